Background: an optimization exercise with open tools, aiming at a short achievable clock period and few clock cycles per item. Do not read the settings as production practice.
Function was checked by simulation only, so behaviour that the tests miss may differ from the original.
The runs stand in the order in which they began. Some may have run side by side, so a run need not build on the results above it, and the first need not be the original design.
Not every run is shown, and edits may drop behaviour that the tests do not exercise.
No activity file was given, so power comes from the tool's default toggle rates.

==> design.v <==
module memory (
    input logic clk,
    input logic [6:0] addr,
    input logic signed [10:0] data,
    input logic write_enable,
    input logic prog_we,
    input logic [6:0] prog_addr,
    input logic [10:0] prog_data,
    output logic signed [10:0] out
);
    logic signed [10:0] underlying_memory [0:99];
    assign out = (addr < 7'd100) ? underlying_memory[addr] : 11'sd0;
    always_ff @(posedge clk) begin
        if (prog_we)
            underlying_memory[prog_addr] <= prog_data;
        else if (write_enable)
            underlying_memory[addr] <= data;
    end
endmodule
module cpu (
    input logic clk,
    input logic reset,
    input logic cont,
    input logic prog_we,
    input logic [6:0] prog_addr,
    input logic [10:0] prog_data,
    output logic signed [10:0] out,
    output logic out_valid,
    output logic halted
);
    logic [6:0] mem_addr;
    logic signed [10:0] mem_data;
    logic mem_we;
    logic signed [10:0] mem_out;
    memory mem(.clk(clk),
               .addr(mem_addr),
               .data(mem_data),
               .write_enable(mem_we),
               .prog_we(prog_we),
               .prog_addr(prog_addr),
               .prog_data(prog_data),
               .out(mem_out));
    typedef enum logic [2:0] { FETCH, LATCH, EXEC, DATA, PAUSE } cpu_state;
    cpu_state state;
    logic [6:0] PC;
    logic [10:0] CIR;
    logic signed [10:0] ACC;
    logic cont_d;
    logic signed [10:0] wrapped_ACC;
    logic [6:0] operand;
    logic [3:0] opcode;
    always_comb begin
        wrapped_ACC = ((ACC + 999) % 1999) - 999;
        opcode = CIR / 100;
        operand = CIR % 100;
        halted = (state == PAUSE);
    end
    always_ff @(posedge clk or posedge reset) begin
        if (reset) begin
            PC <= 0;
            ACC <= 0;
            state <= FETCH;
            out <= 0;
            out_valid <= 0;
            cont_d <= 0;
            mem_we <= 0;
        end else begin
            mem_we <= 0;
            out_valid <= 0;
            cont_d <= cont;
            case(state)
                FETCH: begin
                    mem_addr <= PC;
                    ACC <= wrapped_ACC;
                    state <= LATCH;
                end
                LATCH: begin
                    CIR <= mem_out;
                    PC <= PC + 1;  
                    state <= EXEC;
                end
                EXEC: begin
                    state <= (opcode == 1 || opcode == 2 || opcode == 5) ? DATA : (opcode == 0 ? PAUSE : FETCH);
                    mem_addr <= operand;
                    case(opcode)
                        3: begin  
                            mem_we <= 1;
                            mem_data <= ACC;
                        end
                        6: PC <= operand;                      
                        7: PC <= (ACC == 0) ? operand : PC;  
                        8: PC <= (ACC >= 0) ? operand : PC;  
                        9: begin                               
                            out <= ACC;
                            out_valid <= 1;
                        end
                    endcase
                end
                DATA: begin
                    case(opcode)
                        1: ACC <= ACC + mem_out;  
                        2: ACC <= ACC - mem_out;  
                        5: ACC <= mem_out;  
                    endcase
                    state <= FETCH;
                end
                PAUSE: begin
                    if(cont && !cont_d)
                        state <= FETCH;
                end
                default: state <= FETCH;
            endcase
        end
    end
endmodule
==> run.sh <==
#!/bin/bash
# synth_recipe.tcl (not shown) runs the flow's synth.tcl, then flattens the netlist and writes it again
# the make line also repeats each setting of config.mk as NAME=value (left out here)
make -C /OpenROAD-flow-scripts/flow DESIGN_CONFIG=/design/flow/config.mk WORK_HOME=/design/flow/orfs CLKGATE_MAP_FILE= SYNTH_SCRIPT=/design/flow/synth_recipe.tcl finish
==> config.mk <==
export PLATFORM = sky130hd
export DESIGN_NAME = cpu
export DESIGN_NICKNAME = cpu
export VERILOG_FILES = /design/flow/design.v
export SDC_FILE = /design/flow/constraint.sdc
export NUM_CORES = 4
export LEC_CHECK = 0
export CAP_MARGIN = 20
export CORE_MARGIN = 2
export CORE_UTILIZATION = 40
export SLEW_MARGIN = 20
==> constraint.sdc <==
create_clock -name core_clock -period 10.0 [get_ports {clk}]
set_input_delay 2.0000 -clock core_clock [delete_from_list [all_inputs] [get_ports {clk}]]
set_output_delay 2.0000 -clock core_clock [all_outputs]
set_load 0.01 [all_outputs]
==> results of run 1 <==
==> metrics by stage <==
step	instances	hold WS [ps]	setup slack (ps)	area (µm²)
floorplan	2443	451	3570	48100
global placement	4007	488	2540	50400
detailed placement	4012	499	2370	50500
CTS	4222	512	2330	54100
global route	4232	523	1480	54300
finish	4232	511	2130	54300
==> state kept, by name (all words and copies together) (netlist names), named ones only <==
register	count
out_valid	1
mem_data	11
mem_we	1
mem.underlying_memory	1100
CIR	11
state	3
out	11
mem_addr	7
cont_d	1
PC	7
ACC	11
==> power by group <==
part | total [mW] | internal, mW | switching [mW]
registers | 6.06 | 5.69 | 0.364
clock network | 4.13 | 2.31 | 1.82
logic | 6.55 | 2.89 | 3.66
==> cells by family (layout without fill, tap and decap cells) <==
family | after synthesis | count (layout) | synth area share [%]
AO/OA/AOI/OAI | 209 | 209 | 2.91
XOR/XNOR | 55 | 55 | 1.02
adder cells (fa/ha/maj) | 22 | 22 | 0.577
buffers and inverters | 145 | 322 | 1.27
flip-flops | 1171 | 1171 | 72.6
multiplexers | 397 | 397 | 17.5
AND/OR/NAND/NOR | 444 | 444 | 4.16
==> cell type report <==
cell class,instances,area (µm²)
flip-flops and latches,1171,34900
well taps,1612,2020
fillers,10000,65400
inverters,20,75.1
clock inverters,76,631
repair buffers,92,866
multi-input cells,1127,12800
clock buffers,134,2950
==> cells in the mapped netlist (18+ instances only) <==
cell,instances
sky130_fd_sc_hd__nor3_1,25
sky130_fd_sc_hd__ha_1,19
sky130_fd_sc_hd__inv_1,20
sky130_fd_sc_hd__nand2b_1,19
sky130_fd_sc_hd__o21ai_0,49
sky130_fd_sc_hd__dfrtp_1,35
sky130_fd_sc_hd__clkbuf_1,67
sky130_fd_sc_hd__mux4_2,352
sky130_fd_sc_hd__xor2_1,24
sky130_fd_sc_hd__xnor2_1,30
sky130_fd_sc_hd__a21oi_1,42
sky130_fd_sc_hd__mux2_2,18
sky130_fd_sc_hd__nand2_1,144
sky130_fd_sc_hd__edfxtp_1,1129
sky130_fd_sc_hd__nand3_1,21
sky130_fd_sc_hd__mux2i_1,27
sky130_fd_sc_hd__buf_2,39
sky130_fd_sc_hd__nor2_1,164
==> per-layer routing <==
| metal | global-route usage (%) | share of wire, % |
|---|---|---|
| met1 | 25.8 | 43 |
| met5 | 0 | 0 |
| met4 | 5.21 | 2.5 |
| met3 | 3.14 | 6.0 |
| met2 | 29.7 | 49 |
==> critical path, delay by kind of cell, from the launching register on <==
| kind | cells | cell delay [ps] |
|---|---|---|
| AND/OR/NAND/NOR | 6 | 1890 |
| adder cells (fa/ha/maj) | 2 | 640 |
| AO/OA/AOI/OAI | 18 | 4430 |
| flip-flops | 1 | 480 |
| buffers and inverters | 1 | 80 |
| XOR/XNOR | 2 | 270 |
==> worst paths after layout <==
kind	from	to	cells after the start	slack, ps
min in group asynchronous	reset	out[7]	2	1830
hold reg to reg	out[9]	out[9]	1	510
setup reg to reg	CIR[6]	ACC[10]	29	2130
hold / removal	out[9]	out[9]	1	510
max in group asynchronous	reset	ACC[2]	3	7460
setup / recovery	CIR[6]	ACC[10]	29	2130
==> reports/metrics.json, run 1 <==
{
  "cts_resized": 0,
  "viasPerCell": 5.67,
  "worst_ir_drop_vdd_mv": 0.197,
  "placementRows": 127,
  "cts_hold_buf": 0,
  "die_height_um": 351,
  "cts_sinks": 1171,
  "cp_max_fo": 8,
  "dominant_register_cell_in_the_synthesized_netlist": "sky130_fd_sc_hd__edfxtp_1",
  "timing.fmax_mhz": 127,
  "io_buffer_count": 34,
  "utilization_pct": 45.4,
  "drt-total-wl_um": 112000,
  "most-common-layout-cells": "sky130_fd_sc_hd__edfxtp_1 (1129), sky130_fd_sc_hd__mux4_2 (352), sky130_fd_sc_hd__nand2_1 (131), sky130_fd_sc_hd__nor2_1 (122), sky130_fd_sc_hd__clkbuf_16 (115)",
  "critPathMaxStageDelay_ps": 810,
  "hold_path_class": "reg2reg",
  "p_leak_nw": 17.0,
  "clock_tree.buffer_depth": 3,
  "final_number_of_max_transition_violations": 0,
  "avg_synthesized_cell_area_um2": 19.7,
  "mappedNetlistArea_um2": 48100,
  "ys_seq_area_share_pct": 72.6,
  "fin_crit_ps": 7870,
  "final_common_cell": "sky130_fd_sc_hd__edfxtp_1",
  "grt.overflow.total": 0,
  "track_usage_pct": 18.4,
  "max_cap_viol_count": 0,
  "synthArstFlopShare_pct": 2.99,
  "setup.worst_path.class": "reg2reg",
  "cell_with_the_largest_stage_delay_on_the_worst_path": "sky130_fd_sc_hd__a311oi_1",
  "die_w_um": 351,
  "crit_arrival_ps": 8490,
  "report.power.total_mw": 16.7,
  "remaining_drc_errors": 0,
  "end_kind": "register",
  "drt_iter0_drc": 2348,
  "ys_types": 82,
  "grt_antenna_before_repair": 3,
  "min_period_over_period_pct": 78.7,
  "netlist.area_leader.share_pct": 70.5,
  "drive_above_1_share_pct": 25.4,
  "htreeDepth": 3,
  "synthesis.yosys.warnings": 2,
  "yosys-top-cells-area": "sky130_fd_sc_hd__edfxtp_1 (70%), sky130_fd_sc_hd__mux4_2 (16%), sky130_fd_sc_hd__dfrtp_1 (1.8%), sky130_fd_sc_hd__nor2_1 (1.3%), sky130_fd_sc_hd__nand2_1 (1.1%)",
  "synthesized_instance_count": 2443,
  "post-dp-hpwl_um": 68500,
  "cts-buffers-inserted": 115,
  "vias": 24000,
  "powerDensity_nw_per_um2": 308,
  "timing.critical_path.required_ps": 10620,
  "cts_post_setup_buffers_inserted": 0,
  "coreArea_um2": 120000,
  "grt_setup_unrepaired": "false",
  "setup-tns-final_ps": 0,
  "synth_largest_area_cell": "sky130_fd_sc_hd__edfxtp_1",
  "drtPass1Iterations": 5,
  "run_status": "complete, no violations",
  "drt.antenna.violating_nets": 0,
  "final-setup-viol-count": 0,
  "grt_max_degree": 101,
  "worst_setup_hold_path_clk_slew_ps": 60,
  "final_nets": 2569,
  "n_antenna_cell": 0,
  "area_growth_pct": 12.8,
  "synth-edff-count": 1129,
  "skew_ps": 34.2,
  "root_buffer": "sky130_fd_sc_hd__clkbuf_16",
  "die_area_um2": 123000,
  "timing_worst_slew_pin_value_ps": 1150,
  "floorplan.initialDensity_pct": 40.2,
  "grt_pass1_vias": 24400,
  "ys_ff_latch": 1171,
  "routed_wire_length_per_instance_um": 26.4,
  "tritoncts": "done",
  "worstSetupStartpointType": "register",
  "gp_congestion": 0.866,
  "clock_insertion_delay_worst_skew_ps": 700,
  "floorplan.io_pins": 35,
  "worst_slew_margin_rel_pct": 22.9,
  "grt_first_pass_wirelength_um": 166000,
  "timing.final.hold_violations": 0
}
Testbench counts, summed over its fixed seeds: cycles 241,995, programs 192.
==> run 2: changes to the inputs <==
==> design.v (replaced) <==
module memory (
    input  logic        clk,
    input  logic [6:0]  faddr,
    output logic [3:0]  fop,
    output logic [6:0]  fopd,
    input  logic [6:0]  daddr,
    output logic [10:0] dout,
    input  logic        we,
    input  logic [6:0]  waddr,
    input  logic [10:0] wdata
);
    logic [10:0] raw [0:99];
    logic [3:0]  op  [0:99];
    logic [6:0]  opd [0:99];
    logic [3:0] wop;
    logic [6:0] wopd;
    always_comb begin
        wop  = 4'((wdata / 11'd100) % 11'd16);
        wopd = 7'(wdata % 11'd100);
    end
    assign fop  = (faddr < 7'd100) ? op[faddr]  : 4'd0;
    assign fopd = (faddr < 7'd100) ? opd[faddr] : 7'd0;
    assign dout = (daddr < 7'd100) ? raw[daddr] : 11'd0;
    always_ff @(posedge clk) begin
        if (we) begin
            raw[waddr] <= wdata;
            op[waddr]  <= wop;
            opd[waddr] <= wopd;
        end
    end
endmodule
module cpu (
    input logic clk,
    input logic reset,
    input logic cont,
    input logic prog_we,
    input logic [6:0] prog_addr,
    input logic [10:0] prog_data,
    output logic signed [10:0] out,
    output logic out_valid,
    output logic halted
);
    localparam logic [3:0] OP_HLT = 4'd0, OP_ADD = 4'd1, OP_SUB = 4'd2,
                           OP_STA = 4'd3, OP_LDA = 4'd5, OP_BRA = 4'd6,
                           OP_BRZ = 4'd7, OP_BRP = 4'd8, OP_OUT = 4'd9;
    logic        lw_v;
    logic [6:0]  lw_a;
    logic [10:0] lw_d;
    always_ff @(posedge clk) begin
        lw_v <= prog_we;
        lw_a <= prog_addr;
        lw_d <= prog_data;
    end
    logic [6:0]  pc_f;
    logic        v_r, pt_r;
    logic [6:0]  pc_r;
    logic [3:0]  op_r;
    logic [6:0]  opd_r;
    logic        v_e;
    logic [3:0]  op_e;
    logic [6:0]  opd_e;
    logic [10:0] m_e;
    logic [10:0] acc;
    logic [3:0]  f_op;
    logic [6:0]  f_opd;
    logic [10:0] d_out;
    logic        sta_e;
    logic        mem_we;
    logic [6:0]  mem_wa;
    logic [10:0] mem_wd;
    assign sta_e  = v_e && (op_e == OP_STA);
    assign mem_we = lw_v || sta_e;
    assign mem_wa = lw_v ? lw_a : opd_e;
    assign mem_wd = lw_v ? lw_d : acc;
    memory mem (.clk(clk),
                .faddr(pc_f), .fop(f_op), .fopd(f_opd),
                .daddr(opd_r), .dout(d_out),
                .we(mem_we), .waddr(mem_wa), .wdata(mem_wd));
    logic [10:0] sum, acc_next;
    logic        big;
    always_comb begin
        case (op_e)
            OP_ADD:  sum = acc + m_e;
            OP_SUB:  sum = acc - m_e;
            OP_LDA:  sum = m_e;
            default: sum = acc;
        endcase
        if (!v_e) sum = acc;
        big = !sum[10] && (sum[9:5] == 5'b11111) && (sum[4] || sum[3]);
        acc_next = big ? {5'b10000, 6'(sum[5:0] + 6'd49)} : sum;
    end
    logic sta_hit_r;      
    logic sta_hit_f;      
    logic cond_z, cond_p, br_taken, mispred, halt_r, rv;
    always_comb begin
        sta_hit_r = sta_e && v_r && (opd_e == pc_r);
        sta_hit_f = sta_e && (opd_e == pc_f);
        rv = v_r && !sta_hit_r;
        cond_z = (sum == 11'd0);
        cond_p = !sum[10] && !big;
        case (op_r)
            OP_BRZ:  br_taken = cond_z;
            OP_BRP:  br_taken = cond_p;
            default: br_taken = pt_r;
        endcase
        mispred = rv && (br_taken != pt_r);
        halt_r  = rv && (op_r == OP_HLT);
    end
    logic f_pt;
    logic [6:0] pc_inc;
    assign f_pt   = (f_op == OP_BRA) || (f_op == OP_BRP);
    assign pc_inc = pc_f + 7'd1;
    logic f_stall;
    assign f_stall = halted || (lw_v && lw_a == pc_f);
    always_ff @(posedge clk or posedge reset) begin
        if (reset) begin
            pc_f <= 7'd0;
            v_r <= 1'b0;
            pt_r <= 1'b0;
            pc_r <= 7'd0;
            op_r <= 4'd0;
            opd_r <= 7'd0;
            v_e <= 1'b0;
            op_e <= 4'd0;
            opd_e <= 7'd0;
            m_e <= 11'd0;
            acc <= 11'd0;
            out <= 11'sd0;
            out_valid <= 1'b0;
            halted <= 1'b0;
        end else begin
            acc <= acc_next;
            out_valid <= v_e && (op_e == OP_OUT);
            if (v_e && (op_e == OP_OUT)) out <= acc;
            v_e <= rv && !halt_r;
            op_e <= op_r;
            opd_e <= opd_r;
            m_e <= (sta_e && opd_e == opd_r) ? acc : d_out;
            pc_r <= pc_f;
            op_r <= f_op;
            opd_r <= f_opd;
            pt_r <= f_pt;
            if (halted) begin
                v_r <= 1'b0;
                if (cont) halted <= 1'b0;
            end else if (halt_r) begin
                halted <= 1'b1;
                v_r <= 1'b0;
                pc_f <= pc_r + 7'd1;
            end else if (sta_hit_r) begin
                v_r <= 1'b0;
                pc_f <= pc_r;
            end else if (mispred) begin
                v_r <= 1'b0;
                pc_f <= br_taken ? opd_r : pc_r + 7'd1;
            end else if (sta_hit_f || f_stall) begin
                v_r <= 1'b0;
            end else begin
                v_r <= 1'b1;
                pc_f <= f_pt ? f_opd : pc_inc;
            end
        end
    end
endmodule
==> run 2 against run 1 <==
Compared with the run above:
- global-route usage increased by 2.4 points
- largest power group is now registers
- routed wire length is 100% higher
- sequential power rose by 110%
- maximum frequency is 8.9% higher
- critical path type unchanged
- largest cell class unchanged
==> reports/metrics.json, run 2 <==
{
  "skew_ps": 38.4,
  "drt-total-wl_um": 224000,
  "vias": 42000,
  "setup.worst_path.class": "reg2reg",
  "ys_seq_area_share_pct": 74.1,
  "area.sequential_um2": 62300,
  "netSwitchingFraction_pct": 35.1,
  "finish.cell_count_without_fillers": 7096,
  "yosys-top-cells-area": "sky130_fd_sc_hd__edfxtp_1 (71%), sky130_fd_sc_hd__mux4_2 (18%), sky130_fd_sc_hd__dfrtp_1 (2.2%), sky130_fd_sc_hd__nor2_1 (0.75%), sky130_fd_sc_hd__mux2i_1 (0.64%)",
  "final_number_of_max_transition_violations": 0,
  "mappedNetlistArea_um2": 84100,
  "post-dp-hpwl_um": 129000,
  "cts_post_setup_buffers_inserted": 0,
  "cts_hold_buf": 0,
  "coreArea_um2": 209000,
  "crit_arrival_ps": 7730,
  "worst_slew_margin_rel_pct": 16.7,
  "crit_chain": "buf_4 > mux2i_1 > clkinv_2 > buf_4 > a21oi_1 > a211oi_1 > mux2i_1 > o2111ai_1 > o2111ai_1 > o2bb2a_1 > o22ai_1 > nor2b_1 > o21ai_0 > a21oi_1 > mux2i_4 > buf_4",
  "pre_cts_ws_ps": 2540,
  "seq_power_share_pct": 40.1,
  "combinationalPowerShare_pct": 35.5,
  "placed_cells_incl_taps": 6709,
  "synthesized_instance_count": 3916,
  "grt.overflow.total": 0,
  "cts-buffers-inserted": 204,
  "cts_resized": 0,
  "routed_wire_length_per_instance_um": 31.6,
  "htreeDepth": 4,
  "final.hold.worst_slack_ps": 496,
  "floorplan.io_pins": 35,
  "largestRegisters": "mem.raw x900, mem.opd x700, mem.op x400",
  "avg_synthesized_cell_area_um2": 21.5,
  "area_growth_pct": 13.8,
  "end_kind": "register",
  "final_common_cell": "sky130_fd_sc_hd__edfxtp_1",
  "clock_insertion_delay_worst_skew_ps": 850,
  "power_switching_mw": 11.3,
  "die_height_um": 462,
  "drt_iter0_drc": 5360,
  "most-common-layout-cells": "sky130_fd_sc_hd__edfxtp_1 (2000), sky130_fd_sc_hd__mux4_2 (660), sky130_fd_sc_hd__clkbuf_16 (206), sky130_fd_sc_hd__buf_4 (158), sky130_fd_sc_hd__nand2_1 (118)",
  "drive_above_1_share_pct": 30.7,
  "timing_worst_slew_pin_value_ps": 1250,
  "grt_antenna_before_repair": 9,
  "max_cap_viol_count": 0,
  "gp_congestion": 0.913,
  "internal_power_mw": 20.9,
  "netlist.area_leader.share_pct": 71.4,
  "drt.antenna.violating_nets": 0,
  "final-setup-viol-count": 0,
  "synth-edff-count": 2000,
  "clkPwrFrac_pct": 24.4,
  "max_flop_register": "mem.raw",
  "floorplan.initialDensity_pct": 40.2,
  "remaining_drc_errors": 0,
  "cp_common_cell": "sky130_fd_sc_hd__buf_4",
  "run_status": "complete, no violations",
  "worstSetupStartpointType": "register",
  "ys_ff_latch": 2093,
  "fin_crit_ps": 7220,
  "grt_pass1_vias": 41800,
  "critPathMaxStageDelay_ps": 800,
  "cp_max_fo": 70,
  "hold_path_class": "reg2reg",
  "viasPerCell": 5.91,
  "placementRows": 168,
  "ys_types": 92,
  "grt_setup_unrepaired": "false",
  "largest_register_ffs": 900,
  "synthArstFlopShare_pct": 3.54,
  "worst_setup_hold_path_clk_slew_ps": 60,
  "timing.fmax_mhz": 138,
  "synth_largest_area_cell": "sky130_fd_sc_hd__edfxtp_1",
  "drtPass1Iterations": 6,
  "synth_top_cells_by_count": "sky130_fd_sc_hd__edfxtp_1 (2000), sky130_fd_sc_hd__mux4_2 (660), sky130_fd_sc_hd__nor2_1 (169), sky130_fd_sc_hd__nand2_1 (120), sky130_fd_sc_hd__clkbuf_1 (115)",
  "powerDensity_nw_per_um2": 337,
  "timing.final.hold_violations": 0,
  "dominant_register_cell_in_the_synthesized_netlist": "sky130_fd_sc_hd__edfxtp_1",
  "grt_max_degree": 109,
  "area_of_the_multi_input_gates_um2": 21100,
  "root_buffer": "sky130_fd_sc_hd__clkbuf_16",
  "cts_sinks": 2093,
  "postLayoutSetupSlackWorst_ps": 2780,
  "final_nets": 4149,
  "filler_cell_count": 17300,
  "worst_ir_drop_vdd_mv": 0.580,
  "min_period_over_period_pct": 72.2,
  "tritoncts": "done",
  "die_w_um": 462,
  "yosys.cell_count.top_type": "sky130_fd_sc_hd__edfxtp_1",
  "io_buffer_count": 34,
  "setup-tns-final_ps": 0,
  "track_usage_pct": 20.8,
  "cell_with_the_largest_stage_delay_on_the_worst_path": "sky130_fd_sc_hd__mux2i_1",
  "synthesis.yosys.warnings": 2,
  "timing.critical_path.required_ps": 10510,
  "grt_first_pass_wirelength_um": 318000,
  "p_leak_nw": 29.7,
  "die_area_um2": 214000,
  "clock_tree.buffer_depth": 3
}
## run 2: power by group through the flow
| stage | clock (mW) | combinational [mW] | sequential [mW] |
|---|---|---|---|
| detailed placement | 0 | 11.4 | 13.1 |
| global route | 8.33 | 12.1 | 13.0 |
| finish | 7.87 | 11.4 | 13.0 |
| floorplan | 0 | 7.10 | 13.0 |
| global placement | 0 | 11.1 | 13.2 |
| CTS | 8.00 | 11.4 | 13.0 |
## run 2: layer usage
layer  vias to the layer above  GRT usage [%]  routed length [µm]
li1                      17000              -                   -
met1                     22700           29.8               93300
met2                      1931           32.2              105000
met3                       330           3.80               19200
met4                         2           6.95                6920
met5                         -              0                  12
## run 2: logic make-up (layout without fill, tap and decap cells)
logic type | count (synthesis) | in the layout | share of synthesized area, %
flops | 2093 | 2093 | 74.1
mux | 744 | 744 | 18.7
simple gates | 470 | 470 | 2.62
compound gates | 281 | 281 | 2.41
buf+inv | 254 | 627 | 1.28
xor+xnor | 58 | 58 | 0.613
fa+ha+maj | 16 | 16 | 0.247
other cells | 0 | 2 | 0
## run 2: layout make-up
| type | count | share of cell area, % |
|---|---|---|
| Tap cell | 2805 | 3.67 |
| Multi-Input combinational cell | 1569 | 22.1 |
| Antenna cell | 2 | 0.00523 |
| Inverter | 42 | 0.177 |
| Timing Repair Buffer | 201 | 1.78 |
| Clock inverter | 140 | 1.62 |
| Clock buffer | 244 | 5.54 |
| Sequential cell | 2093 | 65.1 |
## run 2: worst max-delay path: cells and delay by family (launching register included)
kind / cells / cell delay, ps
buffers and inverters: 4 / 2370
AO/OA/AOI/OAI: 8 / 2100
multiplexers: 3 / 1840
flip-flops: 1 / 320
AND/OR/NAND/NOR: 1 / 170
## run 2: path summary, 6_finish.rpt
kind,depth (start not counted),end,slack [ps],start
min in group asynchronous,3,acc[0],1800,reset
min,0,pc_r[3],500,pc_f[3]
max in group asynchronous,3,pc_f[2],7450,reset
max reg2reg,16,mem.opd[16][4],2780,lw_v
min reg2reg,0,pc_r[3],500,pc_f[3]
max,16,mem.opd[16][4],2780,lw_v
## run 2: through the flow
step	cell area, µm²	power [mW]	util, %
2_1_floorplan	84100	20.1	-
4_1_cts	95600	32.4	45.7
6_report	95700	32.3	45.7
3_3_place_gp	88800	24.3	42.4
3_5_place_dp	88800	24.5	42.5
5_1_grt	95700	33.4	45.7
Testbench counts for the RTL of run 2, summed over its fixed seeds: cycles 84,141, programs 192.
==> run 3: changes to the inputs <==
==> design.v (replaced) <==
module memory (
    input  logic        clk,
    input  logic        reset,
    input  logic        we,
    input  logic        w_ld,      
    input  logic [6:0]  wa,
    input  logic [10:0] wd_ld,
    input  logic [10:0] wd_st,
    input  logic        pu_v,
    input  logic [6:0]  pu_a,
    input  logic        pu_d,
    input  logic [6:0]  fpc,
    output logic [55:0] fb,
    input  logic [6:0]  da,
    output logic [10:0] ma,
    input  logic [6:0]  db,
    output logic [10:0] mb
);
    typedef struct packed {
        logic       hlt;
        logic       enA;
        logic [1:0] kA;       
        logic [6:0] da;
        logic       enB;
        logic [1:0] kB;
        logic [6:0] db;
        logic       fa_in;    
        logic       fb_in;    
        logic       fb_v1;    
        logic       enS;
        logic [1:0] sS;       
        logic [6:0] sa;
        logic       enO;
        logic [1:0] sO;       
        logic       cnd;      
        logic       brz;
        logic       pred;     
        logic [6:0] tgt;
        logic [1:0] n;        
        logic [6:0] nxt;      
    } bundle_t;
    logic [10:0] raw [0:99];
    logic [3:0]  op  [0:99];
    logic [6:0]  opd [0:99];
    logic        pb  [0:99];
    logic [99:0][55:0] bt;
    function automatic logic [10:0] dec(input logic [10:0] w);
        logic [10:0] r;
        logic [21:0] ge;
        r = '0;
        ge[0] = 1'b1;
        ge[21] = 1'b0;
        for (int k = 1; k <= 20; k++) ge[k] = (w >= 11'(100 * k));
        for (int k = 0; k <= 20; k++)
            if (ge[k] && !ge[k + 1])
                r = r | {4'(k % 16), 7'(w[6:0] - 7'((100 * k) % 128))};
        dec = r;
    endfunction
    function automatic logic [55:0] mkb(input logic [11:0] o_f, input logic [20:0] d_f,
                                        input logic [2:0] p, input logic [6:0] j);
        bundle_t b;
        logic [3:0] o [0:2];
        logic [6:0] d [0:2];
        logic [1:0] nm;
        logic ns, no, stop, inc, isH, isM, isS, isO, isB, firstlda;
        logic [1:0] k;
        for (int i = 0; i < 3; i++) begin
            o[i] = o_f[4 * i +: 4];
            d[i] = d_f[7 * i +: 7];
        end
        b = '0;
        nm = 2'd0; ns = 1'b0; no = 1'b0; stop = 1'b0; firstlda = 1'b0;
        for (int i = 0; i < 3; i++) begin
            isH = (o[i] == 4'd0);
            isM = (o[i] == 4'd1) || (o[i] == 4'd2) || (o[i] == 4'd5);
            isS = (o[i] == 4'd3);
            isO = (o[i] == 4'd9);
            isB = (o[i] == 4'd6) || (o[i] == 4'd7) || (o[i] == 4'd8);
            k = (o[i] == 4'd5) ? 2'd0 : (o[i] == 4'd1) ? 2'd1 : 2'd2;
            if (i == 0) inc = 1'b1;
            else inc = !stop && !isH && !(isS && ns) && !(isO && no) &&
                       !(isM && nm == 2'd2) &&
                       !(isM && nm == 2'd1 && !firstlda && o[i] != 4'd5);
            if (!inc) stop = 1'b1;
            else begin
                b.n = 2'(i + 1);
                if (isH) begin
                    b.hlt = 1'b1;
                    stop = 1'b1;
                end
                if (isM) begin
                    if (nm == 2'd0) begin
                        b.enA = 1'b1; b.kA = k; b.da = d[i];
                        b.fa_in = ns && (b.sa == d[i]);
                        firstlda = (o[i] == 4'd5);
                    end else begin
                        b.enB = 1'b1; b.kB = k; b.db = d[i];
                        b.fb_in = ns && (b.sa == d[i]);
                        b.fb_v1 = (b.sS == 2'd1);
                    end
                    nm = nm + 2'd1;
                end
                if (isS) begin
                    b.enS = 1'b1; b.sS = nm; b.sa = d[i]; ns = 1'b1;
                    if (7'(d[i] - j) > 7'(i) && 7'(d[i] - j) < 7'd3) stop = 1'b1;
                end
                if (isO) begin
                    b.enO = 1'b1; b.sO = nm; no = 1'b1;
                end
                if (isB) begin
                    b.cnd = (o[i] != 4'd6);
                    b.brz = (o[i] == 4'd7);
                    b.tgt = d[i];
                    b.pred = (o[i] == 4'd6) || ((o[i] == 4'd8) ^ p[i]);
                    stop = 1'b1;
                end
            end
        end
        b.nxt = b.pred ? b.tgt : 7'(j + 7'(b.n));
        mkb = b;
    endfunction
    logic [10:0] dl, ds, dw;
    assign dl = dec(wd_ld);
    assign ds = dec(wd_st);
    assign dw = w_ld ? dl : ds;
    always_ff @(posedge clk) begin
        if (we) begin
            raw[wa] <= w_ld ? wd_ld : wd_st;
            op[wa]  <= dw[10:7];
            opd[wa] <= dw[6:0];
        end
    end
    always_ff @(posedge clk or posedge reset) begin
        if (reset) begin
            for (int j = 0; j < 100; j++) pb[j] <= 1'b0;
        end else if (pu_v) begin
            pb[pu_a] <= pu_d;
        end
    end
    for (genvar j = 0; j < 100; j++) begin : g_bt
        logic [11:0] o;
        logic [20:0] d;
        logic [2:0]  p;
        for (genvar i = 0; i < 3; i++) begin : g_i
            if (j + i < 100) begin : g_in
                assign o[4 * i +: 4] = op[j + i];
                assign d[7 * i +: 7] = opd[j + i];
                assign p[i] = pb[j + i];
            end else begin : g_out
                assign o[4 * i +: 4] = 4'd0;
                assign d[7 * i +: 7] = 7'd0;
                assign p[i] = 1'b0;
            end
        end
        logic [55:0] q;
        always_ff @(posedge clk) q <= mkb(o, d, p, 7'(j));
        assign bt[j] = q;
    end
    bundle_t hb;
    always_comb begin
        hb = '0;
        hb.hlt = 1'b1;
        hb.n = 2'd1;
        hb.nxt = fpc + 7'd1;
    end
    assign fb = (fpc < 7'd100) ? bt[fpc] : hb;
    assign ma = (da < 7'd100) ? raw[da] : 11'd0;
    assign mb = (db < 7'd100) ? raw[db] : 11'd0;
endmodule
module cpu (
    input logic clk,
    input logic reset,
    input logic cont,
    input logic prog_we,
    input logic [6:0] prog_addr,
    input logic [10:0] prog_data,
    output logic signed [10:0] out,
    output logic out_valid,
    output logic halted
);
    typedef struct packed {
        logic       hlt;
        logic       enA;
        logic [1:0] kA;
        logic [6:0] da;
        logic       enB;
        logic [1:0] kB;
        logic [6:0] db;
        logic       fa_in;
        logic       fb_in;
        logic       fb_v1;
        logic       enS;
        logic [1:0] sS;
        logic [6:0] sa;
        logic       enO;
        logic [1:0] sO;
        logic       cnd;
        logic       brz;
        logic       pred;
        logic [6:0] tgt;
        logic [1:0] n;
        logic [6:0] nxt;
    } bundle_t;
    function automatic logic [10:0] wrap(input logic [10:0] x);
        if (!x[10] && x[9:5] == 5'b11111 && (x[4] || x[3]))
            wrap = {5'b10000, 6'(x[5:0] + 6'd49)};
        else
            wrap = x;
    endfunction
    function automatic logic near(input logic [6:0] a, input logic [6:0] pc);
        logic [6:0] t;
        t = a - pc;
        near = t < 7'd3;
    endfunction
    logic        lw_v;
    logic [6:0]  lw_a;
    logic [10:0] lw_d;
    always_ff @(posedge clk) begin
        lw_v <= prog_we;
        lw_a <= prog_addr;
        lw_d <= prog_data;
    end
    logic        sb_v;
    logic [6:0]  sb_a;
    logic [10:0] sb_d;
    logic        s2_v;
    logic [6:0]  s2_a;
    logic        mem_we;
    logic [6:0]  mem_wa;
    assign mem_we = lw_v || sb_v;
    assign mem_wa = lw_v ? lw_a : sb_a;
    always_ff @(posedge clk) begin
        s2_v <= mem_we;
        s2_a <= mem_wa;
    end
    logic [6:0]  pc_f;
    logic        v_r;
    logic [6:0]  pc_r;
    bundle_t     b_r;
    logic        v_e;
    logic [6:0]  pc_e;
    bundle_t     b_e;
    logic [10:0] ma_e, mb_e;
    logic        fa_e, fb_e;     
    logic        v_w, brz_w, pred_w;
    logic [6:0]  tgt_w, ft_w, bpc_w;
    logic [10:0] acc;
    logic [55:0] f_b;
    bundle_t     fb;
    logic [10:0] m_a, m_b;
    logic        pu_v, pu_d;
    assign fb = f_b;
    memory mem (.clk(clk), .reset(reset),
                .we(mem_we), .w_ld(lw_v), .wa(mem_wa), .wd_ld(lw_d), .wd_st(sb_d),
                .pu_v(pu_v), .pu_a(bpc_w), .pu_d(pu_d),
                .fpc(pc_f), .fb(f_b),
                .da(b_r.da), .ma(m_a), .db(b_r.db), .mb(m_b));
    logic cond_w, mp_w;
    always_comb begin
        cond_w = brz_w ? (acc == 11'd0) : !acc[10];
        mp_w   = v_w && (cond_w != pred_w);
        pu_v   = v_w;
        pu_d   = cond_w ^ !brz_w;
    end
    logic [10:0] a_in, wa_v, v1, sa_e, v2lda, b_alu, v2alu, v2, fin, stv, outv;
    logic        ev;      
    always_comb begin
        ev = v_e && !mp_w;
        a_in  = b_e.fa_in ? acc : (fa_e ? sb_d : ma_e);
        wa_v  = wrap(a_in);
        case (b_e.kA)
            2'd1:    sa_e = wrap(acc + a_in);
            2'd2:    sa_e = wrap(acc - a_in);
            default: sa_e = wa_v;
        endcase
        v1 = sa_e;
        if (b_e.fb_in)
            v2lda = b_e.fb_v1 ? v1 : acc;
        else
            v2lda = wrap(fb_e ? sb_d : mb_e);
        b_alu = b_e.fb_in ? (b_e.fb_v1 ? wa_v : acc) : (fb_e ? sb_d : mb_e);
        v2alu = (b_e.kB == 2'd2) ? wrap(wa_v - b_alu) : wrap(wa_v + b_alu);
        v2 = (b_e.kB == 2'd0) ? v2lda : v2alu;
        fin = b_e.enB ? v2 : (b_e.enA ? v1 : acc);
        case (b_e.sS)
            2'd0:    stv = acc;
            2'd1:    stv = v1;
            default: stv = v2;
        endcase
        case (b_e.sO)
            2'd0:    outv = acc;
            2'd1:    outv = v1;
            default: outv = v2;
        endcase
    end
    logic se_v;
    logic smc_r, stall_f, halt_e;
    always_comb begin
        se_v    = v_e && b_e.enS;
        halt_e  = ev && b_e.hlt;
        smc_r   = v_r && se_v && near(b_e.sa, pc_r);
        stall_f = halted ||
                  (se_v && near(b_e.sa, pc_f)) ||
                  (sb_v && near(sb_a, pc_f)) ||
                  (lw_v && near(lw_a, pc_f)) ||
                  (s2_v && near(s2_a, pc_f));
    end
    logic [10:0] ra, rb;
    always_comb begin
        ra = (sb_v && sb_a == b_r.da) ? sb_d : m_a;
        rb = (sb_v && sb_a == b_r.db) ? sb_d : m_b;
    end
    always_ff @(posedge clk or posedge reset) begin
        if (reset) begin
            pc_f <= 7'd0;
            v_r <= 1'b0;
            pc_r <= 7'd0;
            b_r <= '0;
            v_e <= 1'b0;
            pc_e <= 7'd0;
            b_e <= '0;
            ma_e <= 11'd0;
            mb_e <= 11'd0;
            fa_e <= 1'b0;
            fb_e <= 1'b0;
            v_w <= 1'b0;
            brz_w <= 1'b0;
            pred_w <= 1'b0;
            tgt_w <= 7'd0;
            ft_w <= 7'd0;
            bpc_w <= 7'd0;
            acc <= 11'd0;
            sb_v <= 1'b0;
            sb_a <= 7'd0;
            sb_d <= 11'd0;
            out <= 11'sd0;
            out_valid <= 1'b0;
            halted <= 1'b0;
        end else begin
            if (ev) acc <= fin;
            sb_v <= ev && b_e.enS;
            sb_a <= b_e.sa;
            sb_d <= stv;
            out_valid <= ev && b_e.enO;
            if (ev && b_e.enO) out <= outv;
            v_w <= ev && b_e.cnd;
            brz_w <= b_e.brz;
            pred_w <= b_e.pred;
            tgt_w <= b_e.tgt;
            ft_w <= pc_e + 7'(b_e.n);
            bpc_w <= pc_e + 7'(b_e.n) - 7'd1;
            pc_e <= pc_r;
            b_e <= b_r;
            ma_e <= ra;
            mb_e <= rb;
            fa_e <= se_v && (b_e.sa == b_r.da);
            fb_e <= se_v && (b_e.sa == b_r.db);
            pc_r <= pc_f;
            b_r <= fb;
            if (halted && cont) halted <= 1'b0;
            if (mp_w) begin
                v_e <= 1'b0;
                v_r <= 1'b0;
                pc_f <= cond_w ? tgt_w : ft_w;
            end else if (halt_e) begin
                halted <= 1'b1;
                v_e <= 1'b0;
                v_r <= 1'b0;
                pc_f <= pc_e + 7'd1;
            end else if (smc_r) begin
                v_e <= 1'b0;
                v_r <= 1'b0;
                pc_f <= pc_r;
            end else if (stall_f) begin
                v_e <= v_r;
                v_r <= 1'b0;
            end else begin
                v_e <= v_r;
                v_r <= 1'b1;
                pc_f <= fb.nxt;
            end
        end
    end
endmodule
--- a/config.mk
+++ b/config.mk
@@ -5,7 +5,9 @@
 export SDC_FILE = /design/flow/constraint.sdc
 export NUM_CORES = 4
 export LEC_CHECK = 0
+export ABC_CLOCK_PERIOD_IN_PS = 3000
 export CAP_MARGIN = 20
 export CORE_MARGIN = 2
 export CORE_UTILIZATION = 40
+export SETUP_SLACK_MARGIN = 5
 export SLEW_MARGIN = 20
==> run 3 against run 2 <==
Compared with the run above:
- still clean
- total power rose to 3.2 times the previous value
- register-to-register slack improved by 1900 ps
- global-route usage rose by 16 points
- sequential share of layout area fell by 25 points
- sequential power rose to 2.9 times the previous value
- clock-buffer cell count rose by 1019
- hold slack got worse by 150 ps
- setup slack improved by 1900 ps
- first-iteration DRC count rose to 11 times the previous value
- via count rose to 8.4 times the previous value
- final cell count rose to 7.6 times the previous value
- combinational power rose to 2.8 times the previous value
==> reports/metrics.json, run 3 <==
{
  "run_status": "complete, no violations",
  "combinationalPowerShare_pct": 30.5,
  "fin_crit_ps": 5280,
  "ys_seq_area_share_pct": 45.5,
  "yosys-top-cells-area": "sky130_fd_sc_hd__dfxtp_1 (28%), sky130_fd_sc_hd__edfxtp_1 (16%), sky130_fd_sc_hd__mux4_2 (14%), sky130_fd_sc_hd__ha_1 (4.0%), sky130_fd_sc_hd__nand2_1 (3.9%)",
  "finish.cell_count_without_fillers": 53800,
  "dominant_register_cell_in_the_synthesized_netlist": "sky130_fd_sc_hd__dfxtp_1",
  "ys_types": 114,
  "die_w_um": 1010,
  "synth_largest_area_cell": "sky130_fd_sc_hd__dfxtp_1",
  "hold_path_class": "reg2reg",
  "filler_cell_count": 94400,
  "drt.antenna.violating_nets": 0,
  "die_height_um": 1010,
  "p_leak_nw": 174,
  "timing.final.hold_violations": 0,
  "ys_ff_latch": 8108,
  "remaining_drc_errors": 0,
  "grt_first_pass_wirelength_um": 2720000,
  "crit_chain": "buf_6 > buf_6 > mux2_4 > mux2i_4 > a211o_1 > nor2_4 > buf_12 > xnor2_4 > nand2_1 > o211ai_1 > o21ai_1 > ha_2 > fa_2 > a211oi_4 > o21ai_2 > a21o_1 > a222oi_1 > nand3_1 > mux2i_4 > nand2_4 > a311o_1 > o21bai_4 > nand2_2 > o21ai_2",
  "largest_register_ffs": 5583,
  "drive_above_1_share_pct": 19.0,
  "yosys.cell_count.top_type": "sky130_fd_sc_hd__dfxtp_1",
  "final_common_cell": "sky130_fd_sc_hd__dfxtp_1",
  "die_area_um2": 1030000,
  "timing.fmax_mhz": 190,
  "synth-edff-count": 2200,
  "grt_antenna_before_repair": 317,
  "final.hold.worst_slack_ps": 344,
  "clock_tree.buffer_depth": 5,
  "synthesized_instance_count": 39300,
  "grt.overflow.total": 0,
  "area_growth_pct": 14.8,
  "track_usage_pct": 37.3,
  "placementRows": 371,
  "final_nets": 40400,
  "grt_setup_unrepaired": "true",
  "utilization_pct": 46.0,
  "worst_ir_drop_vdd_mv": 0.352,
  "routed_wire_length_per_instance_um": 37.3,
  "floorplan.initialDensity_pct": 40.1,
  "final_number_of_max_transition_violations": 0,
  "design_area_um2": 469000,
  "drt_iter0_drc": 60000,
  "synthArstFlopShare_pct": 3.68,
  "end_kind": "register",
  "grt_pass1_vias": 328000,
  "cp_max_fo": 7,
  "cts-buffers-inserted": 886,
  "internal_power_mw": 66.3,
  "worstSetupStartpointType": "register",
  "clock_insertion_delay_worst_skew_ps": 1320,
  "gp_congestion": 1.02,
  "synthesis.yosys.warnings": 203,
  "synth_top_cells_by_count": "sky130_fd_sc_hd__dfxtp_1 (5610), sky130_fd_sc_hd__nand2_1 (4245), sky130_fd_sc_hd__clkbuf_1 (2643), sky130_fd_sc_hd__nor2_1 (2588), sky130_fd_sc_hd__mux4_2 (2466)",
  "most-common-layout-cells": "sky130_fd_sc_hd__dfxtp_1 (5606), sky130_fd_sc_hd__nand2_1 (4162), sky130_fd_sc_hd__mux4_2 (2466), sky130_fd_sc_hd__nor2_1 (2398), sky130_fd_sc_hd__edfxtp_1 (2200)",
  "io_buffer_count": 34,
  "placed_cells_incl_taps": 51100,
  "clkPwrFrac_pct": 33.6,
  "final-setup-viol-count": 0,
  "netSwitchingFraction_pct": 36.4,
  "viasPerCell": 6.58,
  "drt-total-wl_um": 2010000,
  "power_switching_mw": 37.9,
  "tritoncts": "done",
  "powerDensity_nw_per_um2": 222,
  "vias": 354000,
  "avg_synthesized_cell_area_um2": 10.4,
  "seq_power_share_pct": 35.9,
  "placement.cell_area_um2": 426000,
  "setup.worst_path.class": "reg2reg",
  "skew_ps": 156,
  "floorplan.io_pins": 35,
  "worst_setup_hold_path_clk_slew_ps": 70,
  "worst_slew_margin_rel_pct": 10.3,
  "timing_worst_slew_pin_value_ps": 1340,
  "critPathMaxStageDelay_ps": 450,
  "htreeDepth": 6,
  "timing.critical_path.required_ps": 11050,
  "setup-tns-final_ps": 0,
  "coreArea_um2": 1020000,
  "grt_max_degree": 143,
  "crit_arrival_ps": 6330,
  "root_buffer": "sky130_fd_sc_hd__clkbuf_16",
  "largestRegisters": "mem.g_bt.q x5583, mem.raw x1100, mem.opd x700",
  "max_cap_viol_count": 0,
  "min_period_over_period_pct": 52.8,
  "mappedNetlistArea_um2": 408000,
  "post-dp-hpwl_um": 1470000,
  "cts_sinks": 8108,
  "cell_with_the_largest_stage_delay_on_the_worst_path": "sky130_fd_sc_hd__a311o_1",
  "max_flop_register": "mem.g_bt.q",
  "cts_hold_buf": 0,
  "netlist.area_leader.share_pct": 27.5,
  "drtPass1Iterations": 14
}
==> run 3: cell types whose count changed in the layout (fill, tap and decap cells not counted), sizes merged, moves of 929 or more <==
cell    previous run  this run
inv               40      1621
o21ai             56      2267
nand3             44       973
xnor2             43      1142
nand2            121      4245
buf              167      2075
mux4             660      2466
nor2             169      2590
ha                15      1298
clkbuf           244      1268
dfxtp             19      5610
a21oi             39      1968
==> run 3: cell families after synthesis <==
| group | synth area share (%) |
|---|---|
| compound gates | 14.1 |
| xor+xnor | 3.48 |
| fa+ha+maj | 4.03 |
| buf+inv | 4.51 |
| flops | 45.5 |
| mux | 15.1 |
| other cells | 0.000918 |
| simple gates | 13.3 |
==> run 3: what timing repair did <==
action	CTS	global route
resized for setup	801	570
setup endpoints to repair	4339	3035
pin swaps	94	101
cloned	7	6
setup buffers	291	380
==> run 3: worst paths after layout <==
check,from,slack (ps),to,depth (start not counted)
max in group asynchronous,reset,7080,mem.pb[73],4
min reg2reg,b_r[27],340,b_e[27],0
min,b_r[27],340,b_e[27],0
max reg2reg,fa_e,4720,sb_d[7],24
min in group asynchronous,reset,1280,out_valid,3
max,fa_e,4720,sb_d[7],24
==> run 3: per-stage QoR <==
stage / power [mW] / setup slack, ps
global placement: 67.1 / 2610
detailed placement: 67.2 / 2680
floorplan: 53.3 / 3950
global route: 106 / 4530
CTS: 102 / 4740
finish: 104 / 4720
==> run 3: cell type report <==
| class | count | area [µm²] | area share (%) |
|---|---|---|---|
| antenna | 324 | 811 | 0.173 |
| timing repair inverter | 6 | 30.0 | 0.00641 |
| inverter | 1692 | 6610 | 1.41 |
| tap | 13600 | 17000 | 3.63 |
| multi-input combinational | 26300 | 210000 | 44.9 |
| clock inverter | 395 | 4630 | 0.988 |
| sequential | 8108 | 186000 | 39.7 |
| timing repair buffer | 2115 | 17300 | 3.70 |
| clock buffer | 1263 | 26100 | 5.57 |
==> run 3: power groups by stage <==
| stage | sequential (mW) | combinational (mW) | clock, mW |
|---|---|---|---|
| 2_1_floorplan | 37.1 | 16.2 | 0 |
| 3_3_place_gp | 38.1 | 29.0 | 0 |
| 3_5_place_dp | 38.1 | 29.0 | 0 |
| 4_1_cts | 37.3 | 30.1 | 35.0 |
| 5_1_grt | 37.4 | 32.1 | 36.3 |
| 6_report | 37.4 | 31.8 | 35.0 |
==> run 3: metal layers <==
layer / GRT usage [%] / vias to the layer above / wire length [µm]
li1: - / 145000 / -
met1: 49.8 / 178000 / 767000
met3: 12.4 / 4922 / 279000
met4: 22.2 / 166 / 146000
met2: 52.2 / 26200 / 814000
met5: 0.519 / - / 1570
==> run 3: worst max-delay path, delay by kind of cell (launching register included) <==
kind                     cells  cell delay [ps]
flip-flops                   1              410
buffers and inverters        3              390
adder cells (fa/ha/maj)      2              610
XOR/XNOR                     1              190
AND/OR/NAND/NOR              5              550
multiplexers                 3              770
AO/OA/AOI/OAI               10             2180
Testbench counts for the RTL of run 3, summed over its fixed seeds: cycles 48,492, programs 192.
==> run 4: changes to the inputs <==
==> design.v (replaced) <==
module memory #(parameter int W = 4) (
    input  logic        clk,
    input  logic        reset,
    input  logic        rwe,
    input  logic [6:0]  rwa,
    input  logic [10:0] rwd,
    input  logic        dwe,
    input  logic [6:0]  dwa,
    input  logic [10:0] dwd,
    input  logic        pu_v,
    input  logic [6:0]  pu_a,
    input  logic        pu_d,
    input  logic [6:0]  fpc,
    output logic [57:0] fb,
    input  logic [6:0]  da,
    output logic [10:0] ma,
    input  logic [6:0]  db,
    output logic [10:0] mb
);
    typedef struct packed {
        logic       hlt;
        logic       enA;
        logic [1:0] kA;       
        logic [6:0] da;
        logic       enB;
        logic [1:0] kB;
        logic [6:0] db;
        logic       enS;
        logic [6:0] sa;
        logic       enO;
        logic       cnd;      
        logic       brz;
        logic       pred;     
        logic [6:0] tgt;
        logic [2:0] n;        
        logic [1:0] pA, pB, pS, pO;   
        logic [6:0] nxt;      
    } bundle_t;
    typedef struct packed {
        logic J, P, Z, O, S, U, A, L, H;    
    } cls_t;
    logic [10:0] raw [0:99];
    logic [8:0]  cf  [0:99];
    logic [6:0]  opd [0:99];
    logic        pb  [0:99];
    logic [99:0][57:0] bt;
    function automatic logic [15:0] dec(input logic [10:0] w);
        logic [21:0] ge;
        logic [3:0]  op;
        logic [6:0]  opd;
        cls_t        c;
        op = '0;
        opd = '0;
        ge[0] = 1'b1;
        ge[21] = 1'b0;
        for (int k = 1; k <= 20; k++) ge[k] = (w >= 11'(100 * k));
        for (int k = 0; k <= 20; k++)
            if (ge[k] && !ge[k + 1]) begin
                op = op | 4'(k % 16);
                opd = opd | 7'(w[6:0] - 7'((100 * k) % 128));
            end
        c = '0;
        c.H = (op == 4'd0);
        c.A = (op == 4'd1);
        c.U = (op == 4'd2);
        c.S = (op == 4'd3);
        c.L = (op == 4'd5);
        c.J = (op == 4'd6);
        c.Z = (op == 4'd7);
        c.P = (op == 4'd8);
        c.O = (op == 4'd9);
        dec = {c, opd};
    endfunction
    function automatic logic [57:0] mkb(input logic [9*W-1:0] c_f, input logic [7*W-1:0] d_f,
                                        input logic [W-1:0] p, input logic [6:0] j);
        bundle_t b;
        logic [8:0] c [0:W-1];
        logic [6:0] d [0:W-1];
        logic [W-1:0] H, M, L, S, O, Br, ss, inc, mA, mB, sI, oI, bI;
        logic [1:0] kd [0:W-1];
        logic [1:0] nmb [0:W-1];     
        logic [W-1:0] anyS, anyO, firstL;
        logic [6:0] dd;
        logic [2:0] cnt;
        for (int i = 0; i < W; i++) begin
            c[i] = c_f[9 * i +: 9];
            d[i] = d_f[7 * i +: 7];
            H[i] = c[i][0];
            L[i] = c[i][1];
            M[i] = c[i][2] || c[i][3] || c[i][1];
            S[i] = c[i][4];
            O[i] = c[i][5];
            Br[i] = c[i][8] || c[i][6] || c[i][7];
            kd[i] = c[i][1] ? 2'd0 : c[i][2] ? 2'd1 : 2'd2;
            dd = d[i] - j;
            ss[i] = S[i] && (dd > 7'(i)) && (dd < 7'(W));
        end
        for (int i = 0; i < W; i++) begin
            anyS[i] = 1'b0; anyO[i] = 1'b0; firstL[i] = 1'b0; nmb[i] = 2'd0;
            for (int k = 0; k < i; k++) begin
                anyS[i] = anyS[i] | S[k];
                anyO[i] = anyO[i] | O[k];
            end
            for (int k = i - 1; k >= 0; k--)
                if (M[k]) firstL[i] = L[k];
            for (int k = 0; k < i; k++)
                if (M[k] && nmb[i] != 2'd2) nmb[i] = nmb[i] + 2'd1;
        end
        inc[0] = 1'b1;
        for (int i = 1; i < W; i++)
            inc[i] = inc[i - 1] && !H[i] && !Br[i - 1] && !H[i - 1] && !ss[i - 1] &&
                     !(S[i] && anyS[i]) && !(O[i] && anyO[i]) &&
                     !(M[i] && (nmb[i] == 2'd2 || (nmb[i] == 2'd1 && !firstL[i] && !L[i])));
        for (int i = 0; i < W; i++) begin
            mA[i] = inc[i] && M[i] && (nmb[i] == 2'd0);
            mB[i] = inc[i] && M[i] && (nmb[i] == 2'd1);
            sI[i] = inc[i] && S[i];
            oI[i] = inc[i] && O[i];
            bI[i] = inc[i] && Br[i];
        end
        b = '0;
        b.hlt = H[0];
        cnt = 3'd1;
        for (int i = 1; i < W; i++) if (inc[i]) begin b.n[i - 1] = 1'b1; cnt = 3'(i + 1); end
        for (int i = 0; i < W; i++) begin
            if (mA[i]) begin b.enA = 1'b1; b.kA = kd[i]; b.da = d[i]; b.pA = 2'(i); end
            if (mB[i]) begin b.enB = 1'b1; b.kB = kd[i]; b.db = d[i]; b.pB = 2'(i); end
            if (sI[i]) begin b.enS = 1'b1; b.sa = d[i]; b.pS = 2'(i); end
            if (oI[i]) begin b.enO = 1'b1; b.pO = 2'(i); end
            if (bI[i]) begin
                b.cnd = c[i][6] || c[i][7];
                b.brz = c[i][6];
                b.tgt = d[i];
                b.pred = c[i][8] || (c[i][7] && !p[i]) || (c[i][6] && p[i]);
            end
        end
        b.nxt = b.pred ? b.tgt : 7'(j + 7'(cnt));
        mkb = b;
    endfunction
    logic [15:0] dw;
    assign dw = dec(dwd);
    always_ff @(posedge clk) begin
        if (rwe) raw[rwa] <= rwd;
        if (dwe) begin
            cf[dwa]  <= dw[15:7];
            opd[dwa] <= dw[6:0];
        end
    end
    always_ff @(posedge clk or posedge reset) begin
        if (reset) begin
            for (int j = 0; j < 100; j++) pb[j] <= 1'b0;
        end else if (pu_v) begin
            pb[pu_a] <= pu_d;
        end
    end
    for (genvar j = 0; j < 100; j++) begin : g_bt
        logic [9*W-1:0] c;
        logic [7*W-1:0] d;
        logic [W-1:0]   p;
        for (genvar i = 0; i < W; i++) begin : g_i
            if (j + i < 100) begin : g_in
                assign c[9 * i +: 9] = cf[j + i];
                assign d[7 * i +: 7] = opd[j + i];
                assign p[i] = pb[j + i];
            end else begin : g_out
                assign c[9 * i +: 9] = 9'b000000001;    
                assign d[7 * i +: 7] = 7'd0;
                assign p[i] = 1'b0;
            end
        end
        logic [57:0] q;
        always_ff @(posedge clk) q <= mkb(c, d, p, 7'(j));
        assign bt[j] = q;
    end
    bundle_t hb;
    always_comb begin
        hb = '0;
        hb.hlt = 1'b1;
        hb.n = 3'd0;
        hb.nxt = fpc + 7'd1;
    end
    assign fb = (fpc < 7'd100) ? bt[fpc] : hb;
    assign ma = (da < 7'd100) ? raw[da] : 11'd0;
    assign mb = (db < 7'd100) ? raw[db] : 11'd0;
endmodule
module cpu (
    input logic clk,
    input logic reset,
    input logic cont,
    input logic prog_we,
    input logic [6:0] prog_addr,
    input logic [10:0] prog_data,
    output logic signed [10:0] out,
    output logic out_valid,
    output logic halted
);
    localparam int W = 4;    
    typedef struct packed {
        logic       hlt;
        logic       enA;
        logic [1:0] kA;       
        logic [6:0] da;
        logic       enB;
        logic [1:0] kB;
        logic [6:0] db;
        logic       enS;
        logic [6:0] sa;
        logic       enO;
        logic       cnd;      
        logic       brz;
        logic       pred;     
        logic [6:0] tgt;
        logic [2:0] n;        
        logic [1:0] pA, pB, pS, pO;   
        logic [6:0] nxt;      
    } tbl_t;
    typedef struct packed {
        logic       hlt;
        logic       enA;
        logic [1:0] kA;
        logic [6:0] da;
        logic       enB;
        logic [1:0] kB;
        logic [6:0] db;
        logic       fa_in;
        logic       fb_in;
        logic       fb_v1;
        logic       enS;
        logic [1:0] sS;
        logic [6:0] sa;
        logic       enO;
        logic [1:0] sO;
        logic       cnd;
        logic       brz;
        logic       pred;
        logic [6:0] tgt;
        logic [2:0] n;
        logic [1:0] pA, pB, pS, pO;   
        logic [6:0] nxt;
    } bundle_t;
    function automatic logic [10:0] wrap(input logic [10:0] x);
        if (!x[10] && x[9:5] == 5'b11111 && (x[4] || x[3]))
            wrap = {5'b10000, 6'(x[5:0] + 6'd49)};
        else
            wrap = x;
    endfunction
    function automatic logic [10:0] addw(input logic [10:0] a, input logic [10:0] b, input logic sub);
        addw = wrap(a + (b ^ {11{sub}}) + 11'(sub));
    endfunction
    function automatic logic [7*W-1:0] minus(input logic [6:0] a);
        for (int i = 0; i < W; i++) minus[7 * i +: 7] = a - 7'(i);
    endfunction
    function automatic logic [W-1:0] hits(input logic v, input logic [7*W-1:0] am, input logic [6:0] pc);
        for (int i = 0; i < W; i++) hits[i] = v && (am[7 * i +: 7] == pc);
    endfunction
    logic        lw_v;
    logic [6:0]  lw_a;
    logic [7*W-1:0] lw_am;
    logic [10:0] lw_d;
    always_ff @(posedge clk) begin
        lw_v <= prog_we;
        lw_a <= prog_addr;
        lw_am <= minus(prog_addr);
        lw_d <= prog_data;
    end
    logic        sb_v;
    logic [6:0]  sb_a;
    logic [7*W-1:0] sb_am;
    logic [10:0] sb_d;
    logic        w2_lv, w2_sv;
    logic [6:0]  w2_a;
    logic [7*W-1:0] w2_am;
    logic [10:0] w2_d;
    logic        t_v;
    logic [7*W-1:0] t_am;
    always_ff @(posedge clk) begin
        w2_lv <= lw_v;
        w2_a  <= lw_v ? lw_a : sb_a;
        w2_am <= lw_v ? lw_am : sb_am;
        w2_d  <= lw_v ? lw_d : sb_d;
        t_v   <= w2_lv || w2_sv;
        t_am  <= w2_am;
    end
    always_ff @(posedge clk or posedge reset) begin
        if (reset) w2_sv <= 1'b0;
        else       w2_sv <= sb_v;
    end
    logic [6:0]  pc_f;
    logic        v_r;
    logic [6:0]  pc_r;
    tbl_t        b_r;
    logic        v_e;
    logic [6:0]  pc_e;
    bundle_t     b_e;
    logic [7*W-1:0] sam_e;       
    logic [10:0] max_e, mbx_e, wma_e, wmb_e;    
    logic        v_w, brz_w, pred_w;
    logic [6:0]  tgt_w, ft_w, bpc_w;
    logic [10:0] acc;
    logic [57:0] f_b;
    tbl_t        fb;
    logic [10:0] m_a, m_b;
    logic        pu_v, pu_d;
    assign fb = f_b;
    memory #(.W(W)) mem (.clk(clk), .reset(reset),
                .rwe(lw_v || sb_v), .rwa(lw_v ? lw_a : sb_a), .rwd(lw_v ? lw_d : sb_d),
                .dwe(w2_lv || w2_sv), .dwa(w2_a), .dwd(w2_d),
                .pu_v(pu_v), .pu_a(bpc_w), .pu_d(pu_d),
                .fpc(pc_f), .fb(f_b),
                .da(b_r.da), .ma(m_a), .db(b_r.db), .mb(m_b));
    logic cond_w, mp_w;
    always_comb begin
        cond_w = brz_w ? (acc == 11'd0) : !acc[10];
        mp_w   = v_w && (cond_w != pred_w);
        pu_v   = v_w;
        pu_d   = cond_w ^ !brz_w;
    end
    localparam int NK = 19;    
    localparam logic [NK-1:0] SEL_ACC = 1;
    logic [10:0] cand [0:NK-1];
    logic [NK-1:0] fsel_e, ssel_e, osel_e;
    logic        subA_e, subB_e;
    logic [10:0] fin, stv, outv;
    logic        ev;      
    always_comb begin
        ev = v_e && !mp_w;
        cand[0] = acc;
        cand[1] = wma_e;
        cand[2] = sb_d;
        cand[3] = wmb_e;
        cand[4] = wrap(acc + max_e + 11'(subA_e));
        cand[5] = addw(acc, sb_d, subA_e);
        cand[6] = subA_e ? 11'd0 : wrap(acc + acc);
        for (int x = 0; x < 3; x++) begin
            logic [10:0] av;
            av = (x == 0) ? wma_e : (x == 1) ? sb_d : acc;
            cand[7 + 4 * x]     = wrap(av + mbx_e + 11'(subB_e));
            cand[7 + 4 * x + 1] = addw(av, sb_d, subB_e);
            cand[7 + 4 * x + 2] = addw(av, acc, subB_e);
            cand[7 + 4 * x + 3] = subB_e ? 11'd0 : wrap(av + av);
        end
        fin = '0; stv = '0; outv = '0;
        for (int k = 0; k < NK; k++) begin
            fin  = fin  | (cand[k] & {11{fsel_e[k]}});
            stv  = stv  | (cand[k] & {11{ssel_e[k]}});
            outv = outv | (cand[k] & {11{osel_e[k]}});
        end
    end
    logic se_v;
    logic smc_r, stall_f, halt_e;
    logic [W-1:0] hk;
    logic [2:0] kcut;
    logic [W-1:0] kmask;
    logic       trunc;
    tbl_t       fbt;
    always_comb begin
        se_v = v_e && b_e.enS;
        hk = hits(se_v, sam_e, pc_f) | hits(sb_v, sb_am, pc_f) | hits(lw_v, lw_am, pc_f) |
             hits(w2_lv || w2_sv, w2_am, pc_f) | hits(t_v, t_am, pc_f);
        kcut = 3'(W);
        for (int i = W - 1; i >= 1; i--)
            if (hk[i]) kcut = 3'(i);
        for (int i = 0; i < W; i++) kmask[i] = (3'(i) < kcut);
        trunc = |(hk[W-1:1] & fb.n[W-2:0]);
        fbt = fb;
        if (trunc) begin
            for (int i = 1; i < W; i++) fbt.n[i - 1] = kmask[i];
            fbt.cnd = 1'b0;
            fbt.pred = 1'b0;
            fbt.nxt = pc_f + 7'(kcut);
            fbt.enA = fb.enA && kmask[fb.pA];
            fbt.enB = fb.enB && kmask[fb.pB];
            fbt.enS = fb.enS && kmask[fb.pS];
            fbt.enO = fb.enO && kmask[fb.pO];
        end
    end
    always_comb begin
        halt_e  = ev && b_e.hlt;
        smc_r   = v_r && (|hits(se_v, sam_e, pc_r));
        stall_f = halted || hk[0];
    end
    logic [10:0] ra, rb;
    logic        hae, hbe;
    bundle_t     bx;
    always_comb begin
        bx.hlt = b_r.hlt;
        bx.enA = b_r.enA; bx.kA = b_r.kA; bx.da = b_r.da;
        bx.enB = b_r.enB; bx.kB = b_r.kB; bx.db = b_r.db;
        bx.enS = b_r.enS; bx.sa = b_r.sa;
        bx.enO = b_r.enO;
        bx.cnd = b_r.cnd; bx.brz = b_r.brz; bx.pred = b_r.pred; bx.tgt = b_r.tgt;
        bx.n = 3'd1 + 3'(b_r.n[0]) + 3'(b_r.n[1]) + 3'(b_r.n[2]); bx.nxt = b_r.nxt;
        bx.pA = b_r.pA; bx.pB = b_r.pB; bx.pS = b_r.pS; bx.pO = b_r.pO;
        bx.sS = 2'(b_r.enA && b_r.pA < b_r.pS) + 2'(b_r.enB && b_r.pB < b_r.pS);
        bx.sO = 2'(b_r.enA && b_r.pA < b_r.pO) + 2'(b_r.enB && b_r.pB < b_r.pO);
        bx.fa_in = b_r.enS && b_r.enA && b_r.pS < b_r.pA && b_r.sa == b_r.da;
        bx.fb_in = b_r.enS && b_r.enB && b_r.pS < b_r.pB && b_r.sa == b_r.db;
        bx.fb_v1 = b_r.enA && b_r.pA < b_r.pS;
    end
    logic          fa_n, fb_n;
    logic [NK-1:0] v1s, v2s, fsel_n, ssel_n, osel_n;
    always_comb begin
        logic [1:0] asrc, bsrc;
        fa_n = hae && (b_e.sS != 2'd0);
        fb_n = hbe && (b_e.sS != 2'd0);
        asrc = bx.fa_in ? 2'd2 : (fa_n ? 2'd1 : 2'd0);       
        bsrc = bx.fb_in ? (bx.fb_v1 ? 2'd3 : 2'd2) : (fb_n ? 2'd1 : 2'd0);
        v1s = '0;
        if (b_r.kA == 2'd0) v1s[(asrc == 2'd0) ? 1 : (asrc == 2'd1) ? 2 : 0] = 1'b1;
        else                v1s[4 + 32'(asrc)] = 1'b1;
        v2s = '0;
        if (b_r.kB == 2'd0) begin
            if (bsrc == 2'd3) v2s = v1s;
            else v2s[(bsrc == 2'd0) ? 3 : (bsrc == 2'd1) ? 2 : 0] = 1'b1;
        end else begin
            v2s[7 + 4 * 32'(asrc) + 32'(bsrc)] = 1'b1;
        end
        fsel_n = b_r.enB ? v2s : (b_r.enA ? v1s : SEL_ACC);
        ssel_n = (bx.sS == 2'd0) ? SEL_ACC : (bx.sS == 2'd1) ? v1s : v2s;
        osel_n = (bx.sO == 2'd0) ? SEL_ACC : (bx.sO == 2'd1) ? v1s : v2s;
    end
    always_comb begin
        hae = se_v && (b_e.sa == b_r.da);
        hbe = se_v && (b_e.sa == b_r.db);
        ra = (hae && b_e.sS == 2'd0) ? acc : ((sb_v && sb_a == b_r.da) ? sb_d : m_a);
        rb = (hbe && b_e.sS == 2'd0) ? acc : ((sb_v && sb_a == b_r.db) ? sb_d : m_b);
    end
    always_ff @(posedge clk or posedge reset) begin
        if (reset) begin
            pc_f <= 7'd0;
            v_r <= 1'b0;
            pc_r <= 7'd0;
            b_r <= '0;
            v_e <= 1'b0;
            pc_e <= 7'd0;
            b_e <= '0;
            sam_e <= '0;
            max_e <= 11'd0;
            mbx_e <= 11'd0;
            wma_e <= 11'd0;
            wmb_e <= 11'd0;
            fsel_e <= '0;
            ssel_e <= '0;
            osel_e <= '0;
            subA_e <= 1'b0;
            subB_e <= 1'b0;
            v_w <= 1'b0;
            brz_w <= 1'b0;
            pred_w <= 1'b0;
            tgt_w <= 7'd0;
            ft_w <= 7'd0;
            bpc_w <= 7'd0;
            acc <= 11'd0;
            sb_v <= 1'b0;
            sb_a <= 7'd0;
            sb_am <= '0;
            sb_d <= 11'd0;
            out <= 11'sd0;
            out_valid <= 1'b0;
            halted <= 1'b0;
        end else begin
            if (ev) acc <= fin;
            sb_v <= ev && b_e.enS;
            sb_a <= b_e.sa;
            sb_am <= sam_e;
            sb_d <= stv;
            out_valid <= ev && b_e.enO;
            if (ev && b_e.enO) out <= outv;
            v_w <= ev && b_e.cnd;
            brz_w <= b_e.brz;
            pred_w <= b_e.pred;
            tgt_w <= b_e.tgt;
            ft_w <= pc_e + 7'(b_e.n);
            bpc_w <= pc_e + 7'(b_e.n) - 7'd1;
            pc_e <= pc_r;
            b_e <= bx;
            sam_e <= minus(b_r.sa);
            max_e <= ra ^ {11{b_r.kA == 2'd2}};
            mbx_e <= rb ^ {11{b_r.kB == 2'd2}};
            wma_e <= wrap(ra);
            wmb_e <= wrap(rb);
            fsel_e <= fsel_n;
            ssel_e <= ssel_n;
            osel_e <= osel_n;
            subA_e <= (b_r.kA == 2'd2);
            subB_e <= (b_r.kB == 2'd2);
            pc_r <= pc_f;
            b_r <= fbt;
            if (halted && cont) halted <= 1'b0;
            if (mp_w) begin
                v_e <= 1'b0;
                v_r <= 1'b0;
                pc_f <= cond_w ? tgt_w : ft_w;
            end else if (halt_e) begin
                halted <= 1'b1;
                v_e <= 1'b0;
                v_r <= 1'b0;
                pc_f <= pc_e + 7'd1;
            end else if (smc_r) begin
                v_e <= 1'b0;
                v_r <= 1'b0;
                pc_f <= pc_r;
            end else if (stall_f) begin
                v_e <= v_r;
                v_r <= 1'b0;
            end else begin
                v_e <= v_r;
                v_r <= 1'b1;
                pc_f <= fbt.nxt;
            end
        end
    end
endmodule
==> run 4 against run 3 <==
Compared with the run above:
- still clean
- first-iteration DRC count rose by 29%
- non-clock buffer count decreased by 205
- final cell count rose by 7.7%
- setup slack improved by 45 ps
- synthesized area increased by 10%
- register-to-register slack better by 50 ps
- largest cell class unchanged
- largest power group is now combinational logic
==> reports/metrics.json, run 4 <==
{
  "run_status": "complete, no violations",
  "track_usage_pct": 40.9,
  "met3_usage_pct": 14.7,
  "largestRegisters": "mem.g_bt.q x5771, mem.raw x1100, mem.cf x900",
  "yosys.cell_count.top_type": "sky130_fd_sc_hd__dfxtp_1",
  "grt_util_met2_pct": 57.5,
  "crit_arrival_ps": 6350,
  "share_of_the_synthesized_area_in_compound_gates_ao_oa_aoi_oai_pct": 17.2,
  "root_buffer": "sky130_fd_sc_hd__clkbuf_16",
  "synth-edff-count": 2700,
  "drtPass1Iterations": 15,
  "most-common-layout-cells": "sky130_fd_sc_hd__dfxtp_1 (5868), sky130_fd_sc_hd__nand2_1 (4084), sky130_fd_sc_hd__edfxtp_1 (2700), sky130_fd_sc_hd__nor2_1 (2636), sky130_fd_sc_hd__o21ai_0 (2276)",
  "placementRows": 389,
  "die_height_um": 1060,
  "synthesis.yosys.warnings": 404,
  "skew_ps": 106,
  "drt-total-wl_um": 2430000,
  "clock_insertion_delay_worst_skew_ps": 1330,
  "cts-buffers-inserted": 1107,
  "worstSetupStartpointType": "register",
  "end_kind": "register",
  "die_w_um": 1060,
  "powerDensity_nw_per_um2": 252,
  "critPathMaxStageDelay_ps": 1140,
  "cell_with_the_largest_stage_delay_on_the_worst_path": "sky130_fd_sc_hd__a211oi_1",
  "grt_first_pass_wirelength_um": 3240000,
  "ys_seq_area_share_pct": 46.4,
  "filler_cell_count": 104000,
  "yosys-top-cells-area": "sky130_fd_sc_hd__dfxtp_1 (26%), sky130_fd_sc_hd__edfxtp_1 (18%), sky130_fd_sc_hd__mux4_2 (11%), sky130_fd_sc_hd__nand2_1 (3.4%), sky130_fd_sc_hd__ha_1 (3.1%)",
  "synth_mux_area_share_pct": 13.8,
  "ys_types": 137,
  "final-setup-viol-count": 0,
  "avg_synthesized_cell_area_um2": 10.5,
  "largest_register_ffs": 5771,
  "synth_top_family_by_area": "compound AO/OA/AOI/OAI gates",
  "cts_hold_buf": 0,
  "critical_path.n_buffers_inverters": 3,
  "critPathTopFamily": "buffers and inverters",
  "worst_setup_path_startpoint": "pc_f[2]",
  "worst_setup_hold_path_clk_slew_ps": 60,
  "final_number_of_max_transition_violations": 0,
  "tritoncts": "done",
  "gp_congestion": 1.06,
  "setup.worst_path.class": "reg2reg",
  "synthArstFlopShare_pct": 4.54,
  "r2r-start": "pc_f[2]",
  "timing_worst_slew_pin_value_ps": 1300,
  "synth_largest_area_cell": "sky130_fd_sc_hd__dfxtp_1",
  "timing.critical_path.required_ps": 11120,
  "clock_tree.buffer_depth": 6,
  "vias": 406000,
  "max_flop_register": "mem.g_bt.q",
  "hold_path.startpoint": "w2_am[23]",
  "timing.final.hold_violations": 0,
  "worst_ir_drop_vdd_mv": 0.232,
  "drt.antenna.violating_nets": 0,
  "synthesized_instance_count": 42900,
  "max_cap_viol_count": 0,
  "hold_path_class": "reg2reg",
  "synth_adder_area_share_pct": 3.20,
  "setup-tns-final_ps": 0,
  "worst_slew_margin_rel_pct": 12.5,
  "grt.overflow.total": 0,
  "globalRouteMet1Util_pct": 52.8,
  "area_growth_pct": 12.9,
  "grt_pass1_vias": 373000,
  "final_nets": 43000,
  "synth_xor_xnor_area_share_pct": 1.24,
  "gr-max-usage-layer": "met2",
  "floorplan.initialDensity_pct": 40.1,
  "min_period_over_period_pct": 52.3,
  "timing.fmax_mhz": 191,
  "routed_wire_length_per_instance_um": 42.0,
  "fin_crit_ps": 5230,
  "dominant_register_cell_in_the_synthesized_netlist": "sky130_fd_sc_hd__dfxtp_1",
  "grt_max_degree": 122,
  "grt_setup_unrepaired": "true",
  "cts_sinks": 8982,
  "post-dp-hpwl_um": 1740000,
  "crit_chain": "buf_12 > buf_4 > buf_4 > mux4_2 > mux2i_1 > a211oi_1 > nor2b_1 > o21ai_0 > o21ai_0 > a221oi_1",
  "netlist.area_leader.share_pct": 26.1,
  "remaining_drc_errors": 0,
  "coreArea_um2": 1120000,
  "final.hold.worst_slack_ps": 342,
  "mappedNetlistArea_um2": 450000,
  "die_area_um2": 1130000,
  "synth_top_cells_by_count": "sky130_fd_sc_hd__dfxtp_1 (5874), sky130_fd_sc_hd__nand2_1 (4119), sky130_fd_sc_hd__clkbuf_1 (3233), sky130_fd_sc_hd__nor2_1 (2754), sky130_fd_sc_hd__edfxtp_1 (2700)",
  "ys_ff_latch": 8982,
  "floorplan.io_pins": 35,
  "p_leak_nw": 191,
  "cp_max_fo": 50,
  "synthSimpleGateAreaFrac_pct": 13.1,
  "drt_iter0_drc": 77500,
  "viasPerCell": 7.00,
  "io_buffer_count": 34,
  "grt_antenna_before_repair": 364,
  "htreeDepth": 7,
  "final_common_cell": "sky130_fd_sc_hd__dfxtp_1",
  "drive_above_1_share_pct": 17.3
}
-- run 4: cell types whose count changed after synthesis, sizes merged, moves of 351 or more --
cell and change:
a222oi +664, a221o +383, and2 +351, edfxtp +500, clkbuf +594, xnor2 -724
-- run 4: area by class of cell --
cell class	instances	area (µm²)	share of cell area (%)
antenna	494	1240	0.243
sequential	8982	209000	41.2
timing repair buffer	1910	15900	3.13
multi-input combinational	28300	222000	43.6
timing repair inverter	1	5.00	0.000986
tap	14900	18600	3.66
inverter	1474	5640	1.11
clock buffer	1537	31800	6.27
clock inverter	383	3910	0.770
-- run 4: cells by family after synthesis --
family / after synthesis
AOI/OAI and AO/OA: 10900
xor gates and xnor gates: 634
adders and majority gates: 1142
buffers and inverters: 5561
DFF: 8982
muxes: 3284
other: 1
and+or+nand+nor: 12300
-- run 4: where the power goes --
group | leakage (nW) | internal, mW | switching, mW
clock network | 17.6 | 23.9 | 16.9
logic | 95.7 | 14.1 | 31.2
registers | 77.8 | 39.8 | 1.87
-- run 4: worst paths after layout --
check | end | slack [ps] | depth (start not counted)
hold / removal | t_am[23] | 340 | 0
setup / recovery | b_r[46] | 4770 | 10
setup reg to reg | b_r[46] | 4770 | 10
hold reg to reg | t_am[23] | 340 | 0
min in group asynchronous | mem.pb[91] | 1300 | 2
max in group asynchronous | mem.pb[38] | 6640 | 4
-- run 4: timing repair --
action | CTS | global route
setup buffers | 42 | 68
gates resized for setup | 286 | 305
pin swaps | 11 | 20
setup endpoints to repair | 1777 | 1440
gates cloned | 6 | 7
hold endpoints to repair | 0 | 0
-- run 4: worst reg2reg max path: stages, from the launching register on --
cell and delay, ps:
sky130_fd_sc_hd__dfrtp_4 690, sky130_fd_sc_hd__buf_12 410, sky130_fd_sc_hd__buf_4 730, sky130_fd_sc_hd__buf_4 670, sky130_fd_sc_hd__mux4_2 580, sky130_fd_sc_hd__mux2i_1 270, sky130_fd_sc_hd__a211oi_1 1150, sky130_fd_sc_hd__nor2b_1 230
sky130_fd_sc_hd__o21ai_0 80, sky130_fd_sc_hd__o21ai_0 120, sky130_fd_sc_hd__a221oi_1 130
-- run 4: stage by stage --
step	power, mW	setup WS (ps)	cell area (µm²)	cells	util [%]
after global placement	84.1	3190	466000	55400	41.6
after global routing	129	4930	507000	57600	45.2
after detailed placement	84.2	3650	467000	55400	41.6
final	128	4770	508000	58000	45.3
after CTS	125	4770	504000	57400	45.0
after floorplan	64.2	2500	450000	42900	-
-- run 4: metal layers --
layer | up-vias | part of all wire [%]
met5 | - | 0.065
met4 | 178 | 8.2
met3 | 7101 | 14
met2 | 34600 | 41
met1 | 203000 | 37
li1 | 160000 | -
Testbench counts for the RTL of run 4, summed over its fixed seeds: cycles 46,007, programs 192.

[port drivers added, routing unchanged]
In the flow no input, the clock included, has a driving cell. The finished layouts below were timed again as built, in two steps.
Step 1 (the two cells are an assumption about what drives the block):
set clk [get_ports {clk}]
set_driving_cell -lib_cell sky130_fd_sc_hd__clkbuf_16 $clk
set_driving_cell -lib_cell sky130_fd_sc_hd__buf_2 [delete_from_list [all_inputs] $clk]
Step 2 times the ports against the registers' clock, not the clock port: input delays grow and output delays shrink by t, the midpoint of the rising clock arrivals with the driver on.
a / b / c = ideal / step 1 / step 2; a / b = the first two.
run | t (ns) | setup slack, ns | worst hold slack (ns) | pins driven straight from the clock port
run 1 | 0.760 | 2.132 / 2.132 / 2.132 | 0.511 / 0.511 / 0.511 | 1
run 2 | 0.923 | 2.777 / 2.777 / 2.777 | 0.496 / 0.496 / 0.496 | 1
run 3 | 1.430 | 4.724 / 4.724 / 4.724 | 0.344 / 0.344 / 0.344 | 1
run 4 | 1.466 | 4.769 / 4.769 / 4.769 | 0.342 / 0.342 / 0.342 | 1
After both steps setup and hold are still met in every run listed.
